This is an optimization exercise on Yosys and OpenROAD, whose aim is small area, not a production implementation.
At most, simulation tests tie the RTL to the original design; equivalence was not proved.
The runs stand in the order in which they began. Some may have run side by side, so a run need not build on the results above it, and the first need not be the original design.
Not every run is shown, and edits may drop behaviour that the tests do not exercise.
Only the layout flow was run in run 4; the RTL was not checked for function there.
Power and IR drop assume default switching activity.

$ cat design/flow/design.v
`timescale 1ns / 1ps
module ClockDivider(
    input M_CLK,
    input RST,
    output ONE_CLK,
    output TWO_CLK,
    output FAST_CLK,
    output ADJ_CLK
    );
	reg[16:0] 	one_counter;	 
	reg[15:0]	two_counter;	 
	reg[7:0]	fast_counter;	 
	reg[14:0]	adj_counter;	 
	reg one_clk;
	reg two_clk;
	reg fast_clk;
	reg adj_clk;
	assign ONE_CLK = one_clk;
	assign TWO_CLK = two_clk;
	assign FAST_CLK = fast_clk;
	assign ADJ_CLK = adj_clk;
	always @ (posedge M_CLK)
		if (RST)
		begin
			one_counter <= 0;
			two_counter <= 0;
			fast_counter <= 0;
			adj_counter <= 0;
			one_clk <= 0;
			two_clk <= 0;
			fast_clk <= 0;
			adj_clk <= 0;
		end
		else
		begin
			if (one_counter == 100000)
				begin
					one_counter <= 0;
					one_clk <= 1;
				end
			else
				begin
					one_counter <= one_counter + 17'b1;
					one_clk <= 0;
				end
			if (two_counter == 50000)
				begin
					two_counter <= 0;
					two_clk <= 1;
				end
			else
				begin
					two_counter <= two_counter + 16'b1;
					two_clk <= 0;
				end
			if (fast_counter == 160)
				begin
					fast_counter <= 0;
					fast_clk <= 1;
				end
			else
				begin
					fast_counter <= fast_counter + 8'b1;
					fast_clk <= 0;
				end
			if (adj_counter == 20000)
				begin
					adj_counter <= 0;
					adj_clk <= 1;
				end
			else
				begin
					adj_counter <= adj_counter + 15'b1;
					adj_clk <= 0;
				end
		end
endmodule
`timescale 1ns / 1ps
module BtnDebouncer(
    input btnS,
	input clk,
	input en,
	input rst,
    output O
    );
	reg[2:0] 	step_d;
	reg			clk_en_d;
	reg			o;
	assign O = o;
	always @ (posedge clk)
		if (rst)
			clk_en_d <= 0;
		else if (en)
			clk_en_d <= en;
	always @ (posedge clk)
		if (rst)
			step_d <= 0;
		else if (en)
			step_d[2:0]  <= {btnS, step_d[2:1]};
    always @ (posedge clk)
		if (rst)
			o <= 0;
		else if (en)
			o <= ~step_d[0] & step_d[1] & clk_en_d;
endmodule
`timescale 1ns / 1ps
module SwitchDebouncer(
    input switch,
	input clk,
	input en,
	input rst,
    output O
    );
	reg[2:0] 	step_d;
	reg			clk_en_d;
	reg			o;
	assign O = o;
	always @ (posedge clk)
		if (rst)
			clk_en_d <= 0;
		else if (en)
			clk_en_d <= en;
	always @ (posedge clk)
		if (rst)
			step_d <= 0;
		else if (en)
			step_d[2:0]  <= {switch, step_d[2:1]};
    always @ (posedge clk)
		if (rst)
			o <= 0;
		else if (en)
			o <= step_d[0] & step_d[1] & clk_en_d;
endmodule
`timescale 1ns / 1ps
module TimeToDisplay(
    input SEL,
    input ADJ,
    input ONE_CLK,
    input TWO_CLK,
    input ADJ_CLK,
	input M_CLK,
	input RST,
	input RESET,
    input PAUSE,
    output [3:0] MT,
    output [3:0] MO,
    output [3:0] ST,
    output [3:0] SO,
    output ADJ_MODE
    );
	parameter MINUTES = 0;
	parameter SECONDS = 1;
	reg[3:0] mt;
	reg[3:0] mo;
	reg[3:0] st;
	reg[3:0] so;
	reg adj_mode;
	reg[3:0] n_mt;
	reg[3:0] n_mo;
	reg[3:0] n_st;
	reg[3:0] n_so;
	assign MT = mt;
	assign MO = mo;
	assign ST = st;
	assign SO = so;
	assign ADJ_MODE = adj_mode;
	reg is_paused;
	reg pause_d;
	reg do_reset;
	always @ (posedge M_CLK)
	begin
		n_mt = mt;
		n_mo = mo;
		n_st = st;
		n_so = so;
		if (RST == 1)
			begin
				n_mt = 'b0000;
				n_mo = 'b0000;
				n_st = 'b0000;
				n_so = 'b0000;
				do_reset = 0;
			end
		else
			begin
				if (RESET == 1)
					begin
						do_reset = 1;
					end
				if (ADJ == 1 && TWO_CLK == 1)
					begin
						if (do_reset == 1)
							begin
								n_mt = 'b0000;
								n_mo = 'b0000;
								n_st = 'b0000;
								n_so = 'b0000;
								do_reset = 0;
							end
						else if (SEL == MINUTES)
							begin
								incMin();
							end
						else
							begin
								incSec();
							end
					end
				else if (ADJ == 0 && is_paused == 0 && ONE_CLK == 1)
					begin
						if (do_reset == 1)
							begin
								n_mt = 'b0000;
								n_mo = 'b0000;
								n_st = 'b0000;
								n_so = 'b0000;
								do_reset = 0;
							end
						else
							begin
								incSec();
							end
					end
			end
		mt <= n_mt;
		mo <= n_mo;
		st <= n_st;
		so <= n_so;
	end
	always @ (posedge M_CLK)
		if (RST == 1)
			adj_mode <= 0;
		else if (ADJ_CLK == 1)
			begin
				if (ADJ == 1)
					begin
						adj_mode <= ~adj_mode;
					end
				else
					begin
						adj_mode <= 1;
					end
			end
	always @ (posedge M_CLK)
		if (RST == 1)
			begin
				pause_d <= 0;
				is_paused <= 0;
			end
		else
			begin
				pause_d <= PAUSE;
				if (PAUSE == 1 && pause_d == 0)
					begin
						is_paused <= ~is_paused;
					end
			end
	task incMin;
		begin
			if (n_mo + 4'b0001 >= 10)
				begin
					n_mo = 0;
					if (n_mt + 4'b0001 >= 10)
						begin
							n_mt = 4'b0000;
						end
					else
						begin
							n_mt = n_mt + 4'b0001;
						end
				end
			else
				begin
					n_mo = n_mo + 4'b0001;
				end
		end
	endtask
	task incSec;
		begin
			if (n_so + 4'b0001 >= 10)
				begin
					n_so = 0;
					if (n_st + 4'b0001 >= 6)
						begin
							n_st = 0;
							incMin();
						end
					else
						begin
							n_st = n_st + 4'b0001;
						end
				end
			else
				begin
					n_so = n_so + 4'b0001;
				end
		end
	endtask
endmodule
`timescale 1ns / 1ps
module DispTime(
    input M_CLK,
    input FAST_CLK,
    input RST,
    input EN,
    input [3:0] MT,
    input [3:0] MO,
	input [3:0] ST,
	input [3:0] SO,
    output [3:0] A,
    output [6:0] C
    );
	reg[1:0] digitIndex;
	reg[3:0] a;
	reg[6:0] c;
	reg[6:0] n_c;
	assign A = a;
	assign C = c;
	always @ (posedge M_CLK)
		if (RST)
		begin
			digitIndex <= 0;
			a <= 'b0001;
			c <= 'b0000000;
		end
		else if (FAST_CLK)
		begin
			if (digitIndex == 0)
				begin
					digitIndex <= 3;
				end
			else
				begin
					digitIndex <= digitIndex - 2'b1;
				end
			case(digitIndex)
				3:
					begin
						bin2seg(MT, n_c);
						a <= 'b0111;
					end
				2:
					begin
						bin2seg(MO, n_c);
						a <= 'b1011;
					end
				1:
					begin
						bin2seg(ST, n_c);
						a <= 'b1101;
					end
				default:
					begin
						bin2seg(SO, n_c);
						a <= 'b1110;
					end
			endcase
			c <= n_c;
		end
	task bin2seg;
		input [3:0] number;
		output [6:0] segment;
		begin
			if (EN == 1)
				begin
					case(number)
						1: segment = 'b1111001;
						2: segment = 'b0100100;
						3: segment = 'b0110000;
						4: segment = 'b0011001;
						5: segment = 'b0010010;
						6: segment = 'b0000010;
						7: segment = 'b1111000;
						8: segment = 'b0000000;
						9: segment = 'b0010000;
						default: segment = 'b1000000;
					endcase
				end
			else
				begin
					segment = 'b1111111;
				end
		end
	endtask
endmodule
`timescale 1ns / 1ps
module Stopwatch(
    input sw6,  
    input sw7,  
    input btnR,  
    input btnS,  
    input clk,
    input rst,
    output [6:0] seg,
	output [3:0] an
    );
	wire one_clk;
	wire two_clk;
	wire fast_clk;
	wire adj_clk;
	wire sel;
	wire adj;
	wire reset;
	wire pause;
	SwitchDebouncer sel_db(
		.clk(clk),
		.en(fast_clk),
		.rst(rst),
		.switch(sw6),
		.O(sel)
	);
	SwitchDebouncer adj_db(
		.clk(clk),
		.en(fast_clk),
		.rst(rst),
		.switch(sw7),
		.O(adj)
	);
	BtnDebouncer reset_db(
		.clk(clk),
		.en(fast_clk),
		.rst(rst),
		.btnS(btnR),
		.O(reset)
	);
	BtnDebouncer pause_db(
		.clk(clk),
		.en(fast_clk),
		.rst(rst),
		.btnS(btnS),
		.O(pause)
	);
	ClockDivider cd(
		.M_CLK(clk),
		.RST(rst),
		.ONE_CLK(one_clk),
		.TWO_CLK(two_clk),
		.FAST_CLK(fast_clk),
		.ADJ_CLK(adj_clk)
	);
	wire [3:0] mt;
	wire [3:0] mo;
	wire [3:0] st;
	wire [3:0] so;
	wire adj_mode;
	TimeToDisplay ttd(
		.SEL(sel),
		.ADJ(adj),
		.RESET(reset),
		.PAUSE(pause),
		.ONE_CLK(one_clk),
		.TWO_CLK(two_clk),
		.ADJ_CLK(adj_clk),
		.M_CLK(clk),
		.RST(rst),
		.MT(mt),
		.MO(mo),
		.ST(st),
		.SO(so),
		.ADJ_MODE(adj_mode)
	);
	DispTime dt(
		.M_CLK(clk),
		.FAST_CLK(fast_clk),
		.RST(rst),
		.EN(adj_mode),
		.MT(mt),
		.MO(mo),
		.ST(st),
		.SO(so),
		.A(an),
		.C(seg)
	);
endmodule
$ cat design/flow/run.sh
#!/bin/bash
# synth_recipe.tcl (not shown) runs the flow's synth.tcl, then flattens the netlist and writes it again
# the make line also repeats each setting of config.mk as NAME=value (left out here)
make -C /OpenROAD-flow-scripts/flow DESIGN_CONFIG=/design/flow/config.mk WORK_HOME=/design/flow/orfs CLKGATE_MAP_FILE= SYNTH_SCRIPT=/design/flow/synth_recipe.tcl finish
$ cat design/flow/config.mk
export PLATFORM = sky130hd
export DESIGN_NAME = Stopwatch
export DESIGN_NICKNAME = Stopwatch
export VERILOG_FILES = /design/flow/design.v
export SDC_FILE = /design/flow/constraint.sdc
export NUM_CORES = 4
export LEC_CHECK = 0
export CAP_MARGIN = 20
export CORE_MARGIN = 2
export CORE_UTILIZATION = 40
export PLACE_DENSITY = 0.6
export SLEW_MARGIN = 20
$ cat design/flow/constraint.sdc
create_clock -name core_clock -period 10.0 [get_ports {clk}]
set_input_delay 2.0000 -clock core_clock [delete_from_list [all_inputs] [get_ports {clk}]]
set_output_delay 2.0000 -clock core_clock [all_outputs]
set_load 0.01 [all_outputs]
==> summary.md, run 1 <==
| Metric | Value |
|---|---|
| Clock transition at path regs | `roughly 60 ps` |
| DRC errors left | `0` |
| Final hold violations | `0` |
| Final max-slew violation count | `0` |
| CTS tree | `yes` |
| Std cell rows | `46` |
| Total Routed Length | `13.1 mm` |
| Clock root cell | `clkbuf_16` |
| Vias in the first global route | `4857` |
| RePlAce Congestion | `0.795` |
| Synth top cells by count | `dfxtp_1, nor2_1, ha_1, inv_1, nand2_1` |
| Seq/Total Area, Yosys | `approximately 42%` |
| Min cycle time layout | `approximately 3700 ps` |
| Fin Hold WS | `between 400 and 500 ps` |
| IO Pins | `17` |
| Skew final | `around 10 ps` |
| DR WL/cell | `roughly 13 um` |
| Antenna-violating nets left | `0` |
| Pwr dens | `162 mW/mm2` |
| Total Nets Final | `between 700 and 800` |
| Vias | `5061` |
| Synthesis Warnings | `5` |
| Largest cells by area after synthesis | `dfxtp_1, ha_1, nor2_1` |
| Clk buf depth | `2` |
| Hold Crit Depth | `1` |
| Area after DPL | `~0.0069 mm2` |
| Die W | `about 130 um` |
| Drt pass-1 iters | `6` |
| CP required | `just over 10000 ps` |
| Slew margin rel. | `41.4%` |
| Initial antenna violation count | `0` |
| Fin crit share | `a little under two fifths` |
| Setup WS post-layout | `between 6000 and 7000 ps` |
| Area growth syn-to-layout | `14.0%` |
| EDFF count, synth | `0` |
| Critical Path AT | `3970 ps` |
| MaxCap Viol Count | `0` |
| Status | `complete, no violations` |
| Final-report setup violation count | `0` |
| Final Instance Area | `between 0.007 and 0.008 mm2` |
| Synth Flop Type | `dfxtp_1` |
| CP max-delay cell | `buf_4` |
| All-Layer GR Usage | `between 10% and 20%` |
| Critical path class | `input pin to flip-flop` |
| VDD IR-drop max | `between 0.1 and 0.15 mV` |
| Critical Path Sink Type | `flip-flop` |
| Placed Cells | `about 940` |
| Initial core utilization | `approximately two fifths` |
| Min-Delay Path Class | `flip-flop to flip-flop` |
| Post-route non-filler standard cell count | `~1000` |
| Crit Path Max Fanout | `54` |
| Unrepaired setup endpoints after global routing | `no` |
| Post-synthesis register bit count | `between 100 and 150` |
| Setup bufs post-CTS | `0` |
| Clock Sinks | `around 140` |
| Via density | `~5.2` |
| Antenna cell count | `0` |
| Cell count after synthesis | `~740` |
| Setup WS pre-CTS | `around 6000 ps` |
| Dominant cell type by area after synthesis | `dfxtp_1` |
| Die Ht | `~130 um` |
| Core ar. | `0.0159 mm2` |
| Global-route wire length before repair | `22.2 mm` |
| Startpoint types | `input pin` |
| Fill count | `1520` |
| Worst reg-to-reg path cell count | `11` |
| Grt ovf | `0` |
| Hpwl dp | `roughly 9 mm` |
| Number of port buffers | `16` |
| Synthesized area | `approximately 0.0066 mm2` |
| Leak Pwr | `between 2 and 3 nW` |
| Syn nets | `about 790` |
| Yosys top cell area share | `a little over two fifths` |
| Worst-Margin Slew | `879 ps` |
| Fraction of layout cells with a size suffix above 1 | `just over 7%` |
| Largest stage delay, worst path | `between 500 and 600 ps` |
| Die area | `around 0.017 mm2` |
| Mapped Avg Cell Area | `around 8.9 um2` |
| Top-count cell post-synth | `dfxtp_1` |
| Initial DRC Count | `about 320` |
| Hold_buf cts | `0` |
| Critical-path cell list | `buf_2 > buf_4 > or2_1 > inv_1 > ha_1 > nor4_1 > nor3_1` |
| Fmax | `~270 MHz` |
| CTS resizes | `0` |
| Sum Neg Setup Slack | `0 ps` |
| Asr flop ratio synth | `0%` |
| Largest net degree at the start of global routing | `between 50 and 60` |
| Yosys cell types | `72` |
| CTS Buf Count | `17` |
| Clk latency of the worst-skew pair | `between 400 and 500 ps` |
| Number of H-tree levels | `4` |
[layer usage]
metal  track usage (%)  share of wire, %  up-vias
met5                 0                 0        -
li1                  -                 -     2573
met1              19.9                48     2383
met4              6.10               1.4        0
met3              3.46               3.1       19
met2              24.8                47       86
[worst paths after layout]
| kind | start | end | slack (ps) |
|---|---|---|---|
| max | rst | flip-flop | 6330 |
| min | cd.adj_counter[0]$_SDFF_PP0_ | cd.adj_counter[0]$_SDFF_PP0_ | 460 |
| min reg2reg | cd.adj_counter[0]$_SDFF_PP0_ | cd.adj_counter[0]$_SDFF_PP0_ | 460 |
| max reg2reg | ttd.mo[1]$_SDFFE_PP0N_ | flip-flop | 6810 |
[cells in the final DEF, fill, tap and decap left out, types with 3 or more instances in the layout]
cell,netlist,layout
a2111oi_0,3,3
nand4_1,8,8
inv_1,33,33
and3_1,21,21
ha_1,43,43
clkdlybuf4s50_1,0,15
inv_6,0,5
and2_1,5,5
xor2_1,31,31
nor2b_1,9,9
a211oi_1,8,8
a31oi_1,3,3
a21oi_2,3,3
or3_1,4,4
xnor2_1,20,20
nand2_1,32,32
mux2i_1,27,27
or2_2,6,6
nor4b_1,5,5
o22ai_1,3,3
nor4_1,4,4
dfxtp_1,138,137
nor3b_1,3,3
nor2_1,127,127
nand3_1,28,28
nand2b_1,23,23
clkbuf_16,0,17
o21ai_0,13,13
clkinvlp_4,0,4
nand4b_1,3,3
o211ai_1,4,4
a21o_1,3,3
nor3_1,19,19
a222oi_1,7,7
a21oi_1,29,29
[through the flow]
step	total power [mW]	utilization (%)
global route	1.26	47.0
finish	1.21	47.0
CTS	1.23	47.0
global placement	0.606	43.3
floorplan	0.598	-
detailed placement	0.608	43.3
[layout make-up]
class                   count  area [um2]  area share [%]
well taps                 216         270            3.61
inverters                  35         131            1.75
repair buffers             17         163            2.17
multi-input cells         537        3570            47.7
flip-flops and latches    138        2760            36.9
clock inverters            13         133            1.77
clock buffers              19         453            6.05
[where the power goes]
group	switching (mW)	internal (mW)
clock	0.253	0.361
sequential	0.00674	0.557
combinational	0.0198	0.0124
[cells by family (layout without fill, tap and decap cells)]
family | Yosys count | in the layout | synth area share (%)
AND/OR/NAND/NOR | 313 | 313 | 23.8
flip-flops | 138 | 138 | 42.1
AO/OA/AOI/OAI | 103 | 103 | 11.5
buffers and inverters | 61 | 84 | 3.51
XOR/XNOR | 51 | 51 | 6.80
adder cells (fa/ha/maj) | 43 | 43 | 8.19
multiplexers | 27 | 27 | 4.12
[critical path, delay by kind of cell]
kind                       cells  cell delay (ps)
buffers and inverters          3             1040
adders and majority gates      1              220
and+or+nand+nor                3              680
==> run 2, diff against run 1 <==
==> design/flow/design.v (replaced) <==
`timescale 1ns / 1ps
module ClockDivider(
    input M_CLK,
    input RST,
    output ONE_CLK,
    output TWO_CLK,
    output FAST_CLK,
    output ADJ_CLK
    );
	LfsrDiv #(.N(17), .A(0), .B(2), .XN(1'b0),
		.T(17'd129250), .M(17'b11111110111111110)) one_div(
		.clk(M_CLK), .rst(RST), .pulse(ONE_CLK));
	LfsrDiv #(.N(16), .A(0), .B(13), .XN(1'b0),
		.T(16'd61664), .M(16'b1011110111111111)) two_div(
		.clk(M_CLK), .rst(RST), .pulse(TWO_CLK));
	LfsrDiv #(.N(8), .A(0), .B(3), .XN(1'b0),
		.T(8'd70), .M(8'b11110101)) fast_div(
		.clk(M_CLK), .rst(RST), .pulse(FAST_CLK));
	LfsrDiv #(.N(15), .A(0), .B(1), .XN(1'b0),
		.T(15'd23905), .M(15'b011111111001111)) adj_div(
		.clk(M_CLK), .rst(RST), .pulse(ADJ_CLK));
endmodule
module LfsrDiv #(
    parameter N = 8,
    parameter A = 0,
    parameter B = 1,
    parameter XN = 1'b0,
    parameter [N-1:0] T = 0,
    parameter [N-1:0] M = 0
    ) (
    input clk,
    input rst,
    output pulse
    );
	reg [N-1:0] r;
	reg p;
	wire tc = ((r ^ T) & M) == 0;
	wire clr = rst | tc;
	wire fb = r[A] ^ r[B] ^ XN;
	assign pulse = p;
	always @ (posedge clk)
	begin
		if (clr)
			r <= 0;
		else
			r <= {~fb, ~r[N-1:1]};
		p <= tc & ~rst;
	end
endmodule
`timescale 1ns / 1ps
module BtnDebouncer(
    input btnS,
	input clk,
	input en,
	input rst,
    output O
    );
	reg[2:0] 	step_d;
	reg			o;
	assign O = o;
	always @ (posedge clk)
		if (rst)
		begin
			step_d <= 0;
			o <= 0;
		end
		else if (en)
		begin
			step_d <= {btnS, step_d[2:1]};
			o <= ~step_d[0] & step_d[1];
		end
endmodule
`timescale 1ns / 1ps
module SwitchDebouncer(
    input switch,
	input clk,
	input en,
	input rst,
    output O
    );
	reg[2:0] 	step_d;
	reg			o;
	assign O = o;
	always @ (posedge clk)
		if (rst)
		begin
			step_d <= 0;
			o <= 0;
		end
		else if (en)
		begin
			step_d <= {switch, step_d[2:1]};
			o <= step_d[0] & step_d[1];
		end
endmodule
`timescale 1ns / 1ps
module TimeToDisplay(
    input SEL,
    input ADJ,
    input ONE_CLK,
    input TWO_CLK,
    input ADJ_CLK,
	input M_CLK,
	input RST,
	input RESET,
    input PAUSE,
    output [3:0] MT,
    output [3:0] MO,
    output [3:0] ST,
    output [3:0] SO,
    output ADJ_MODE
    );
	reg[3:0] mt;
	reg[3:0] mo;
	reg[2:0] st;
	reg[3:0] so;
	reg adj_mode;
	reg is_paused;
	reg pause_d;
	reg do_reset;
	assign MT = mt;
	assign MO = mo;
	assign ST = {1'b0, st};
	assign SO = so;
	assign ADJ_MODE = adj_mode;
	wire adj_tick = ADJ & TWO_CLK;
	wire run_tick = ~ADJ & ~is_paused & ONE_CLK;
	wire tick = adj_tick | run_tick;
	wire dr = do_reset | RESET;
	wire clr = RST | (tick & dr);
	wire inc_sec = ~dr & (run_tick | (adj_tick & SEL));
	wire so9 = so[3] & so[0];
	wire st5 = st[2] & st[0];
	wire mo9 = mo[3] & mo[0];
	wire mt9 = mt[3] & mt[0];
	wire inc_st = inc_sec & so9;
	wire inc_mo = (~dr & adj_tick & ~SEL) | (inc_st & st5);
	wire inc_mt = inc_mo & mo9;
	always @ (posedge M_CLK)
	begin
		if (clr)
		begin
			so <= 0;
			st <= 0;
			mo <= 0;
			mt <= 0;
		end
		else
		begin
			if (inc_sec)
				so <= so9 ? 4'd0 : so + 4'd1;
			if (inc_st)
				st <= st5 ? 3'd0 : st + 3'd1;
			if (inc_mo)
				mo <= mo9 ? 4'd0 : mo + 4'd1;
			if (inc_mt)
				mt <= mt9 ? 4'd0 : mt + 4'd1;
		end
		if (RST)
			do_reset <= 0;
		else
			do_reset <= dr & ~tick;
	end
	always @ (posedge M_CLK)
		if (RST == 1)
			adj_mode <= 0;
		else if (ADJ_CLK == 1)
			adj_mode <= ~(ADJ & adj_mode);
	always @ (posedge M_CLK)
		pause_d <= PAUSE;
	always @ (posedge M_CLK)
		if (RST == 1)
			is_paused <= 0;
		else if (PAUSE & ~pause_d)
			is_paused <= ~is_paused;
endmodule
`timescale 1ns / 1ps
module DispTime(
    input M_CLK,
    input FAST_CLK,
    input RST,
    input EN,
    input [3:0] MT,
    input [3:0] MO,
	input [3:0] ST,
	input [3:0] SO,
    output [3:0] A,
    output [6:0] C
    );
	reg[1:0] digitIndex;	 
	reg[3:0] code;
	wire init = ~(code[3] & code[1] & ~code[0]);
	assign A[0] = ~init | (digitIndex != 2'd3);
	assign A[1] = init & (digitIndex != 2'd0);
	assign A[2] = init & (digitIndex != 2'd1);
	assign A[3] = init & (digitIndex != 2'd2);
	reg[3:0] digit;
	always @*
		case (digitIndex)
			2'd3: digit = MT;
			2'd2: digit = MO;
			2'd1: digit = ST;
			default: digit = SO;
		endcase
	always @ (posedge M_CLK)
		if (RST)
		begin
			digitIndex <= 0;
			code <= 4'd10;
		end
		else if (FAST_CLK)
		begin
			digitIndex <= digitIndex - 2'b1;
			code <= digit | {4{~EN}};
		end
	wire[3:0] q = code;
	assign C[0] = (q[2]&~q[1]&~q[0]) | (q[3]&q[2]) | (~q[3]&~q[2]&~q[1]&q[0]);
	assign C[1] = ~((~q[1]&~q[0]) | (~q[2]) | (~q[3]&q[1]&q[0]));
	assign C[2] = (q[3]&q[2]) | (~q[3]&~q[2]&q[1]&~q[0]);
	assign C[3] = (q[2]&~q[1]&~q[0]) | (q[2]&q[1]&q[0]) | (~q[3]&~q[2]&~q[1]&q[0]);
	assign C[4] = q[0] | (q[2]&~q[1]);
	assign C[5] = (q[1]&q[0]) | (~q[3]&~q[2]&q[0]) | (~q[3]&~q[2]&q[1]);
	assign C[6] = (q[2]&q[1]&q[0]) | (~q[3]&~q[2]&~q[1]);
endmodule
`timescale 1ns / 1ps
module Stopwatch(
    input sw6,  
    input sw7,  
    input btnR,  
    input btnS,  
    input clk,
    input rst,
    output [6:0] seg,
	output [3:0] an
    );
	wire one_clk;
	wire two_clk;
	wire fast_clk;
	wire adj_clk;
	wire sel;
	wire adj;
	wire reset;
	wire pause;
	SwitchDebouncer sel_db(
		.clk(clk),
		.en(fast_clk),
		.rst(rst),
		.switch(sw6),
		.O(sel)
	);
	SwitchDebouncer adj_db(
		.clk(clk),
		.en(fast_clk),
		.rst(rst),
		.switch(sw7),
		.O(adj)
	);
	BtnDebouncer reset_db(
		.clk(clk),
		.en(fast_clk),
		.rst(rst),
		.btnS(btnR),
		.O(reset)
	);
	BtnDebouncer pause_db(
		.clk(clk),
		.en(fast_clk),
		.rst(rst),
		.btnS(btnS),
		.O(pause)
	);
	ClockDivider cd(
		.M_CLK(clk),
		.RST(rst),
		.ONE_CLK(one_clk),
		.TWO_CLK(two_clk),
		.FAST_CLK(fast_clk),
		.ADJ_CLK(adj_clk)
	);
	wire [3:0] mt;
	wire [3:0] mo;
	wire [3:0] st;
	wire [3:0] so;
	wire adj_mode;
	TimeToDisplay ttd(
		.SEL(sel),
		.ADJ(adj),
		.RESET(reset),
		.PAUSE(pause),
		.ONE_CLK(one_clk),
		.TWO_CLK(two_clk),
		.ADJ_CLK(adj_clk),
		.M_CLK(clk),
		.RST(rst),
		.MT(mt),
		.MO(mo),
		.ST(st),
		.SO(so),
		.ADJ_MODE(adj_mode)
	);
	DispTime dt(
		.M_CLK(clk),
		.FAST_CLK(fast_clk),
		.RST(rst),
		.EN(adj_mode),
		.MT(mt),
		.MO(mo),
		.ST(st),
		.SO(so),
		.A(an),
		.C(seg)
	);
endmodule
==> run 2 against run 1 <==
  * Clock skew increased by 5.7 ps
  * Core utilization decreased by 1.8 points
  * Total power decreased by 42%
  * Via count decreased by 49%
  * Largest cell class is now registers
  * Clock power decreased by about 60%
  * Non-clock buffer count decreased by 1
  * Cell count decreased by 48%
  * Still clean
  * Synthesized area decreased by 43%
==> summary.md, run 2 <==
| Metric | Value |
|---|---|
| Commonest cells after routing, fill and taps aside | `dfxtp_1, nor2_1, mux2i_1` |
| Antenna-violating nets left | `0` |
| Final Instance Area | `0.00411 mm2` |
| Hpwl dp | `approximately 4.3 mm` |
| Slew margin rel. | `a little over two fifths` |
| Initial DRC Count | `about 110` |
| Wl on met1 | `roughly 3.1 mm` |
| Via density | `roughly 5.1` |
| Unrepaired setup endpoints after global routing | `no` |
| Fin crit share | `between 40% and 50%` |
| CTS resizes | `0` |
| Global-route wire length before repair | `between 10 and 15 mm` |
| Synthesized area | `roughly 0.0037 mm2` |
| Seq/Total Area, Yosys | `approximately 54%` |
| Clk buf depth | `2` |
| Clock root cell | `clkbuf_8` |
| Initial antenna violation count | `0` |
| Hold_buf cts | `0` |
| Clock transition at path regs | `approximately 100 ps` |
| Pwr dens | `approximately 170 mW/mm2` |
| Die Ht | `roughly 100 um` |
| Total Nets Final | `407` |
| Largest cells by area after synthesis | `dfxtp_1, nor2_1, mux2i_1` |
| Largest stage delay, worst path | `530 ps` |
| Critical path class | `flip-flop to primary output` |
| Area after DPL | `0.00392 mm2` |
| CP max-delay cell | `clkdlybuf4s50_1` |
| Area growth syn-to-layout | `10.7%` |
| Critical Path Sink Type | `primary output` |
| Synthesis Warnings | `8` |
| IO Pins | `17` |
| Grt ovf | `0` |
| Core ar. | `between 0.009 and 0.01 mm2` |
| Biggest regs | `cd.one_div.r x17, cd.two_div.r x16, cd.adj_div.r x15` |
| Fraction of layout cells with a size suffix above 1 | `6.31%` |
| Antenna cell count | `0` |
| Critical Path AT | `about 2000 ps` |
| Crit path buffers/inverters | `2` |
| Most common cell after layout, fill and taps aside | `dfxtp_1` |
| Min-Delay Path Class | `flip-flop to flip-flop` |
| EDFF count, synth | `0` |
| Initial core utilization | `about two fifths` |
| Number of port buffers | `16` |
| Worst-Margin Slew | `slightly below 900 ps` |
| DRC errors left | `0` |
| Clock Sinks | `between 100 and 150` |
| Critical-path cell list | `inv_1 > nor3_1 > nand2b_1 > clkdlybuf4s50_1` |
| Metal2 WL | `between 3 and 4 mm` |
| All-Layer GR Usage | `about 14%` |
| Min cycle time layout | `between 4000 and 5000 ps` |
| Max FFs per register | `17` |
| Met3 routed WL | `around 210 um` |
| Asr flop ratio synth | `0%` |
| Synth top cells by count | `dfxtp_1, nor2_1, mux2i_1, nand2_1, nand3_1` |
| CTS Buf Count | `9` |
| Yosys top cell area share | `a little over half` |
| CP required | `8000 ps` |
| Status | `complete, no violations` |
| Die area | `a little over 0.01 mm2` |
| Std cell rows | `35` |
| Syn nets | `about 400` |
| Crit Path Max Fanout | `10` |
| Top-count cell post-synth | `dfxtp_1` |
| Sum Neg Setup Slack | `0 ps` |
| Mapped Avg Cell Area | `approximately 9.7 um2` |
| Final-report setup violation count | `0` |
| Dominant cell type by area after synthesis | `dfxtp_1` |
| Yosys cell types | `52` |
| Die W | `between 100 and 150 um` |
| DR WL/cell | `12.6 um` |
| Vias in the first global route | `approximately 2500` |
| Setup bufs post-CTS | `0` |
| Fmax | `around 250 MHz` |
| Leak Pwr | `~1.6 nW` |
| Largest reg by FF count | `cd.one_div.r` |
| Synth Flop Type | `dfxtp_1` |
| Vias | `approximately 2600` |
| VDD IR-drop max | `0.0990 mV` |
| CTS tree | `yes` |
| Startpoint types | `flip-flop` |
| Total Routed Length | `about 6.4 mm` |
| Setup WS post-layout | `approximately 6000 ps` |
| Final hold violations | `0` |
| Setup WS pre-CTS | `roughly 6300 ps` |
| Drt pass-1 iters | `6` |
| RePlAce Congestion | `slightly below 0.8` |
| MaxCap Viol Count | `0` |
| Top delay family on crit path | `buffers and inverters` |
| Skew final | `approximately 16 ps` |
| Cell count after synthesis | `roughly 380` |
| Clk latency of the worst-skew pair | `between 300 and 400 ps` |
| Largest net degree at the start of global routing | `about 50` |
| Post-synthesis register bit count | `just over 100` |
| Top layer used by detailed routing | `met4` |
| Number of H-tree levels | `3` |
| Final max-slew violation count | `0` |
==> run 2: changes by cell type after synthesis, moves of 11 or more <==
cell,delta
nand2b_1,-18
a21oi_1,-16
nor2_1,-42
xor2_1,-28
dfxtp_1,-37
xnor2_1,-16
ha_1,-33
and3_1,-20
nand3_1,-11
nor3_1,-14
nand2_1,-14
inv_1,-23
==> run 2: area by class of cell <==
class                           count  area (um2)
Tap cell                          111         139
Sequential cell                   101        2020
Clock buffer                        9         124
Fill cell                         896        5000
Clock inverter                      7        63.8
Multi-Input combinational cell    253        1570
Inverter                           10        37.5
Timing Repair Buffer               16         155
==> run 2: logic make-up (layout without fill, tap and decap cells) <==
group                      after synthesis  in the layout  share of synthesized area, %
and+or+nand+nor                        163            163                          21.4
DFF                                    101            101                          54.4
AOI/OAI and AO/OA                       52             52                          10.1
buffers and inverters                   28             42                          3.34
muxes                                   20             20                          5.39
adders and majority gates               11             11                          3.64
xor gates and xnor gates                 7              7                          1.65
==> run 2: worst paths after layout <==
kind,startpoint,endpoint,slack (ps),depth (start not counted)
max reg2reg,cd.adj_div.r[13]$_SDFF_PP0_,cd.adj_div.r[6]$_SDFF_PP0_,8240,4
min reg2reg,pause_db.o$_SDFFE_PP0P_,ttd.pause_d$_DFF_P_,370,0
min,pause_db.o$_SDFFE_PP0P_,ttd.pause_d$_DFF_P_,370,0
max,dt.code[1]$_SDFFE_PP1P_,an[0],6000,4
==> run 2: per-stage QoR <==
| step | hold slack, ps | util, % | cells | power (mW) |
|---|---|---|---|---|
| after global routing | 389 | 45.1 | 507 | 0.734 |
| after CTS | 372 | 45.1 | 507 | 0.710 |
| after detailed placement | 357 | 43.0 | 491 | 0.464 |
| after floorplan | 345 | - | 382 | 0.455 |
| after global placement | 352 | 43.0 | 491 | 0.463 |
| final | 368 | 45.1 | 507 | 0.698 |
==> run 2: layer usage <==
layer	up-vias	track usage, %
met3	9	3.34
li1	1333	-
met4	0	6.64
met5	-	0
met2	42	22.6
met1	1202	17.6
==> run 2: worst register-to-register path, stage by stage, from the launching register on <==
cell,delay [ps]
dfxtp_1,320
or4b_1,510
nor4_1,390
or2_1,350
nor2_1,80
==> run 2: power by group <==
group	switching [mW]	internal [mW]
Combinational	0.0137	0.0107
Clock	0.147	0.0971
Sequential	0.00973	0.420
Total	0.170	0.528
==> run 3, diff against run 2 <==
--- a/design/flow/config.mk
+++ b/design/flow/config.mk
@@ -5,6 +5,7 @@
 export SDC_FILE = /design/flow/constraint.sdc
 export NUM_CORES = 4
 export LEC_CHECK = 0
+export ABC_AREA = 1
 export CAP_MARGIN = 20
 export CORE_MARGIN = 2
 export CORE_UTILIZATION = 40
==> run 3 against run 2 <==
  * Still clean
  * Clock power is essentially flat
  * Die area decreased by 3.4%
  * Clock skew hardly changed
  * Global-route usage is 0.23 points higher
  * Count of clock-buffer cells in the layout is 2 higher
  * First-iteration DRC count unchanged
  * Critical path type unchanged
==> summary.md, run 3 <==
| Metric | Value |
|---|---|
| Largest reg by FF count | `cd.one_div.r` |
| IO Pins | `17` |
| Area growth syn-to-layout | `11.8%` |
| Total Nets Final | `roughly 460` |
| Initial DRC Count | `~110` |
| Clock Sinks | `approximately 100` |
| Final max-slew violation count | `0` |
| Post-route non-filler standard cell count | `556` |
| MaxCap Viol Count | `0` |
| Yosys top cell area share | `between 50% and 60%` |
| Synth Flop Type | `dfxtp_1` |
| Clock root cell | `clkbuf_8` |
| Largest cells by area after synthesis | `dfxtp_1, nor2_1, nand2_1` |
| Fmax | `roughly 270 MHz` |
| Hpwl dp | `around 4.4 mm` |
| Mux share of post-synthesis cell area | `0%` |
| Total Routed Length | `approximately 6 mm` |
| Vias in the first global route | `about 2600` |
| Critical Path Sink Type | `primary output` |
| Sum Neg Setup Slack | `0 ps` |
| Main combinational cell family by area after synthesis | `simple AND/OR/NAND/NOR gates` |
| Largest stage delay, worst path | `around 540 ps` |
| Clk latency of the worst-skew pair | `360 ps` |
| Die area | `between 0.009 and 0.01 mm2` |
| VDD IR-drop max | `around 0.13 mV` |
| Pwr dens | `175 mW/mm2` |
| Xor/xnor share of the synthesized area | `roughly 1.5%` |
| Placed Cells | `540` |
| Worst-Margin Slew | `~640 ps` |
| Initial antenna violation count | `0` |
| Number of port buffers | `16` |
| Crit Path Max Fanout | `5` |
| DRC errors left | `0` |
| Core ar. | `about 0.0087 mm2` |
| Asr flop ratio synth | `0%` |
| Clk buf depth | `2` |
| Top-count cell post-synth | `nor2_1` |
| RePlAce Congestion | `about 0.75` |
| Commonest cells after routing, fill and taps aside | `nor2_1, dfxtp_1, nand2_1` |
| Leak Pwr | `around 1.7 nW` |
| Via density | `~4.8` |
| Status | `complete, no violations` |
| Startpoint types | `flip-flop` |
| Largest net degree at the start of global routing | `23` |
| Seq/Total Area, Yosys | `between 50% and 60%` |
| Most common cell after layout, fill and taps aside | `nor2_1` |
| Hold_buf cts | `0` |
| Biggest regs | `cd.one_div.r x17, cd.two_div.r x16, cd.adj_div.r x15` |
| Post-synthesis register bit count | `101` |
| Std cell rows | `34` |
| DR WL/cell | `10.8 um` |
| Skew final | `~16 ps` |
| Antenna cell count | `0` |
| All-Layer GR Usage | `14.2%` |
| Synth top cells by count | `nor2_1, dfxtp_1, nand2_1, inv_1` |
| Dominant cell type by area after synthesis | `dfxtp_1` |
| Drt pass-1 iters | `4` |
| Yosys cell types | `35` |
| Compound-Gate Fraction of Synth Area | `approximately 8.3%` |
| Post-Synth Simple-Gate Area | `25.7%` |
| Unrepaired setup endpoints after global routing | `no` |
| Cell count after synthesis | `426` |
| Fin crit share | `between 30 and 40%` |
| CTS tree | `yes` |
| Critical path class | `flip-flop to primary output` |
| Die Ht | `98.7 um` |
| Min cycle time layout | `3750 ps` |
| Critical Path AT | `1750 ps` |
| Synthesized area | `between 0.003 and 0.004 mm2` |
| Mapped Avg Cell Area | `8.41 um2` |
| Clock transition at path regs | `approximately 100 ps` |
| CTS resizes | `0` |
| Syn nets | `442` |
| CP max-delay cell | `clkdlybuf4s50_1` |
| CP required | `approximately 8000 ps` |
| Initial core utilization | `between 40% and 50%` |
| Number of H-tree levels | `3` |
| Global-route wire length before repair | `approximately 11 mm` |
| Slew margin rel. | `between 50 and 60%` |
| EDFF count, synth | `0` |
| Final-report setup violation count | `0` |
| Min-Delay Path Class | `flip-flop to flip-flop` |
| Final hold violations | `0` |
| Critical-path cell list | `inv_1 > ha_1 > nor2_1 > clkdlybuf4s50_1` |
| Grt ovf | `0` |
| Vias | `around 2700` |
| Die W | `roughly 99 um` |
| Post-Synth Adder-Cell Area | `around 3.5%` |
| CTS Buf Count | `9` |
| Antenna-violating nets left | `0` |
| Synthesis Warnings | `8` |
| Setup bufs post-CTS | `0` |
| Max FFs per register | `17` |
| Fraction of layout cells with a size suffix above 1 | `5.80%` |
==> run 3: final timing paths <==
| check | startpoint | to | slack (ps) | cells after the start |
|---|---|---|---|---|
| setup reg to reg | cd.fast_div.p$_DFF_P_ | dt.code[0]$_SDFFE_PP0P_ | 8120 | 2 |
| setup / recovery | dt.digitIndex[0]$_SDFFE_PP0P_ | an[3] | 6250 | 4 |
| hold / removal | pause_db.o$_SDFFE_PP0P_ | ttd.pause_d$_DFF_P_ | 380 | 0 |
| hold reg to reg | pause_db.o$_SDFFE_PP0P_ | ttd.pause_d$_DFF_P_ | 380 | 0 |
==> run 3: final cells by class <==
class	instances	area [um2]
Fill cell	849	4720
Sequential cell	101	2020
Multi-Input combinational cell	287	1400
Timing Repair Buffer	16	160
Clock buffer	11	141
Tap cell	108	135
Inverter	28	105
Clock inverter	5	46.3
==> run 3: cells by family after synthesis <==
| kind of cell | after synthesis |
|---|---|
| compound gates | 54 |
| xor+xnor | 6 |
| fa+ha+maj | 10 |
| buf+inv | 38 |
| flops | 101 |
| simple gates | 217 |
==> run 3: per-stage QoR <==
stage	area [um2]	setup slack [ps]	utilization (%)	hold WS (ps)	power [mW]
after floorplan	3580	7150	-	352	0.457
after global placement	3820	6140	43.8	359	0.464
after detailed placement	3820	6010	43.8	364	0.466
after CTS	4010	6230	45.9	379	0.712
after global routing	4010	6150	45.9	384	0.733
final	4010	6250	45.9	384	0.699
==> run 3: critical path: cells and delay by family, from the launching register on <==
family,cells,cell delay (ps)
adder cells (fa/ha/maj),1,270
buffers and inverters,2,650
AND/OR/NAND/NOR,1,110
flip-flops,1,370
==> run 3: power by group <==
group / total (mW) / switching [mW] / internal (mW)
sequential: 0.430 / 0.00940 / 0.421
clock: 0.243 / 0.141 / 0.103
combinational: 0.0255 / 0.0147 / 0.0107
total: 0.699 / 0.165 / 0.534
==> run 3: metal layers <==
layer,GRT usage (%),up-vias,routed length [um]
met3,4.68,8,189
li1,-,1409,-
met5,0,-,0
met2,23.7,31,2830
met1,17.1,1228,2880
met4,5.58,0,86
==> run 4, diff against run 3 <==
--- a/design/flow/design.v
+++ b/design/flow/design.v
@@ -48,7 +48,9 @@
 	end
 endmodule
 `timescale 1ns / 1ps
-module BtnDebouncer(
+module BtnDebouncer #(
+    parameter HOLD = 1
+    ) (
     input btnS,
 	input clk,
 	input en,
@@ -59,16 +61,28 @@
 	reg			o;
 	assign O = o;
 	always @ (posedge clk)
+		if (en)
+			step_d[0] <= step_d[1];
+	always @ (posedge clk)
 		if (rst)
-		begin
-			step_d <= 0;
-			o <= 0;
-		end
+			step_d[2:1] <= 0;
 		else if (en)
-		begin
-			step_d <= {btnS, step_d[2:1]};
-			o <= ~step_d[0] & step_d[1];
+			step_d[2:1] <= {btnS, step_d[2]};
+	generate
+		if (HOLD)
+		begin : held
+			always @ (posedge clk)
+				if (rst)
+					o <= 0;
+				else if (en)
+					o <= ~step_d[0] & step_d[1];
 		end
+		else
+		begin : pulse
+			always @ (posedge clk)
+				o <= en & ~step_d[0] & step_d[1] & ~rst;
+		end
+	endgenerate
 endmodule
 `timescale 1ns / 1ps
 module SwitchDebouncer(
@@ -82,14 +96,17 @@
 	reg			o;
 	assign O = o;
 	always @ (posedge clk)
+		if (en)
+			step_d[0] <= step_d[1];
+	always @ (posedge clk)
 		if (rst)
 		begin
-			step_d <= 0;
+			step_d[2:1] <= 0;
 			o <= 0;
 		end
 		else if (en)
 		begin
-			step_d <= {switch, step_d[2:1]};
+			step_d[2:1] <= {switch, step_d[2]};
 			o <= step_d[0] & step_d[1];
 		end
 endmodule
@@ -116,7 +133,6 @@
 	reg[3:0] so;
 	reg adj_mode;
 	reg is_paused;
-	reg pause_d;
 	reg do_reset;
 	assign MT = mt;
 	assign MO = mo;
@@ -167,11 +183,9 @@
 		else if (ADJ_CLK == 1)
 			adj_mode <= ~(ADJ & adj_mode);
 	always @ (posedge M_CLK)
-		pause_d <= PAUSE;
-	always @ (posedge M_CLK)
 		if (RST == 1)
 			is_paused <= 0;
-		else if (PAUSE & ~pause_d)
+		else if (PAUSE)
 			is_paused <= ~is_paused;
 endmodule
 `timescale 1ns / 1ps
@@ -262,7 +276,7 @@
 		.btnS(btnR),
 		.O(reset)
 	);
-	BtnDebouncer pause_db(
+	BtnDebouncer #(.HOLD(0)) pause_db(
 		.clk(clk),
 		.en(fast_clk),
 		.rst(rst),
--- a/design/flow/config.mk
+++ b/design/flow/config.mk
@@ -8,6 +8,6 @@
 export ABC_AREA = 1
 export CAP_MARGIN = 20
 export CORE_MARGIN = 2
-export CORE_UTILIZATION = 40
-export PLACE_DENSITY = 0.6
+export CORE_UTILIZATION = 65
+export PLACE_DENSITY = 0.8
 export SLEW_MARGIN = 20
==> run 4 against run 3 <==
  * Still clean on timing, DRC and antenna
  * Hold slack better by 1.5 ps
  * Die area is 38% lower
  * Combinational power increased by 2%
  * Maximum frequency decreased by 1.7%
  * Sequential share of layout area rose by 1.1 points
==> summary.md, run 4 <==
| Metric | Value |
|---|---|
| Worst-Margin Slew | `751 ps` |
| EDFF count, synth | `4` |
| MaxCap Viol Count | `0` |
| Crit Path Max Fanout | `5` |
| CTS tree | `yes` |
| Die Ht | `about 80 um` |
| Worst reg-to-reg path cell count | `2` |
| Status | `complete, no violations` |
| Most common cell after layout, fill and taps aside | `nor2_1` |
| Post-synthesis register bit count | `100` |
| Total Nets Final | `around 450` |
| Int Power | `between 0.5 and 0.6 mW` |
| Sum Neg Setup Slack | `0 ps` |
| Antenna-violating nets left | `0` |
| Clk buf depth | `2` |
| Largest net degree at the start of global routing | `25` |
| Clock Sinks | `100` |
| Dominant cell type by area after synthesis | `dfxtp_1` |
| Antenna cell count | `0` |
| Drt pass-1 iters | `4` |
| Top delay family on crit path | `buffers and inverters` |
| Area after DPL | `0.00374 mm2` |
| Asr flop ratio synth | `0%` |
| Die area | `roughly 0.006 mm2` |
| VDD IR-drop max | `approximately 0.18 mV` |
| Sequential power share | `roughly 60%` |
| Cell count after synthesis | `slightly above 400` |
| Synthesis Warnings | `9` |
| Commonest cells after routing, fill and taps aside | `nor2_1, dfxtp_1, nand2_1` |
| Biggest regs | `cd.one_div.r x17, cd.two_div.r x16, cd.adj_div.r x15` |
| Top-count cell post-synth | `nor2_1` |
| Comb pwr share | `about 3.6%` |
| Instance count on the critical path | `4` |
| Setup bufs post-CTS | `0` |
| Fmax | `between 200 and 300 MHz` |
| RePlAce Congestion | `roughly 0.84` |
| Via density | `roughly 5.2` |
| Sw Share | `around 23%` |
| Hpwl dp | `roughly 4.3 mm` |
| Initial core utilization | `~68%` |
| Area growth syn-to-layout | `11.4%` |
| Clock transition at path regs | `roughly 100 ps` |
| Clock root cell | `clkbuf_8` |
| Die W | `a little under 80 um` |
| Number of H-tree levels | `3` |
| Skew final | `8.45 ps` |
| CP required | `approximately 8000 ps` |
| CTS Buf Count | `9` |
| IO Pins | `17` |
| R2r endpoint | `dt.code[0]$_SDFFE_PP0P_` |
| Pwr dens | `between 150 and 200 mW/mm2` |
| Critical Path Sink Type | `primary output` |
| Placed Cells | `489` |
| All-Layer GR Usage | `22.0%` |
| Crit path buffers/inverters | `2` |
| Largest reg by FF count | `cd.one_div.r` |
| Largest cells by area after synthesis | `dfxtp_1, nor2_1, nand2_1` |
| Core ar. | `between 0.005 and 0.006 mm2` |
| Vias in the first global route | `2512` |
| Initial antenna violation count | `0` |
| Grt ovf | `0` |
| Fin crit share | `38.1%` |
| Synth Flop Type | `dfxtp_1` |
| Min-Delay Path Class | `flip-flop to flip-flop` |
| Leak Pwr | `roughly 1.7 nW` |
| Post-route non-filler standard cell count | `around 510` |
| Min cycle time layout | `3810 ps` |
| Critical path class | `flip-flop to primary output` |
| Synth top cells by count | `nor2_1, dfxtp_1, nand2_1, inv_1, o21ai_0` |
| Psw | `~0.16 mW` |
| Final hold violations | `0` |
| Clk latency of the worst-skew pair | `360 ps` |
| Number of port buffers | `16` |
| R2R setup slack | `8250 ps` |
| Unrepaired setup endpoints after global routing | `no` |
| Yosys top cell area share | `around 54%` |
| Vias | `around 2600` |
| Final Power | `0.721 mW` |
| CP max-delay cell | `clkdlybuf4s50_1` |
| Final-report setup violation count | `0` |
| Syn nets | `around 430` |
| Largest stage delay, worst path | `between 500 and 600 ps` |
| Slew margin rel. | `between 40% and 50%` |
| Seq/Total Area, Yosys | `about 57%` |
| Std cell rows | `26` |
| Mapped Avg Cell Area | `8.60 um2` |
| CP startpoint | `dt.digitIndex[0]$_SDFFE_PP0P_` |
| CTS resizes | `0` |
| Synthesized area | `0.00355 mm2` |
| Global-route wire length before repair | `about 11 mm` |
| Final max-slew violation count | `0` |
| Fraction of layout cells with a size suffix above 1 | `roughly 6.4%` |
| Startpoint types | `flip-flop` |
| DRC errors left | `0` |
| Critical-path cell list | `inv_1 > ha_1 > nor2_1 > clkdlybuf4s50_1` |
| Reg2reg start | `cd.fast_div.p$_DFF_P_` |
| DR WL/cell | `about 12 um` |
| Total Routed Length | `6.00 mm` |
| CP Capture Point | `an[3]` |
| Critical Path AT | `between 1500 and 2000 ps` |
| Initial DRC Count | `100` |
| Hold_buf cts | `0` |
| Final Instance Area | `0.00396 mm2` |
| Clock share of power | `between 30% and 40%` |
| Max FFs per register | `17` |
| Yosys cell types | `35` |
[run 4: kinds of logic (layout without fill, tap and decap cells)]
family	after synthesis	after routing	synth area share, %
and+or+nand+nor	209	209	25.2
DFF	100	100	57.5
AOI/OAI and AO/OA	51	51	7.75
buffers and inverters	37	59	4.61
adders and majority gates	10	10	3.52
xor gates and xnor gates	6	6	1.48
[run 4: final cells by class]
class | count | area (um2)
clock inverters | 6 | 82.6
flip-flops and latches | 100 | 2040
well taps | 70 | 87.6
multi-input cells | 276 | 1350
clock buffers | 10 | 138
inverters | 27 | 101
repair buffers | 16 | 160
fillers | 389 | 1250
[run 4: layer usage]
layer  wire (um)  GRT usage, %  vias to the layer above
met5           0             0                        -
met4          53          6.49                        0
met3         164          6.28                        6
met2        2900          38.5                       33
met1        2890          26.3                     1203
li1            -             -                     1366
[run 4: worst min path at each step]
stage	start	endpoint	slack, ps	cells past startpoint
3_5_place_dp	cd.adj_div.r[14]$_SDFF_PP0_	cd.adj_div.r[13]$_SDFF_PP0_	370	1
3_3_place_gp	cd.adj_div.r[14]$_SDFF_PP0_	cd.adj_div.r[13]$_SDFF_PP0_	370	1
6_report	cd.fast_div.r[1]$_SDFF_PP0_	cd.fast_div.r[0]$_SDFF_PP0_	390	1
5_1_grt	cd.fast_div.r[1]$_SDFF_PP0_	cd.fast_div.r[0]$_SDFF_PP0_	410	1
2_1_floorplan	cd.adj_div.r[14]$_SDFF_PP0_	cd.adj_div.r[13]$_SDFF_PP0_	370	1
4_1_cts	cd.fast_div.r[1]$_SDFF_PP0_	cd.fast_div.r[0]$_SDFF_PP0_	390	1
[run 4: per-stage QoR]
stage | hold WS, ps | util (%) | setup WS (ps)
final | 386 | 76.1 | 6190
after global routing | 407 | 76.1 | 6070
after CTS | 390 | 76.1 | 6170
after detailed placement | 375 | 71.8 | 5980
after global placement | 371 | 71.8 | 6120
after floorplan | 368 | - | 7150
[run 4: power by group through the flow]
| stage | Clock, mW | Combinational, mW | Sequential (mW) |
|---|---|---|---|
| after floorplan | 0 | 0.0200 | 0.436 |
| after global placement | 0 | 0.0248 | 0.438 |
| after detailed placement | 0 | 0.0263 | 0.438 |
| after CTS | 0.275 | 0.0265 | 0.429 |
| after global routing | 0.290 | 0.0306 | 0.432 |
| final | 0.266 | 0.0259 | 0.429 |
==> run 5, diff against run 4 <==
--- a/design/flow/design.v
+++ b/design/flow/design.v
@@ -152,26 +152,27 @@
 	wire inc_st = inc_sec & so9;
 	wire inc_mo = (~dr & adj_tick & ~SEL) | (inc_st & st5);
 	wire inc_mt = inc_mo & mo9;
+	wire[3:0] so_t = {inc_sec & so[0] & (so[3] | (so[2] & so[1])),
+	                  inc_sec & so[0] & so[1],
+	                  inc_sec & so[0] & ~so[3],
+	                  inc_sec};
+	wire[2:0] st_t = {inc_st & st[0] & (st[2] | st[1]),
+	                  inc_st & st[0] & ~st[2],
+	                  inc_st};
+	wire[3:0] mo_t = {inc_mo & mo[0] & (mo[3] | (mo[2] & mo[1])),
+	                  inc_mo & mo[0] & mo[1],
+	                  inc_mo & mo[0] & ~mo[3],
+	                  inc_mo};
+	wire[3:0] mt_t = {inc_mt & mt[0] & (mt[3] | (mt[2] & mt[1])),
+	                  inc_mt & mt[0] & mt[1],
+	                  inc_mt & mt[0] & ~mt[3],
+	                  inc_mt};
 	always @ (posedge M_CLK)
 	begin
-		if (clr)
-		begin
-			so <= 0;
-			st <= 0;
-			mo <= 0;
-			mt <= 0;
-		end
-		else
-		begin
-			if (inc_sec)
-				so <= so9 ? 4'd0 : so + 4'd1;
-			if (inc_st)
-				st <= st5 ? 3'd0 : st + 3'd1;
-			if (inc_mo)
-				mo <= mo9 ? 4'd0 : mo + 4'd1;
-			if (inc_mt)
-				mt <= mt9 ? 4'd0 : mt + 4'd1;
-		end
+		so <= {4{~clr}} & (so ^ so_t);
+		st <= {3{~clr}} & (st ^ st_t);
+		mo <= {4{~clr}} & (mo ^ mo_t);
+		mt <= {4{~clr}} & (mt ^ mt_t);
 		if (RST)
 			do_reset <= 0;
 		else
==> design/flow/flow/run.sh (new file) <==
#!/bin/bash
# The standard layout, with the smallest buffer on the ports.
export BUFFER_PORTS_ARGS="-buffer_cell sky130_fd_sc_hd__buf_1"
bash standard.sh > standard.log 2>&1
==> design/flow/standard.sh (new file) <==
#!/bin/bash
# synth_recipe.tcl (not shown) runs the flow's synth.tcl, then flattens the netlist and writes it again
# the make line also repeats each setting of config.mk as NAME=value (left out here)
make -C /OpenROAD-flow-scripts/flow DESIGN_CONFIG=/design/flow/config.mk WORK_HOME=/design/flow/orfs CLKGATE_MAP_FILE= SYNTH_SCRIPT=/design/flow/synth_recipe.tcl "${@:-finish}"
removed: design/flow/run.sh
==> run 5 against run 4 <==
  * Sequential power barely moved
  * Register-to-register slack improved by 110 ps
  * Maximum frequency rose by 12%
  * Largest cell class unchanged
  * Sequential share of layout area rose by 2.7 points
  * Count of clock-buffer cells in the layout did not move
  * Non-clock buffer count did not move
  * Highest routed layer unchanged
  * Critical path depth did not move
==> summary.md, run 5 <==
| Metric | Value |
|---|---|
| Status | `complete, no violations` |
| Fraction of layout cells with a size suffix above 1 | `between 6 and 7%` |
| Number of H-tree levels | `3` |
| Dominant cell type by area after synthesis | `dfxtp_1` |
| Top-count cell post-synth | `nor2_1` |
| Area growth syn-to-layout | `6.68%` |
| Vias in the first global route | `2364` |
| Crit Path Max Fanout | `5` |
| Largest net degree at the start of global routing | `23` |
| Synth Flop Type | `dfxtp_1` |
| Final-report setup violation count | `0` |
| Busiest grt layer | `met2` |
| Hpwl dp | `3.96 mm` |
| Number of port buffers | `16` |
| Critical Path Sink Type | `primary output` |
| Final hold violations | `0` |
| CTS tree | `yes` |
| EDFF count, synth | `4` |
| Std cell rows | `26` |
| Startpoint types | `flip-flop` |
| IO Pins | `17` |
| Cell count after synthesis | `around 390` |
| Met1 usage | `23.8%` |
| Final max-slew violation count | `0` |
| Biggest regs | `cd.one_div.r x17, cd.two_div.r x16, cd.adj_div.r x15` |
| Die area | `about 0.006 mm2` |
| Initial DRC Count | `105` |
| VDD IR-drop max | `about 0.14 mV` |
| Clock transition at path regs | `approximately 90 ps` |
| CP required | `~8000 ps` |
| CTS resizes | `0` |
| Seq/Total Area, Yosys | `between 50% and 60%` |
| MaxCap Viol Count | `0` |
| Largest reg by FF count | `cd.one_div.r` |
| Skew final | `8.00 ps` |
| Setup WS post-layout | `roughly 6600 ps` |
| Drt pass-1 iters | `4` |
| DRC errors left | `0` |
| Via density | `~5.0` |
| Setup WS pre-CTS | `6670 ps` |
| Commonest cells after routing, fill and taps aside | `nor2_1, dfxtp_1, nand2_1` |
| GR Util met3 | `between 6 and 7%` |
| Unrepaired setup endpoints after global routing | `no` |
| RePlAce Congestion | `around 0.84` |
| Initial core utilization | `between 60% and 70%` |
| Clock root cell | `clkbuf_8` |
| Yosys cell types | `32` |
| Total Nets Final | `roughly 430` |
| Clk buf depth | `2` |
| CTS Buf Count | `9` |
| All-Layer GR Usage | `between 20% and 30%` |
| Most common cell after layout, fill and taps aside | `nor2_1` |
| Vias | `2438` |
| Setup bufs post-CTS | `0` |
| Synthesized area | `0.00352 mm2` |
| Core ar. | `between 0.005 and 0.006 mm2` |
| Asr flop ratio synth | `0%` |
| Die W | `around 78 um` |
| Antenna-violating nets left | `0` |
| Yosys top cell area share | `54.5%` |
| Largest cells by area after synthesis | `dfxtp_1, nor2_1, nand2_1` |
| Min-Delay Path Class | `flip-flop to flip-flop` |
| Fin crit share | `33.9%` |
| GR met2 Demand/Resource | `a little over a third` |
| Synth top cells by count | `nor2_1, dfxtp_1, nand2_1, inv_1, o21ai_0` |
| Slew margin rel. | `~55%` |
| Synthesis Warnings | `9` |
| Clk latency of the worst-skew pair | `~360 ps` |
| Worst-Margin Slew | `674 ps` |
| Global-route wire length before repair | `9.89 mm` |
| Max FFs per register | `17` |
| Die Ht | `between 70 and 80 um` |
| Leak Pwr | `roughly 1.6 nW` |
| Critical Path AT | `around 1400 ps` |
| DR WL/cell | `between 10 and 15 um` |
| Fmax | `295 MHz` |
| Pwr dens | `179 mW/mm2` |
| Initial antenna violation count | `0` |
| Critical path class | `flip-flop to primary output` |
| Grt ovf | `0` |
| Clock Sinks | `100` |
| Min cycle time layout | `roughly 3400 ps` |
| Post-synthesis register bit count | `100` |
| Syn nets | `407` |
| Mapped Avg Cell Area | `about 9 um2` |
| Antenna cell count | `0` |
| Total Routed Length | `5.62 mm` |
| Hold_buf cts | `0` |
| Sum Neg Setup Slack | `0 ps` |
## run 5: changes by cell type after synthesis, sizes merged, moves of 3 or more
cell    delta
a21boi     +4
and3b      +5
clkbuf     -4
nand2      -7
nand3      -7
nor2       -4
nor4       -5
o21ai      -5
or2        -3
## run 5: cell families after synthesis
logic type	count (synthesis)	share of synthesized area [%]
xor gates and xnor gates	5	1.24
and+or+nand+nor	195	24.7
DFF	100	58.0
AOI/OAI and AO/OA	48	7.53
buffers and inverters	33	5.04
adders and majority gates	10	3.55
## run 5: path summary, 6_finish.rpt
kind / start / endpoint / slack (ps) / cells past startpoint
setup / recovery: dt.digitIndex[0]$_SDFFE_PP0P_ / an[3] / 6610 / 4
setup reg to reg: adj_db.o$_SDFFE_PP0P_ / ttd.mt[2]$_DFF_P_ / 8360 / 8
hold / removal: cd.two_div.r[9]$_SDFF_PP0_ / cd.two_div.r[8]$_SDFF_PP0_ / 390 / 1
hold reg to reg: cd.two_div.r[9]$_SDFF_PP0_ / cd.two_div.r[8]$_SDFF_PP0_ / 390 / 1
## run 5: final cells by class
class | instances | area [um2]
clock inverter | 5 | 38.8
fill | 395 | 1410
sequential | 100 | 2040
timing repair buffer | 16 | 60.1
multi-input combinational | 258 | 1300
inverter | 25 | 98.8
clock buffer | 10 | 128
tap | 70 | 87.6
## run 5: routing by layer
| layer | up-vias | routed length, um |
|---|---|---|
| li1 | 1297 | - |
| met1 | 1093 | 2690 |
| met2 | 36 | 2620 |
| met3 | 12 | 198 |
| met4 | 0 | 112 |
| met5 | - | 0 |
## run 5: report_power, final
part	total, mW	switching (mW)	internal [mW]
registers	0.429	0.00978	0.419
logic	0.0252	0.0158	0.00938
clock network	0.220	0.130	0.0904
## run 5: worst max-delay path, cell delays in order (launching register included)
cell and delay (ps):
dfxtp_1 360, inv_1 110, ha_1 280, nor2_1 120, buf_1 150
## run 5: per-stage QoR
step	area [um2]	std cells	hold slack (ps)	utilization [%]	total power [mW]
floorplan	3520	391	368	-	0.458
global placement	3590	469	370	69.4	0.462
detailed placement	3590	469	372	69.4	0.464
CTS	3760	484	385	72.7	0.683
global route	3760	484	400	72.7	0.704
finish	3760	484	385	72.7	0.674
==> run 6, diff against run 5 <==
==> design/flow/flow/run.sh (replaced) <==
#!/bin/bash
# The standard layout, with the smallest buffer on the ports and the
# resizer's power recovery (downsizing off the critical paths) after CTS.
export BUFFER_PORTS_ARGS="-buffer_cell sky130_fd_sc_hd__buf_1"
export RECOVER_POWER=100
bash standard.sh > standard.log 2>&1
==> run 6 against run 5 <==
  * First-iteration DRC count up 10%
  * Critical path depth up 1
  * Maximum frequency is 9.2% lower
==> summary.md, run 6 <==
| Metric | Value |
|---|---|
| Number of port buffers | `16` |
| Largest cells by area after synthesis | `dfxtp_1, nor2_1, nand2_1` |
| Drt pass-1 iters | `4` |
| Total Nets Final | `426` |
| Seq/Total Area, Yosys | `58.0%` |
| EDFF count, synth | `4` |
| Syn nets | `between 400 and 500` |
| Via density | `between 5 and 6` |
| Critical-path cell list | `clkbuf_1 > clkinvlp_2 > nand2_1 > nand2_1 > and3b_1` |
| CP max-delay cell | `clkinvlp_2` |
| CP most frequent cell | `nand2_1` |
| Min-Delay Path Class | `flip-flop to flip-flop` |
| Synthesis Warnings | `9` |
| Clock transition at path regs | `about 80 ps` |
| Sum Neg Setup Slack | `0 ps` |
| Status | `complete, no violations` |
| Critical path class | `input pin to flip-flop` |
| Top-count cell post-synth | `nor2_1` |
| Crit path buffers/inverters | `2` |
| Xor/xnor share of the synthesized area | `about 1.2%` |
| Fin Hold WS | `between 300 and 400 ps` |
| Initial core utilization | `between 60% and 70%` |
| All-Layer GR Usage | `20.7%` |
| Clk latency of the worst-skew pair | `approximately 360 ps` |
| Total Routed Length | `~5.6 mm` |
| Largest stage delay, worst path | `roughly 700 ps` |
| Pwr dens | `about 180 mW/mm2` |
| Final hold violations | `0` |
| Dominant cell type by area after synthesis | `dfxtp_1` |
| Antenna-violating nets left | `0` |
| CTS tree | `yes` |
| Compound-Gate Fraction of Synth Area | `under 10%` |
| Core ar. | `roughly 0.0052 mm2` |
| Area growth syn-to-layout | `5.43%` |
| Post-Synth Simple-Gate Area | `about 25%` |
| Cell count after synthesis | `391` |
| Fill count | `between 400 and 500` |
| Worst-Margin Slew | `between 600 and 700 ps` |
| Hold Startpoint | `cd.two_div.r[9]$_SDFF_PP0_` |
| CP required | `10250 ps` |
| Clock Sinks | `100` |
| Fraction of layout cells with a size suffix above 1 | `under 10%` |
| Vias | `~2400` |
| Leak Pwr | `approximately 1.6 nW` |
| Skew final | `between 8 and 9 ps` |
| Number of H-tree levels | `3` |
| CTS resizes | `0` |
| Initial antenna violation count | `0` |
| CP startpoint | `rst` |
| Final-report setup violation count | `0` |
| Hold_buf cts | `0` |
| Vias in the first global route | `2364` |
| Fmax | `about 270 MHz` |
| Setup bufs post-CTS | `0` |
| Reg2reg start | `reset_db.o$_SDFFE_PP0P_` |
| IO Pins | `17` |
| Grt ovf | `0` |
| Std cell rows | `26` |
| Hpwl dp | `3.96 mm` |
| DR WL/cell | `about 12 um` |
| MaxCap Viol Count | `0` |
| Largest reg by FF count | `cd.one_div.r` |
| Top delay family on crit path | `buffers and inverters` |
| Critical Path Sink Type | `flip-flop` |
| CTS Buf Count | `9` |
| Multi-input gate area | `~0.0013 mm2` |
| Sequential cell area | `roughly 0.0020 mm2` |
| Global-route wire length before repair | `9.89 mm` |
| Synth top cells by count | `nor2_1, dfxtp_1, nand2_1, inv_1, o21ai_0` |
| Post-synthesis register bit count | `100` |
| Slew margin rel. | `a little under three fifths` |
| Main combinational cell family by area after synthesis | `simple AND/OR/NAND/NOR gates` |
| Synth Flop Type | `dfxtp_1` |
| Commonest cells after routing, fill and taps aside | `nor2_1, dfxtp_1, nand2_1` |
| Mapped Avg Cell Area | `approximately 9 um2` |
| Die area | `0.00603 mm2` |
| Initial DRC Count | `~120` |
| Final max-slew violation count | `0` |
| Synthesized area | `around 0.0035 mm2` |
| Finished Core Util | `a little under three quarters` |
| Fin crit share | `37.3%` |
| Biggest regs | `cd.one_div.r x17, cd.two_div.r x16, cd.adj_div.r x15` |
| VDD IR-drop max | `0.141 mV` |
| Mux share of post-synthesis cell area | `0%` |
| Antenna cell count | `0` |
| RePlAce Congestion | `~0.84` |
| Die W | `between 70 and 80 um` |
| Clock root cell | `clkbuf_8` |
| Yosys cell types | `32` |
| Most common cell after layout, fill and taps aside | `nor2_1` |
| Post-route non-filler standard cell count | `between 400 and 500` |
| Post-Synth Adder-Cell Area | `around 3.6%` |
| Yosys top cell area share | `around 55%` |
| Placed Cells | `~470` |
| Max FFs per register | `17` |
| Largest net degree at the start of global routing | `23` |
| Critical Path AT | `~4000 ps` |
| Unrepaired setup endpoints after global routing | `no` |
| Asr flop ratio synth | `0%` |
| Die Ht | `just under 80 um` |
| Startpoint types | `input pin` |
| Clk buf depth | `2` |
| DRC errors left | `0` |
| Min cycle time layout | `roughly 3700 ps` |
| Crit Path Max Fanout | `22` |
## run 6: cell counts after synthesis
No cell type changed its count.
## run 6: area by class of cell
| class | instances | share of cell area (%) |
|---|---|---|
| Sequential cell | 100 | 55.0 |
| Multi-Input combinational cell | 258 | 34.0 |
| Clock buffer | 10 | 3.44 |
| Inverter | 25 | 2.56 |
| Tap cell | 70 | 2.36 |
| Timing Repair Buffer | 16 | 1.62 |
| Clock inverter | 5 | 1.04 |
## run 6: final timing paths
kind / depth (start not counted) / slack [ps] / to
max: 5 / 6270 / ttd.mt[1]$_DFF_P_
max reg2reg: 8 / 8380 / ttd.mt[2]$_DFF_P_
min: 1 / 390 / cd.two_div.r[8]$_SDFF_PP0_
min reg2reg: 1 / 390 / cd.two_div.r[8]$_SDFF_PP0_
## run 6: through the flow
| stage | power [mW] | area [um2] | worst slack [ps] |
|---|---|---|---|
| 2_1_floorplan | 0.458 | 3520 | 7150 |
| 3_3_place_gp | 0.462 | 3590 | 6760 |
| 3_5_place_dp | 0.464 | 3590 | 6670 |
| 5_1_grt | 0.702 | 3710 | 6070 |
| 4_1_cts | 0.683 | 3760 | 6600 |
| 6_report | 0.672 | 3710 | 6270 |
## run 6: power breakdown
group,total (mW),internal [mW],leakage (nW),switching (mW)
clock network,0.220,0.0904,0.0827,0.129
logic,0.0238,0.00878,0.705,0.0150
registers,0.429,0.419,0.829,0.00980
total,0.672,0.518,1.62,0.154
## run 6: worst register-to-register path, cell delays in order (launching register included)
cell and delay (ps):
dfxtp_1 350, nor2_4 140, inv_1 80, nor2_1 80, nand3_1 110, a21oi_1 180
ha_1 260, nand3_1 120, and3b_1 190
## run 6: logic make-up (layout without fill, tap and decap cells)
logic type	count (synthesis)	count (layout)
adders and majority gates	10	10
xor gates and xnor gates	5	5
DFF	100	100
buffers and inverters	33	56
AOI/OAI and AO/OA	48	48
and+or+nand+nor	195	195
## run 6: layer usage
metal | track usage (%) | part of all wire (%)
met3 | 6.05 | 3.7
met5 | 0 | 0
met4 | 8.57 | 1.8
met1 | 23.8 | 47
met2 | 35.9 | 47
==> run 7, diff against run 6 <==
--- a/design/flow/design.v
+++ b/design/flow/design.v
@@ -202,30 +202,23 @@
     output [3:0] A,
     output [6:0] C
     );
-	reg[1:0] digitIndex;	 
+	reg[1:0] g;
 	reg[3:0] code;
 	wire init = ~(code[3] & code[1] & ~code[0]);
-	assign A[0] = ~init | (digitIndex != 2'd3);
-	assign A[1] = init & (digitIndex != 2'd0);
-	assign A[2] = init & (digitIndex != 2'd1);
-	assign A[3] = init & (digitIndex != 2'd2);
-	reg[3:0] digit;
-	always @*
-		case (digitIndex)
-			2'd3: digit = MT;
-			2'd2: digit = MO;
-			2'd1: digit = ST;
-			default: digit = SO;
-		endcase
+	assign A[0] = ~init | g[1] | ~g[0];
+	assign A[1] = init & (g[1] | g[0]);
+	assign A[2] = init & ~(g[1] & ~g[0]);
+	assign A[3] = init & ~(g[1] & g[0]);
+	wire[3:0] digit = g[1] ? (g[0] ? MO : ST) : (g[0] ? MT : SO);
 	always @ (posedge M_CLK)
 		if (RST)
 		begin
-			digitIndex <= 0;
+			g <= 2'b00;
 			code <= 4'd10;
 		end
 		else if (FAST_CLK)
 		begin
-			digitIndex <= digitIndex - 2'b1;
+			g <= {g[0], ~g[1]};
 			code <= digit | {4{~EN}};
 		end
 	wire[3:0] q = code;
==> design/flow/flow/run.sh (replaced) <==
#!/bin/bash
# The standard layout, with the smallest buffer on the ports, a one-buffer
# clock tree, and the resizer's power recovery (downsizing off the critical
# paths) after global routing.
export BUFFER_PORTS_ARGS="-buffer_cell sky130_fd_sc_hd__buf_1"
export RECOVER_POWER=100
export CTS_ARGS="-buf_list sky130_fd_sc_hd__clkbuf_16 -root_buf sky130_fd_sc_hd__clkbuf_16 -sink_clustering_enable -sink_clustering_size 100 -sink_clustering_max_diameter 1000 -repair_clock_nets"
bash standard.sh > standard.log 2>&1
==> run 7 against run 6 <==
  * Still clean
  * Synthesized cell count down 0.51%
  * Hold slack about the same
  * Cell count down 0.21%
  * Maximum frequency down 2.2%
  * Synthesized area down 1.1%
  * Sequential share of layout area down 0.95 points
  * Sequential power about the same
  * Sequential cell count unchanged
  * Register-to-register slack worse by 160 ps
  * Via count up 1.7%
  * Critical endpoint is now ttd.st[1]$_DFF_P_
  * Largest power group unchanged
==> summary.md, run 7 <==
| Metric | Value |
|---|---|
| Status | `complete, no violations` |
| Die area | `just under 0.006 mm2` |
| Leak Pwr | `about 1.7 nW` |
| Final-report setup violation count | `0` |
| Largest cells by area after synthesis | `dfxtp_1, nor2_1, nand2_1` |
| Biggest regs | `cd.one_div.r x17, cd.two_div.r x16, cd.adj_div.r x15` |
| Top delay family on crit path | `buffers and inverters` |
| Slew margin rel. | `between 50% and 60%` |
| DRC errors left | `0` |
| VDD IR-drop max | `~0.13 mV` |
| Initial DRC Count | `between 100 and 150` |
| Post-synthesis register bit count | `100` |
| Number of port buffers | `16` |
| Hold_buf cts | `0` |
| Sum Neg Setup Slack | `0 ps` |
| Vias in the first global route | `approximately 2400` |
| Synthesis Warnings | `9` |
| Unrepaired setup endpoints after global routing | `no` |
| Compound-Gate Fraction of Synth Area | `8.19%` |
| CP most frequent cell | `nand2_1` |
| Fraction of layout cells with a size suffix above 1 | `around 5.6%` |
| Pwr dens | `207 mW/mm2` |
| Synth Flop Type | `dfxtp_1` |
| Antenna cell count | `0` |
| CP max-delay cell | `clkinvlp_2` |
| Min cycle time layout | `between 3000 and 4000 ps` |
| Cell count after synthesis | `~390` |
| Critical Path AT | `around 4100 ps` |
| Synthesized area | `0.00348 mm2` |
| Critical-path cell list | `clkbuf_1 > clkinvlp_2 > nand2_1 > nand2_1 > and3b_1` |
| Clk buf depth | `2` |
| Crit Path Max Fanout | `22` |
| Global-route wire length before repair | `around 10 mm` |
| Clk latency of the worst-skew pair | `roughly 330 ps` |
| Synth top cells by count | `nor2_1, dfxtp_1, nand2_1, inv_1, o21ai_0` |
| Vias | `about 2500` |
| Mux share of post-synthesis cell area | `0%` |
| Clock Sinks | `100` |
| Worst-Margin Slew | `just under 700 ps` |
| Critical Path Sink Type | `flip-flop` |
| Main combinational cell family by area after synthesis | `simple AND/OR/NAND/NOR gates` |
| Yosys top cell area share | `55.2%` |
| Seq/Total Area, Yosys | `58.6%` |
| Critical path class | `input pin to flip-flop` |
| Fmax | `around 260 MHz` |
| Fin Hold WS | `just under 400 ps` |
| IO Pins | `17` |
| Dominant cell type by area after synthesis | `dfxtp_1` |
| Largest reg by FF count | `cd.one_div.r` |
| Die Ht | `just under 80 um` |
| RePlAce Congestion | `0.840` |
| Top-count cell post-synth | `nor2_1` |
| Crit path buffers/inverters | `2` |
| Asr flop ratio synth | `0%` |
| Via density | `5.14` |
| Post-Synth Adder-Cell Area | `1.80%` |
| Area growth syn-to-layout | `8.51%` |
| Initial core utilization | `67.8%` |
| Std cell rows | `26` |
| Grt ovf | `0` |
| Post-Synth Simple-Gate Area | `24.3%` |
| CP required | `~10000 ps` |
| Commonest cells after routing, fill and taps aside | `nor2_1, dfxtp_1, nand2_1` |
| CTS tree | `yes` |
| Most common cell after layout, fill and taps aside | `nor2_1` |
| CTS resizes | `0` |
| EDFF count, synth | `4` |
| Initial antenna violation count | `0` |
| Total Nets Final | `~420` |
| Min-Delay Path Class | `flip-flop to flip-flop` |
| Number of H-tree levels | `3` |
| Core ar. | `approximately 0.005 mm2` |
| Clock root cell | `clkbuf_16` |
| MaxCap Viol Count | `0` |
| Total Routed Length | `between 5 and 6 mm` |
| Startpoint types | `input pin` |
| DR WL/cell | `approximately 12 um` |
| Fin crit share | `between 30% and 40%` |
| Die W | `77.2 um` |
| Max FFs per register | `17` |
| Drt pass-1 iters | `4` |
| Clock transition at path regs | `roughly 70 ps` |
| Largest stage delay, worst path | `about 730 ps` |
| Hpwl dp | `about 3.8 mm` |
| Mapped Avg Cell Area | `between 8 and 9 um2` |
| Final hold violations | `0` |
| CTS Buf Count | `9` |
| Final max-slew violation count | `0` |
| Setup bufs post-CTS | `0` |
| Skew final | `~4.5 ps` |
| Xor/xnor share of the synthesized area | `~1.3%` |
| Syn nets | `400` |
| All-Layer GR Usage | `between 20 and 25%` |
| Yosys cell types | `35` |
| Largest net degree at the start of global routing | `23` |
| Antenna-violating nets left | `0` |
run 7: per-layer routing:
metal  track usage (%)  vias up  share of wire [%]
met5                 0        -                  0
met4              9.11        0                1.0
met3              5.41        6                4.0
met2              36.3       49                 48
met1              27.3     1136                 47
li1                  -     1290                  -
run 7: final timing paths:
kind                                             startpoint                           to  slack [ps]  cells past startpoint
worst min register to register  cd.adj_div.r[14]$_SDFF_PP0_  cd.adj_div.r[13]$_SDFF_PP0_         390                      1
worst max register to register      reset_db.o$_SDFFE_PP0P_            ttd.mt[2]$_DFF_P_        8220                      9
worst min-delay path            cd.adj_div.r[14]$_SDFF_PP0_  cd.adj_div.r[13]$_SDFF_PP0_         390                      1
worst max-delay path                                    rst            ttd.st[1]$_DFF_P_        6180                      5
run 7: logic make-up after synthesis:
family | count (synthesis)
buf+inv | 37
flops | 100
fa+ha+maj | 5
simple gates | 191
xor+xnor | 5
compound gates | 51
run 7: per-stage QoR:
stage               instances  setup WS, ps  power [mW]  area, um2  utilization, %
detailed placement        467          6770       0.464       3540            68.9
global route              483          5910       0.809       3780            73.5
floorplan                 389          7210       0.459       3480               -
CTS                       483          6730       0.788       3830            74.4
global placement          467          6840       0.462       3540            68.9
finish                    483          6180       0.782       3780            73.5
run 7: power breakdown:
part | leakage (nW) | switching (mW) | internal [mW]
Combinational | 0.684 | 0.0152 | 0.00866
Sequential | 0.829 | 0.00990 | 0.419
Clock | 0.144 | 0.155 | 0.174
Total | 1.66 | 0.180 | 0.602
run 7: layout make-up:
| class | count | area (um2) |
|---|---|---|
| Multi-Input combinational cell | 252 | 1200 |
| Sequential cell | 100 | 2040 |
| Fill cell | 416 | 1360 |
| Inverter | 29 | 110 |
| Timing Repair Buffer | 16 | 60.1 |
| Tap cell | 70 | 87.6 |
| Clock buffer | 9 | 225 |
| Clock inverter | 7 | 57.6 |
==> run 8, diff against run 7 <==
==> design/flow/flow/run.sh (replaced) <==
#!/bin/bash
# The standard layout, with the smallest buffer on the ports and the
# resizer's power recovery (downsizing off the critical paths) after CTS.
export BUFFER_PORTS_ARGS="-buffer_cell sky130_fd_sc_hd__buf_1"
export RECOVER_POWER=100
bash standard.sh > standard.log 2>&1
--- a/design/flow/config.mk
+++ b/design/flow/config.mk
@@ -9,5 +9,6 @@
 export CAP_MARGIN = 20
 export CORE_MARGIN = 2
 export CORE_UTILIZATION = 65
+export CTS_BUF_LIST = sky130_fd_sc_hd__clkbuf_2 sky130_fd_sc_hd__clkbuf_4 sky130_fd_sc_hd__clkbuf_8
 export PLACE_DENSITY = 0.8
 export SLEW_MARGIN = 20
==> run 8 against run 7 <==
  * Clock skew is 4.5 ps higher
  * Combinational power is 2% lower
  * Count of clock-buffer cells in the layout is 1 higher
  * Core utilization is 1.8 points lower
  * Global-route usage is 1.1 points lower
  * Register-to-register slack better by 90 ps
  * Design area is 2.4% lower
  * Synthesized cell count stayed put
  * Sequential power hardly changed
  * Clock power is 25% lower
  * Hold slack better by 4.6 ps
  * Largest cell class unchanged
  * Largest power group unchanged
==> summary.md, run 8 <==
| Metric | Value |
|---|---|
| Asr flop ratio synth | `0%` |
| Worst Hold Endpoint | `cd.adj_div.r[13]$_SDFF_PP0_` |
| Fmax | `267 MHz` |
| Setup WS pre-CTS | `between 6000 and 7000 ps` |
| Synthesis Warnings | `9` |
| Synth Flop Type | `dfxtp_1` |
| Setup bufs post-CTS | `0` |
| Die Ht | `between 70 and 80 um` |
| Critical Path AT | `4000 ps` |
| CP required | `a little over 10000 ps` |
| RePlAce Congestion | `between 0.8 and 0.9` |
| Synth top cells by count | `nor2_1, dfxtp_1, nand2_1, inv_1, o21ai_0` |
| Psw | `about 0.17 mW` |
| Worst reg-to-reg path cell count | `9` |
| Critical Path Sink Type | `flip-flop` |
| EDFF count, synth | `4` |
| Pwr dens | `~190 mW/mm2` |
| Number of port buffers | `16` |
| Leak Pwr | `1.62 nW` |
| Min cycle time layout | `3740 ps` |
| Startpoint types | `input pin` |
| Clk buf depth | `2` |
| DRC errors left | `0` |
| Final hold violations | `0` |
| Grt ovf | `0` |
| CTS resizes | `0` |
| Largest net degree at the start of global routing | `23` |
| Sequential power share | `61.4%` |
| Most common cell after layout, fill and taps aside | `nor2_1` |
| Initial DRC Count | `~140` |
| Unrepaired setup endpoints after global routing | `no` |
| Crit Path Max Fanout | `22` |
| Clock share of power | `roughly a third` |
| Comb pwr share | `~3.4%` |
| Hold Crit Depth | `1` |
| Yosys top cell area share | `between 50 and 60%` |
| Fill count | `between 400 and 500` |
| Min-Delay Path Class | `flip-flop to flip-flop` |
| Antenna-violating nets left | `0` |
| Top-count cell post-synth | `nor2_1` |
| Skew final | `between 9 and 10 ps` |
| Placed Cells | `about 470` |
| Fraction of layout cells with a size suffix above 1 | `5.81%` |
| CTS Buf Count | `9` |
| Cell count after synthesis | `about 390` |
| Number of H-tree levels | `3` |
| Hold Startpoint | `cd.adj_div.r[14]$_SDFF_PP0_` |
| Hold_buf cts | `0` |
| Critical path class | `input pin to flip-flop` |
| R2r endpoint | `ttd.mt[2]$_DFF_P_` |
| Final-report setup violation count | `0` |
| Core ar. | `a little over 0.005 mm2` |
| Via density | `approximately 5` |
| Hpwl dp | `3.84 mm` |
| Vias in the first global route | `roughly 2300` |
| Fin Hold WS | `between 300 and 400 ps` |
| Total Nets Final | `~420` |
| Int Power | `~0.53 mW` |
| Die area | `roughly 0.006 mm2` |
| Antenna cell count | `0` |
| Mapped Avg Cell Area | `a little under 9 um2` |
| Total Routed Length | `5.58 mm` |
| Dominant cell type by area after synthesis | `dfxtp_1` |
| IO Pins | `17` |
| Status | `complete, no violations` |
| Die W | `between 70 and 80 um` |
| Clk latency of the worst-skew pair | `roughly 360 ps` |
| Syn nets | `400` |
| Finished Core Util | `71.8%` |
| Initial core utilization | `67.8%` |
| Largest cells by area after synthesis | `dfxtp_1, nor2_1, nand2_1` |
| Seq/Total Area, Yosys | `58.6%` |
| Final max-slew violation count | `0` |
| VDD IR-drop max | `between 0.15 and 0.2 mV` |
| Max FFs per register | `17` |
| Area growth syn-to-layout | `5.89%` |
| All-Layer GR Usage | `between 20% and 30%` |
| CTS tree | `yes` |
| Yosys cell types | `35` |
| Biggest regs | `cd.one_div.r x17, cd.two_div.r x16, cd.adj_div.r x15` |
| Std cell rows | `26` |
| Initial antenna violation count | `0` |
| Vias | `between 2000 and 2500` |
| Clock root cell | `clkbuf_8` |
| Synthesized area | `approximately 0.0035 mm2` |
| Post-synthesis register bit count | `100` |
| Setup WS post-layout | `between 6000 and 7000 ps` |
| Clock transition at path regs | `~100 ps` |
| Clock Sinks | `100` |
| Slew margin rel. | `54.3%` |
| DR WL/cell | `approximately 12 um` |
| Reg2reg start | `reset_db.o$_SDFFE_PP0P_` |
| MaxCap Viol Count | `0` |
| Commonest cells after routing, fill and taps aside | `nor2_1, dfxtp_1, nand2_1` |
| Drt pass-1 iters | `4` |
| Largest reg by FF count | `cd.one_div.r` |
| Global-route wire length before repair | `about 9.9 mm` |
| Worst-Margin Slew | `682 ps` |
| R2R setup slack | `slightly above 8000 ps` |
| Sw Share | `24.0%` |
| Sum Neg Setup Slack | `0 ps` |
| Post-route non-filler standard cell count | `483` |
| Fin crit share | `around 37%` |
run 8: kinds of logic (layout without fill, tap and decap cells):
| logic type | count (synthesis) | count (layout) | synth area share (%) |
|---|---|---|---|
| AND/OR/NAND/NOR | 191 | 191 | 24.3 |
| XOR/XNOR | 5 | 5 | 1.26 |
| adder cells (fa/ha/maj) | 5 | 5 | 1.80 |
| buffers and inverters | 37 | 61 | 5.85 |
| flip-flops | 100 | 100 | 58.6 |
| AO/OA/AOI/OAI | 51 | 51 | 8.19 |
run 8: worst max-delay path by stage:
stage | startpoint | end | slack (ps) | depth (start not counted)
4_1_cts | dt.code[1]$_SDFFE_PP1P_ | an[1] | 6690 | 4
3_5_place_dp | rst | ttd.st[1]$_DFF_P_ | 6770 | 5
3_3_place_gp | rst | ttd.so[2]$_DFF_P_ | 6840 | 5
5_1_grt | rst | ttd.st[1]$_DFF_P_ | 5970 | 5
6_report | rst | ttd.st[1]$_DFF_P_ | 6260 | 5
2_1_floorplan | dt.code[1]$_SDFFE_PP1P_ | seg[1] | 7210 | 3
run 8: final cells by class:
| class | count | area (um2) | area share [%] |
|---|---|---|---|
| clock buffers | 10 | 138 | 3.73 |
| clock inverters | 6 | 53.8 | 1.46 |
| inverters | 29 | 110 | 2.99 |
| multi-input cells | 252 | 1200 | 32.5 |
| flip-flops and latches | 100 | 2040 | 55.4 |
| well taps | 70 | 87.6 | 2.37 |
| repair buffers | 16 | 60.1 | 1.63 |
run 8: worst max-delay path: stages:
cell and delay (ps):
clkbuf_1 350, clkinvlp_2 720, nand2_1 430, nand2_1 240, and3b_1 240
run 8: metrics by stage:
| stage | power [mW] | area, um2 |
|---|---|---|
| finish | 0.698 | 3690 |
| global route | 0.727 | 3690 |
| CTS | 0.707 | 3730 |
| detailed placement | 0.464 | 3540 |
| global placement | 0.462 | 3540 |
| floorplan | 0.459 | 3480 |
run 8: power groups by stage:
stage          clock network, mW  registers [mW]  logic, mW
2_1_floorplan                  0           0.436     0.0233
3_3_place_gp                   0           0.438     0.0243
3_5_place_dp                   0           0.438     0.0255
4_1_cts                    0.252           0.429     0.0256
5_1_grt                    0.268           0.431     0.0282
6_report                   0.246           0.429     0.0235
run 8: layer usage:
layer / GRT usage [%] / vias to the layer above / wire length (um)
met5: 0 / - / 0
met4: 7.32 / 0 / 51
met3: 7.18 / 6 / 226
met2: 33.2 / 41 / 2580
met1: 26.2 / 1112 / 2720
li1: - / 1294 / -
==> run 9, diff against run 8 <==
--- a/design/flow/config.mk
+++ b/design/flow/config.mk
@@ -9,6 +9,5 @@
 export CAP_MARGIN = 20
 export CORE_MARGIN = 2
 export CORE_UTILIZATION = 65
-export CTS_BUF_LIST = sky130_fd_sc_hd__clkbuf_2 sky130_fd_sc_hd__clkbuf_4 sky130_fd_sc_hd__clkbuf_8
 export PLACE_DENSITY = 0.8
 export SLEW_MARGIN = 20
==> run 9 against run 8 <==
  * First-iteration DRC count unchanged
  * Sequential power about the same
  * Die area unchanged
  * Non-clock buffer count unchanged
  * Sequential cell count unchanged
  * Critical endpoint unchanged
  * Largest power group unchanged
==> summary.md, run 9 <==
| Metric | Value |
|---|---|
| Antenna cell count | `0` |
| Crit path buffers/inverters | `2` |
| CP required | `between 10000 and 15000 ps` |
| Finished Core Util | `a little over 70%` |
| Min cycle time layout | `approximately 3700 ps` |
| Synthesized area | `approximately 0.0035 mm2` |
| Skew final | `between 9 and 10 ps` |
| MaxCap Viol Count | `0` |
| Largest net degree at the start of global routing | `23` |
| Die area | `between 0.005 and 0.006 mm2` |
| Startpoint types | `input pin` |
| Clock transition at path regs | `about 100 ps` |
| Worst-Margin Slew | `a little under 700 ps` |
| Min-Delay Path Class | `flip-flop to flip-flop` |
| Yosys cell types | `35` |
| Area after DPL | `0.00354 mm2` |
| Number of H-tree levels | `3` |
| Critical Path Sink Type | `flip-flop` |
| Status | `complete, no violations` |
| Total Routed Length | `about 5.6 mm` |
| DR WL/cell | `approximately 12 um` |
| Final Instance Area | `approximately 0.0037 mm2` |
| Top delay family on crit path | `buffers and inverters` |
| Crit Path Max Fanout | `22` |
| Number of port buffers | `16` |
| Fmax | `around 270 MHz` |
| Initial DRC Count | `roughly 140` |
| Vias in the first global route | `~2300` |
| CP most frequent cell | `nand2_1` |
| Clock share of power | `about a third` |
| VDD IR-drop max | `0.172 mV` |
| RePlAce Congestion | `approximately 0.84` |
| Final-report setup violation count | `0` |
| Critical Path AT | `4000 ps` |
| All-Layer GR Usage | `between 20% and 30%` |
| Cell count after synthesis | `~400` |
| Setup bufs post-CTS | `0` |
| Int Power | `0.531 mW` |
| IO Pins | `17` |
| Post-synthesis register bit count | `100` |
| Antenna-violating nets left | `0` |
| CP startpoint | `rst` |
| Synth top cells by count | `nor2_1, dfxtp_1, nand2_1, inv_1, o21ai_0` |
| CTS Buf Count | `9` |
| Top-count cell post-synth | `nor2_1` |
| Hold Startpoint | `cd.adj_div.r[14]$_SDFF_PP0_` |
| Most common cell after layout, fill and taps aside | `nor2_1` |
| Initial core utilization | `slightly below 70%` |
| Biggest regs | `cd.one_div.r x17, cd.two_div.r x16, cd.adj_div.r x15` |
| CTS resizes | `0` |
| Sum Neg Setup Slack | `0 ps` |
| Drt pass-1 iters | `4` |
| Mapped Avg Cell Area | `8.95 um2` |
| Global-route wire length before repair | `9.92 mm` |
| Hpwl dp | `approximately 3.8 mm` |
| Clock root cell | `clkbuf_8` |
| Critical path class | `input pin to flip-flop` |
| Largest cells by area after synthesis | `dfxtp_1, nor2_1, nand2_1` |
| Via density | `about 5` |
| Leak Pwr | `1.62 nW` |
| Comb pwr share | `3.4%` |
| Std cell rows | `26` |
| Clk latency of the worst-skew pair | `about 360 ps` |
| Slew margin rel. | `between 50% and 60%` |
| Asr flop ratio synth | `0%` |
| Sequential power share | `between 60% and 70%` |
| Vias | `2453` |
| Clock Sinks | `100` |
| EDFF count, synth | `4` |
| Core ar. | `0.00514 mm2` |
| Die Ht | `around 77 um` |
| Clk buf depth | `2` |
| CTS tree | `yes` |
| Die W | `approximately 77 um` |
| Syn nets | `400` |
| Fraction of layout cells with a size suffix above 1 | `under 10%` |
| Largest reg by FF count | `cd.one_div.r` |
| Pwr dens | `between 150 and 200 mW/mm2` |
| Grt ovf | `0` |
| Commonest cells after routing, fill and taps aside | `nor2_1, dfxtp_1, nand2_1` |
| Unrepaired setup endpoints after global routing | `no` |
| Largest stage delay, worst path | `720 ps` |
| Sw Share | `roughly a quarter` |
| Yosys top cell area share | `between 50 and 60%` |
| DRC errors left | `0` |
| Final hold violations | `0` |
| Hold_buf cts | `0` |
| Synthesis Warnings | `9` |
| Reg2reg start | `reset_db.o$_SDFFE_PP0P_` |
| Psw | `between 0.15 and 0.2 mW` |
| Total Nets Final | `roughly 420` |
| Max FFs per register | `17` |
| Area growth syn-to-layout | `5.89%` |
| CP max-delay cell | `clkinvlp_2` |
| Fin crit share | `between 30% and 40%` |
| Dominant cell type by area after synthesis | `dfxtp_1` |
| Synth Flop Type | `dfxtp_1` |
| Initial antenna violation count | `0` |
| Final max-slew violation count | `0` |
| Seq/Total Area, Yosys | `58.6%` |
| Critical-path cell list | `clkbuf_1 > clkinvlp_2 > nand2_1 > nand2_1 > and3b_1` |
## run 9: cell counts after synthesis
Identical to the previous run, type by type.
## run 9: layout make-up
cell class	instances	area (um2)
clock buffers	10	138
clock inverters	6	53.8
fillers	426	1450
inverters	29	110
multi-input cells	252	1200
flip-flops and latches	100	2040
well taps	70	87.6
repair buffers	16	60.1
## run 9: power groups by stage
| stage | sequential [mW] | clock [mW] | combinational, mW |
|---|---|---|---|
| after floorplan | 0.436 | 0 | 0.0233 |
| after global placement | 0.438 | 0 | 0.0243 |
| after detailed placement | 0.438 | 0 | 0.0255 |
| after CTS | 0.429 | 0.252 | 0.0256 |
| after global routing | 0.431 | 0.268 | 0.0282 |
| final | 0.429 | 0.246 | 0.0235 |
## run 9: final timing paths
path,slack [ps],to,cells after the start
max reg2reg,8310,ttd.mt[2]$_DFF_P_,9
max,6260,ttd.st[1]$_DFF_P_,5
min,390,cd.adj_div.r[13]$_SDFF_PP0_,1
min reg2reg,390,cd.adj_div.r[13]$_SDFF_PP0_,1
## run 9: per-layer routing
layer / GRT usage, % / vias up / share of wire (%)
met5: 0 / - / 0
met4: 7.32 / 0 / 0.91
met3: 7.18 / 6 / 4.1
met2: 33.2 / 41 / 46
met1: 26.2 / 1112 / 49
li1: - / 1294 / -
## run 9: cells by family (layout without fill, tap and decap cells)
group                      count (synthesis)  in the layout  share of synthesized area, %
adders and majority gates                  5              5                          1.80
buffers and inverters                     37             61                          5.85
and+or+nand+nor                          191            191                          24.3
AOI/OAI and AO/OA                         51             51                          8.19
DFF                                      100            100                          58.6
xor gates and xnor gates                   5              5                          1.26
## run 9: through the flow
stage / setup WS (ps) / hold WS [ps] / power (mW) / cells
final: 6260 / 390 / 0.698 / 483
after global routing: 5970 / 407 / 0.727 / 483
after CTS: 6690 / 390 / 0.707 / 483
after detailed placement: 6770 / 373 / 0.464 / 467
after global placement: 6840 / 369 / 0.462 / 467
after floorplan: 7210 / 368 / 0.459 / 389

[re-timing with driven ports]
The flow's constraints put no driver on any port. The routed layouts listed below were extracted and timed again, unchanged, in two steps. Step 1: set_driving_cell puts a clkbuf_16 on clk and a buf_2 on each other input, an assumption about the parent block. Step 2 also shifts input and output timing later by t, the mid clock arrival at the registers, as if the neighbouring blocks saw the same clock. Slacks: ideal / step 1 / step 2; pairs: ideal / step 1.
| run | shift t [ns] | slack for setup (ns) | clock arrival spread, ns | worst register clock-pin slew, ns |
|---|---|---|---|---|
| run 1 | 0.453 | 6.329 / 6.345 / 5.893 | 0.011 / 0.011 | 0.06 / 0.06 |
| run 2 | 0.387 | 5.997 / 5.966 / 6.263 | 0.017 / 0.017 | 0.11 / 0.11 |
| run 3 | 0.387 | 6.251 / 6.220 / 6.072 | 0.016 / 0.017 | 0.10 / 0.10 |
| run 4 | 0.378 | 6.187 / 6.161 / 5.961 | 0.010 / 0.010 | 0.10 / 0.10 |
| run 5 | 0.385 | 6.610 / 6.581 / 6.666 | 0.008 / 0.008 | 0.09 / 0.09 |
| run 6 | 0.384 | 6.266 / 6.265 / 5.881 | 0.009 / 0.009 | 0.09 / 0.09 |
| run 7 | 0.366 | 6.183 / 6.186 / 5.820 | 0.007 / 0.007 | 0.07 / 0.07 |
| run 8 | 0.388 | 6.260 / 6.263 / 5.875 | 0.010 / 0.010 | 0.10 / 0.10 |
| run 9 | 0.388 | 6.260 / 6.263 / 5.875 | 0.010 / 0.010 | 0.10 / 0.10 |
After both steps setup and hold are still met in every run listed. For run 1, which loses most, drivers alone change the setup slack by +0.016 ns; drivers and shift together by -0.436 ns.
